This design comes from an exercise in tuning for small area, a short achievable clock period and few clock cycles on the open sky130 flow, not from production work.
At most, simulation tests tie the RTL to the original design; equivalence was not proved.
Order is by start time. A run may have started before the one above it ended, and the first run may already hold edits.
Some runs may be left out. An edit can pass the tests and still lose a function that they never use.
Function not checked in run 3: the RTL went through the layout flow alone.
No activity file was given, so power comes from the tool's default toggle rates.

==> flow/constraint.sdc <==
create_clock -name core_clock -period 12.0 [get_ports {clk}]
set_input_delay 2.4000 -clock core_clock [delete_from_list [all_inputs] [get_ports {clk}]]
set_output_delay 2.4000 -clock core_clock [all_outputs]
set_load 0.01 [all_outputs]
==> flow/run.sh <==
#!/bin/bash
# synth_recipe.tcl (not shown) runs the flow's synth.tcl, then flattens the netlist and writes it again
# the make line also repeats each setting of config.mk as NAME=value (left out here)
make -C /OpenROAD-flow-scripts/flow DESIGN_CONFIG=/design/flow/config.mk WORK_HOME=/design/flow/orfs CLKGATE_MAP_FILE= SYNTH_SCRIPT=/design/flow/synth_recipe.tcl finish
==> flow/design.v <==
module ALU(Data1In,Data2In,OperatorIn,LessOut,ZeroOut,ResultOut);
  input[31:0] Data1In;         
  input[31:0] Data2In;         
  input[2:0] OperatorIn;       
  output LessOut;              
  output ZeroOut;              
  output reg[31:0] ResultOut;  
  always @(*) begin
    case (OperatorIn)
      3'b001: ResultOut<=Data1In+Data2In;  
      3'b010: ResultOut<=Data1In-Data2In;  
      3'b011: ResultOut<=Data1In&Data2In;  
      3'b100: ResultOut<=Data1In|Data2In;  
      3'b101: ResultOut<=Data1In^Data2In;  
      3'b110: if (Data2In>31) ResultOut<=32'h00000000;
              else if (Data2In>0) ResultOut<=Data1In<<Data2In;  
              else ResultOut<=Data1In;
      3'b111: if (Data2In>31) ResultOut<=32'h00000000;
              else if (Data2In>0) ResultOut<=Data1In>>Data2In;  
              else ResultOut<=Data1In;
     default: ResultOut<=32'h00000000;  
    endcase
  end  
  assign LessOut=(Data1In<Data2In)?1:0;
  assign ZeroOut=(ResultOut==0)?1:0;
endmodule
module ALUMUX(DataIn,Imm32In,SelectorIn,DataOut);
  input[31:0] DataIn;  
  input[31:0] Imm32In;     
  input SelectorIn;        
  output[31:0] DataOut;    
  assign DataOut=SelectorIn?DataIn:Imm32In;
endmodule
module AddrMUX(LessIn,ZeroIn,RegRelAddrIn,
               PCRelAddrIn,SeqAddrIn,SelectorIn,AddrOut);
  input LessIn;               
  input ZeroIn;               
  input[31:0] RegRelAddrIn;   
  input[31:0] PCRelAddrIn;    
  input[31:0] SeqAddrIn;      
  input[2:0] SelectorIn;      
  output reg[31:0] AddrOut;   
  always @(*) begin
    if (SelectorIn==0) AddrOut<=SeqAddrIn;
    else if (SelectorIn==1) begin              
      if (LessIn==1) AddrOut<=PCRelAddrIn; 
      else AddrOut<=SeqAddrIn;
    end
    else if (SelectorIn==2) begin              
      if (ZeroIn==1) AddrOut<=PCRelAddrIn; 
      else AddrOut<=SeqAddrIn;
    end
    else if (SelectorIn==3) AddrOut<=PCRelAddrIn;     
    else if (SelectorIn==4) AddrOut<=RegRelAddrIn;     
    else AddrOut<=0;   
  end
endmodule
module Controller(opcodeIn,ctrSignalsOut);
  input[4:0] opcodeIn;  
  output reg[11:0] ctrSignalsOut; 
  always @(*) begin
    case (opcodeIn)
      5'b00001: ctrSignalsOut<=12'b100000000011;  
      5'b00010: ctrSignalsOut<=12'b100000000010;  
      5'b00011: ctrSignalsOut<=12'b100000000101;  
      5'b00100: ctrSignalsOut<=12'b100000000111;  
      5'b00101: ctrSignalsOut<=12'b100000000110;  
      5'b00110: ctrSignalsOut<=12'b100000001001;  
      5'b00111: ctrSignalsOut<=12'b100000001000;  
      5'b01000: ctrSignalsOut<=12'b100000001011;  
      5'b01001: ctrSignalsOut<=12'b100000001010;  
      5'b01010: ctrSignalsOut<=12'b100000001101;  
      5'b01011: ctrSignalsOut<=12'b100000001100;  
      5'b01100: ctrSignalsOut<=12'b100000001111;  
      5'b01101: ctrSignalsOut<=12'b100000001110;  
      5'b01110: ctrSignalsOut<=12'b101000000000;  
      5'b01111: ctrSignalsOut<=12'b110100000010;  
      5'b10000: ctrSignalsOut<=12'b000010000010;  
      5'b10001: ctrSignalsOut<=12'b000000010101;  
      5'b10010: ctrSignalsOut<=12'b000000100101;  
      5'b10011: ctrSignalsOut<=12'b111000110000;  
      5'b10100: ctrSignalsOut<=12'b111001000010;  
       default: ctrSignalsOut<=12'b000000000000;  
    endcase
  end
endmodule
module DMem(clkIn,resetIn,AddrIn,DataIn,ReadIn,WriteIn,DataOut);
  input clkIn;           
  input resetIn;
  input[31:0] AddrIn;    
  input[31:0] DataIn;    
  input ReadIn;          
  input WriteIn;         
  output[31:0] DataOut;  
  reg[31:0] RAM[31:0];   
  integer k;
  assign DataOut=ReadIn?RAM[AddrIn[4:0]]:0;
  always @(posedge clkIn) begin
    if (~resetIn) begin
      for (k=0;k<32;k=k+1) RAM[k]<=0;
    end
    else if (WriteIn) RAM[AddrIn[4:0]]<=DataIn;
  end
endmodule
module DataMUX(ResultIn,Imm32In,DataIn,AddrIn,SelectorIn,DataOut);
  input[31:0] ResultIn;      
  input[31:0] Imm32In;       
  input[31:0] DataIn;        
  input[31:0] AddrIn;        
  input[1:0] SelectorIn;     
  output reg[31:0] DataOut;  
  always @(*) begin
    if (SelectorIn==0) DataOut<=ResultIn;
    else if (SelectorIn==1) DataOut<=Imm32In;
    else if (SelectorIn==2) DataOut<=DataIn;
    else DataOut<=AddrIn;
  end
endmodule
`timescale 1ns / 1ps
module EXMEMReg(clkIn,resetn,flushIn,rdIn,AddrIn,retAddrIn,ImmIn,Data2In,LessIn,ZeroIn,ResultIn,Ctrl_signalIn,rdOut,AddrOut,retAddrOut,ImmOut,Data2Out,LessOut,ZeroOut,ResultOut,ctrSignalsOut);
input clkIn;
input resetn;
input flushIn;
input[4:0] rdIn;
input[31:0] AddrIn;
input[31:0] retAddrIn;
input[31:0] ImmIn;
input[31:0] Data2In;
input LessIn;
input ZeroIn;
input[31:0] ResultIn;
input[11:0] Ctrl_signalIn;
output reg [4:0] rdOut;
output reg [31:0] AddrOut;
output reg [31:0] retAddrOut;
output reg [31:0] ImmOut;
output reg [31:0] Data2Out;
output reg LessOut;
output reg ZeroOut;
output reg [31:0] ResultOut;
output reg [11:0] ctrSignalsOut;
always @(posedge clkIn) begin
   if(~resetn)begin
      rdOut<=5'b0;
      AddrOut<=32'b0;
      retAddrOut<=32'b0;
      ImmOut<=32'b0;
      Data2Out<=32'b0;
      LessOut<=0;
      ZeroOut<=0;
      ResultOut<=32'b0;
      ctrSignalsOut<=12'b0;
   end
   else if(flushIn)begin
      rdOut<=5'b0;
      AddrOut<=32'b0;
      retAddrOut<=32'b0;
      ImmOut<=32'b0;
      Data2Out<=32'b0;
      LessOut<=0;
      ZeroOut<=0;
      ResultOut<=32'b0;
      ctrSignalsOut<=12'b0;
   end 
   else begin
      rdOut<=rdIn;
      AddrOut<=AddrIn;
      retAddrOut<=retAddrIn;
      ImmOut<=ImmIn;
      Data2Out<=Data2In;
      LessOut<=LessIn;
      ZeroOut<=ZeroIn;
      ResultOut<=ResultIn;
      ctrSignalsOut<=Ctrl_signalIn;
   end
end
endmodule
module FWD(
  input[4:0]      IDEXrs1In,     
  input[4:0]      IDEXrs2In,     
  input           EXMAwriteIn,   
  input[4:0]      EXMArdIn,      
  input[1:0]      EXMADataSelectorIn,      
  input           MAWBwriteIn,   
  input[4:0]      MAWBrdIn,      
  output reg[2:0] forward1Out,      
  output reg[2:0] forward2Out       
);
  always @(*) begin
    if ((EXMAwriteIn)&&(EXMArdIn==IDEXrs1In)) begin
      if      (EXMADataSelectorIn==0) forward1Out<=1;
      else if (EXMADataSelectorIn==1) forward1Out<=2;
      else if (EXMADataSelectorIn==3) forward1Out<=3;
      else                            forward1Out<=5;
    end
    else if ((MAWBwriteIn)&&(MAWBrdIn==IDEXrs1In)) forward1Out<=4;
    else forward1Out<=0;
  end
  always @(*) begin
    if ((EXMAwriteIn)&&(EXMArdIn==IDEXrs2In)) begin
      if      (EXMADataSelectorIn==0) forward2Out<=1;
      else if (EXMADataSelectorIn==1) forward2Out<=2;
      else if (EXMADataSelectorIn==3) forward2Out<=3;
      else                            forward2Out<=5;  
    end
    else if ((MAWBwriteIn)&&(MAWBrdIn==IDEXrs2In)) forward2Out<=4;
    else forward2Out<=0;
  end
endmodule
module FWDMUX(
  input[31:0]      IDEXdata1In,
  input[31:0]      IDEXdata2In,
  input[31:0]      EXMAresultIn,   
  input[31:0]      EXMAimm32In,
  input[31:0]      EXMAaddrIn,
  input[31:0]      MAWBdataIn,
  input[2:0]       forward1In,
  input[2:0]       forward2In,
  output reg[31:0] data1Out,
  output reg[31:0] data2Out
);
  always @(IDEXdata1In,EXMAresultIn,EXMAimm32In,EXMAaddrIn,MAWBdataIn,forward1In) begin
    if      (forward1In==0) data1Out<=IDEXdata1In;
    else if (forward1In==1) data1Out<=EXMAresultIn;
    else if (forward1In==2) data1Out<=EXMAimm32In;
    else if (forward1In==3) data1Out<=EXMAaddrIn;
    else if (forward1In==4) data1Out<=MAWBdataIn;
    else                    data1Out<=0;
  end                         
  always @(IDEXdata2In,EXMAresultIn,EXMAimm32In,EXMAaddrIn,MAWBdataIn,forward2In) begin
    if      (forward2In==0) data2Out<=IDEXdata2In;
    else if (forward2In==1) data2Out<=EXMAresultIn;
    else if (forward2In==2) data2Out<=EXMAimm32In;
    else if (forward2In==3) data2Out<=EXMAaddrIn;
    else if (forward2In==4) data2Out<=MAWBdataIn;
    else                    data2Out<=0;
  end
endmodule
module Flush(
  input lessIn,          
  input zeroIn,          
  input[2:0] AddrSelectorIn,   
  output reg flushOut    
);
  always @(*) begin
    if (AddrSelectorIn==1) begin   
      if (lessIn==1) flushOut<=1; 
      else flushOut<=0; 
    end
    else if (AddrSelectorIn==2) begin   
      if (zeroIn==1) flushOut<=1;
      else flushOut<=0;
    end
    else if (AddrSelectorIn==3) flushOut<=1;   
    else if (AddrSelectorIn==4) flushOut<=1;   
    else flushOut<=0;
  end
endmodule
`timescale 1ns / 1ps
module IDEXReg(clkIn,resetn,flushIn,stallIn,rs1In,rs2In,rdIn,AddrIn,ImmIn,
Data1In,Data2In,rdOut,rs1Out,rs2Out,AddrOut,ImmOut,Data1Out,Data2Out,ctrSignalsIn,ctrSignalsOut);
input clkIn;
input resetn;
input flushIn;       
input stallIn;
input[4:0] rs1In;
input[4:0] rs2In;        
input[4:0] rdIn;
input[31:0] AddrIn;
input[31:0] ImmIn;
input[31:0] Data1In;
input[31:0] Data2In;
input[11:0] ctrSignalsIn;
output reg [4:0] rdOut;
output reg [4:0] rs1Out;
output reg [4:0] rs2Out;
output reg [31:0] AddrOut;
output reg [31:0] ImmOut;
output reg [31:0] Data1Out;
output reg [31:0] Data2Out;
output reg [11:0] ctrSignalsOut;
always @(posedge clkIn) begin
   if(~resetn)begin
      rdOut<=5'b0;
      AddrOut<=32'b0;
      ImmOut<=32'b0;
      Data1Out<=32'b0;
      Data2Out<=32'b0;
      ctrSignalsOut<=12'b0;
      rs1Out<=5'b0;
      rs2Out<=5'b0;
   end
   else if(flushIn)begin
      rdOut<=5'b0;
      AddrOut<=32'b0;
      ImmOut<=32'b0;
      Data1Out<=32'b0;
      Data2Out<=32'b0;
      ctrSignalsOut<=12'b0;
      rs1Out<=5'b0;
      rs2Out<=5'b0;
   end
   else if(stallIn==0)begin
      rdOut<=rdIn;
      AddrOut<=AddrIn;
      ImmOut<=ImmIn;
      Data1Out<=Data1In;
      Data2Out<=Data2In;
      ctrSignalsOut<=ctrSignalsIn;
      rs1Out<=rs1In;
      rs2Out<=rs2In;
   end
   else begin
      rdOut<=5'b0;
      AddrOut<=32'b0;
      ImmOut<=32'b0;
      Data1Out<=32'b0;
      Data2Out<=32'b0;
      ctrSignalsOut<=12'b0;
      rs1Out<=5'b0;
      rs2Out<=5'b0;
   end
end
endmodule
`timescale 1ns / 1ps
module IFIDReg(clkIn,resetn,AddrIn,InsIn,flushIn,stallIn,AddrOut,InsOut);
input clkIn;
input resetn;
input [31:0]AddrIn;
input [31:0]InsIn;
input flushIn;
input stallIn;
output reg [31:0] AddrOut;
output reg [31:0] InsOut;
always @(posedge clkIn) begin
   if(~resetn)begin
      InsOut<=32'b0;
      AddrOut<=32'b0;
   end
   else if(flushIn) begin
       AddrOut<=32'b0;
       InsOut<=32'b0;
   end
   else if(stallIn==0)begin
      InsOut<=InsIn;
      AddrOut<=AddrIn;
   end
end
endmodule
module ImmGen(InsIn,Imm32Out);
  input[31:0] InsIn;          
  output reg[31:0] Imm32Out;  
  wire[4:0] opcode;
  assign opcode=InsIn[4:0];
  wire[4:0] imm5;
  assign imm5=InsIn[11:7];
  wire[5:0] imm6;
  assign imm6=InsIn[25:20];
  wire[6:0] imm7;
  assign imm7=InsIn[31:25];
  wire[11:0] imm12;
  assign imm12=InsIn[31:20];
  wire[19:0] imm20;
  assign imm20=InsIn[31:12];
  always @(InsIn) begin
    case (opcode)
      5'b00010: if (imm12[11]) Imm32Out<={20'hfffff,imm12[11:0]};
                else Imm32Out<={20'h00000,imm12[11:0]};
      5'b00101: Imm32Out<={20'h00000,imm12[11:0]};
      5'b00111: Imm32Out<={20'h00000,imm12[11:0]};
      5'b01001: Imm32Out<={20'h00000,imm12[11:0]};
      5'b01011: Imm32Out<={26'h0000000,imm6[5:0]};
      5'b01101: Imm32Out<={26'h0000000,imm6[5:0]};
      5'b01110: Imm32Out<={imm20,12'h000};
      5'b01111: if (imm12[11]) Imm32Out<={20'hfffff,imm12[11:0]};
                else Imm32Out<={20'h00000,imm12[11:0]};
      5'b10000: if (imm7[6]) Imm32Out<={20'hfffff,imm7[6:0],imm5[4:0]};
                else Imm32Out<={20'h00000,imm7[6:0],imm5[4:0]};
      5'b10001: if (imm7[6]) Imm32Out<={20'hfffff,imm7[6:0],imm5[4:0]};
                else Imm32Out<={20'h00000,imm7[6:0],imm5[4:0]};
      5'b10010: if (imm7[6]) Imm32Out<={20'hfffff,imm7[6:0],imm5[4:0]};
                else Imm32Out<={20'h00000,imm7[6:0],imm5[4:0]};
      5'b10011: if (imm20[19]) Imm32Out<={12'hfff,imm20[19:0]};
                else Imm32Out<={12'h000,imm20[19:0]};
      5'b10100: if (imm12[11]) Imm32Out<={20'hfffff,imm12[11:0]};
                else Imm32Out<={20'h00000,imm12[11:0]};
       default: Imm32Out<=32'h00000000;
    endcase
  end
endmodule
`timescale 1ns / 1ps
module MEMWBReg(clkIn,resetn,rdIn,retAddrIn,ImmIn,Data2In,ResultIn,Ctrl_signalIn,rdOut,retAddrOut,ImmOut,Data2Out,ResultOut,ctrSignalsOut);
input clkIn;
input resetn;
input[4:0] rdIn;
input[31:0] retAddrIn;
input[31:0] ImmIn;
input[31:0] Data2In;
input[31:0] ResultIn;
input[11:0] Ctrl_signalIn;
output reg [4:0] rdOut;
output reg [31:0] retAddrOut;
output reg [31:0] ImmOut;
output reg [31:0] Data2Out;
output reg [31:0] ResultOut;
output reg [11:0] ctrSignalsOut;
always @(posedge clkIn) begin
   if(~resetn)begin
      rdOut<=5'b0;
      retAddrOut<=32'b0;
      ImmOut<=32'b0;
      Data2Out<=32'b0;
      ResultOut<=32'b0;
      ctrSignalsOut<=12'b0;
   end
   else begin
      rdOut<=rdIn;
      retAddrOut<=retAddrIn;
      ImmOut<=ImmIn;
      Data2Out<=Data2In;
      ResultOut<=ResultIn;
      ctrSignalsOut<=Ctrl_signalIn;
   end
end
endmodule
module PC(clkIn,resetIn,AddrIn,flushIn,stallIn,AddrOut);
  input clkIn;
  input resetIn;
  input[31:0] AddrIn;
  input flushIn;
  input stallIn;
  output reg[31:0] AddrOut;
  always @(posedge clkIn) begin
    if (~resetIn) AddrOut<=0;
    else if (flushIn) AddrOut<=AddrIn;
    else if (stallIn==0) AddrOut<=AddrIn;
  end
endmodule
module PCRelAddrAdder(OffsetIn,AddrIn,AddrOut);
  input[31:0] OffsetIn;  
  input[31:0] AddrIn;    
  output[31:0] AddrOut;  
  assign AddrOut=AddrIn+OffsetIn;
endmodule
 module Reg(clkIn,resetIn,rs1In,rs2In,rdIn,DataIn,WriteIn,Data1Out,Data2Out,portOut);
  input clkIn;           
  input resetIn;
  input[4:0] rs1In;       
  input[4:0] rs2In;       
  input[4:0] rdIn;        
  input[31:0] DataIn;     
  input WriteIn;          
  output[31:0] Data1Out;  
  output[31:0] Data2Out;  
  output[15:0] portOut;   
  reg[31:0] regs[31:0];   
  integer k;
  assign Data1Out=regs[rs1In];
  assign Data2Out=regs[rs2In];
  assign portOut=regs[31][15:0];  
  always @(posedge clkIn) begin
    if (~resetIn) begin
      for (k=0;k<32;k=k+1) regs[k]<=0;
    end
    else if (WriteIn) regs[rdIn]<=DataIn;
  end
endmodule
module SeqAddrAdder(AddrIn,AddrOut);
  input[31:0] AddrIn;    
  output[31:0] AddrOut;  
  assign AddrOut=AddrIn+1;
endmodule
module Stall(
  input[4:0] IFIDrs1In,     
  input[4:0] IFIDrs2In,     
  input      IDEXIn,    
  input[4:0] IDEXrdIn,      
  input      MEMWBRegWriteIn,
  input[4:0] MEMWBrdIn,  
  output reg stallOut   
);
  always @(*) begin
    if ((IDEXIn)&&(IDEXrdIn==IFIDrs1In||IDEXrdIn==IFIDrs2In)) stallOut<=1;
    else if ((MEMWBRegWriteIn)&&(MEMWBrdIn==IFIDrs1In||MEMWBrdIn==IFIDrs2In)) stallOut<=1;
    else stallOut<=0;
  end
endmodule
`timescale 1ns / 1ps
module retAddrAdder(AddrIn,AddrOut);
  input[31:0] AddrIn;
  output[31:0] AddrOut;
  assign AddrOut=AddrIn+1;
endmodule
module Core(clk,rstn,imem_addr,imem_data,wb_en,wb_rd,wb_data,st_en,st_addr,st_data);
  input clk;
  input rstn;
  output [31:0] imem_addr;
  input  [31:0] imem_data;
  output wb_en;
  output [4:0] wb_rd;
  output [31:0] wb_data;
  output st_en;
  output [4:0] st_addr;
  output [31:0] st_data;
  wire clkIn;
  assign clkIn=clk;
  wire flush;
  wire stall;
  wire[31:0] AddrMUX_AddrOut;
  wire[31:0] PC_AddrOut;
  PC myPC(clkIn,rstn,AddrMUX_AddrOut,flush,stall,PC_AddrOut);
  wire[31:0] IMem_InsOut;
  assign imem_addr=PC_AddrOut;
  assign IMem_InsOut=imem_data;
  wire [31:0] IFID_AddrOut;
  wire [31:0] IFID_InsOut;
  IFIDReg IFIDRegister(clkIn,rstn,PC_AddrOut,IMem_InsOut,flush,stall,IFID_AddrOut,IFID_InsOut);
  wire[31:0] SeqAddrAdder_AddrOut;
  SeqAddrAdder mySeqAddrAdder(PC_AddrOut,SeqAddrAdder_AddrOut);
  wire[11:0] Controller_ctrSignalsOut;
  Controller myController (IFID_InsOut[4:0],Controller_ctrSignalsOut);
  wire [11:0] MEMWB_ctrSignalsOut;
  wire [4:0] MEMWB_rdOut;
  wire [31:0] DataMUX_DataOut;
  wire [31:0] Reg_Data1Out;
  wire [31:0] Reg_Data2Out;
  wire [15:0] portOut;
  Reg myReg(clkIn,rstn,IFID_InsOut[19:15],IFID_InsOut[24:20],MEMWB_rdOut,DataMUX_DataOut,MEMWB_ctrSignalsOut[11],Reg_Data1Out,Reg_Data2Out,portOut);
  wire[31:0] ImmGen_Imm32Out;
  ImmGen myImmGen(IFID_InsOut,ImmGen_Imm32Out);
  wire[4:0] IDEX_rdOut;
  wire[11:0] IDEX_ctrSignalsOut;
  wire [4:0] EXMEM_rdOut;
  wire[11:0] EXMEM_ctrSignalsOut;
  Stall myStall(IFID_InsOut[19:15],IFID_InsOut[24:20],IDEX_ctrSignalsOut[8],IDEX_rdOut,MEMWB_ctrSignalsOut[11],MEMWB_rdOut,stall);
  wire[31:0] IDEX_AddrOut;
  wire[31:0] IDEX_Imm32Out;
  wire[31:0] IDEX_Data1Out;
  wire[31:0] IDEX_Data2Out;
  wire[4:0] IDEX_rs1Out;
  wire[4:0] IDEX_rs2Out;
  IDEXReg IDEXRegister(clkIn,rstn,flush,stall,IFID_InsOut[19:15],IFID_InsOut[24:20],IFID_InsOut[11:7],IFID_AddrOut,ImmGen_Imm32Out,Reg_Data1Out,
  Reg_Data2Out,IDEX_rdOut,IDEX_rs1Out,IDEX_rs2Out,IDEX_AddrOut,IDEX_Imm32Out,IDEX_Data1Out,IDEX_Data2Out,Controller_ctrSignalsOut,IDEX_ctrSignalsOut);
  wire [31:0] EXMEM_ResultOut;
  wire [31:0] EXMEM_Imm32Out;
  wire [31:0] EXMEM_AddrOut;
  wire [31:0] EXMEM_retAddrOut;
  wire[31:0] FWDMUX_Data1Out;
  wire[31:0] FWDMUX_Data2Out;
  wire [2:0]forward1;
  wire [2:0]forward2;
  FWDMUX myFWDMUX(IDEX_Data1Out,IDEX_Data2Out,EXMEM_ResultOut,EXMEM_Imm32Out,EXMEM_retAddrOut,
  DataMUX_DataOut,forward1,forward2,FWDMUX_Data1Out,FWDMUX_Data2Out);
  FWD myFWD(IDEX_rs1Out,IDEX_rs2Out,EXMEM_ctrSignalsOut[11],EXMEM_rdOut
  ,EXMEM_ctrSignalsOut[10:9],MEMWB_ctrSignalsOut[11],MEMWB_rdOut,forward1,forward2);
  wire[31:0] ALUMUX_DataOut;
  ALUMUX myALUMUX(FWDMUX_Data2Out,IDEX_Imm32Out,IDEX_ctrSignalsOut[0],ALUMUX_DataOut);
  wire ALU_LessOut;
  wire ALU_ZeroOut;
  wire[31:0] ALU_ResultOut;
  ALU myALU(FWDMUX_Data1Out,ALUMUX_DataOut,IDEX_ctrSignalsOut[3:1],ALU_LessOut,ALU_ZeroOut,ALU_ResultOut);
  wire[31:0] PCRelAddrAdder_AddrOut;
  PCRelAddrAdder myPCRelAddrAdder(IDEX_Imm32Out,IDEX_AddrOut,PCRelAddrAdder_AddrOut);
  wire[31:0] retAddrAdder_retAddrOut;
  retAddrAdder myretAddrAdder(IDEX_AddrOut,retAddrAdder_retAddrOut);
  wire EXMEM_LessOut;
  wire EXMEM_ZeroOut;
  wire [31:0] EXMEM_Data2Out;
  EXMEMReg EXMEMRegister(clkIn,rstn,flush,IDEX_rdOut,PCRelAddrAdder_AddrOut,retAddrAdder_retAddrOut,IDEX_Imm32Out,FWDMUX_Data2Out,ALU_LessOut,ALU_ZeroOut,ALU_ResultOut,IDEX_ctrSignalsOut,
  EXMEM_rdOut,EXMEM_AddrOut,EXMEM_retAddrOut,EXMEM_Imm32Out,EXMEM_Data2Out,EXMEM_LessOut,EXMEM_ZeroOut,EXMEM_ResultOut,EXMEM_ctrSignalsOut);
  AddrMUX myAddrMUX(EXMEM_LessOut,EXMEM_ZeroOut,EXMEM_ResultOut,EXMEM_AddrOut,SeqAddrAdder_AddrOut,EXMEM_ctrSignalsOut[6:4],AddrMUX_AddrOut);
  Flush myFlush(EXMEM_LessOut,EXMEM_ZeroOut,EXMEM_ctrSignalsOut[6:4],flush);
  wire[31:0] DMem_DataOut;
  DMem myDMem(clkIn,rstn,EXMEM_ResultOut,EXMEM_Data2Out,EXMEM_ctrSignalsOut[8],EXMEM_ctrSignalsOut[7],DMem_DataOut);
  wire [31:0] MEMWB_ResultOut;
  wire [31:0] MEMWB_Data2Out;
  wire [31:0] MEMWB_Imm32Out;
  wire [31:0] MEMWB_retAddrOut;
  MEMWBReg MEMWBRegister(clkIn,rstn,EXMEM_rdOut,EXMEM_retAddrOut,EXMEM_Imm32Out,DMem_DataOut,EXMEM_ResultOut,EXMEM_ctrSignalsOut
  ,MEMWB_rdOut,MEMWB_retAddrOut,MEMWB_Imm32Out,MEMWB_Data2Out,MEMWB_ResultOut,MEMWB_ctrSignalsOut);
  DataMUX myDataMUX(MEMWB_ResultOut,MEMWB_Imm32Out,MEMWB_Data2Out,MEMWB_retAddrOut,MEMWB_ctrSignalsOut[10:9],DataMUX_DataOut);
  assign wb_en=MEMWB_ctrSignalsOut[11];
  assign wb_rd=MEMWB_rdOut;
  assign wb_data=DataMUX_DataOut;
  assign st_en=EXMEM_ctrSignalsOut[7];
  assign st_addr=EXMEM_ResultOut[4:0];
  assign st_data=EXMEM_Data2Out;
endmodule
==> flow/config.mk <==
export PLATFORM = sky130hd
export DESIGN_NAME = Core
export DESIGN_NICKNAME = Core
export VERILOG_FILES = /design/flow/design.v
export SDC_FILE = /design/flow/constraint.sdc
export NUM_CORES = 4
export LEC_CHECK = 0
export CAP_MARGIN = 20
export CORE_MARGIN = 2
export CORE_UTILIZATION = 45
export PLACE_DENSITY = 0.6
export SLEW_MARGIN = 20
==> results of run 1 <==
[sequential cells by signal, indices dropped and copies added (netlist names), 12 cells and up]
| register | flops |
|---|---|
| myPC.AddrOut | 32 |
| EXMEMRegister.retAddrOut | 32 |
| EXMEMRegister.ResultOut | 32 |
| IFIDRegister.InsOut | 30 |
| myDMem.RAM | 1024 |
| MEMWBRegister.retAddrOut | 32 |
| IDEXRegister.Data2Out | 32 |
| EXMEMRegister.AddrOut | 32 |
| myReg.regs | 1024 |
| EXMEMRegister.ImmOut | 32 |
| IDEXRegister.ctrSignalsOut | 12 |
| MEMWBRegister.Data2Out | 32 |
| MEMWBRegister.ResultOut | 32 |
| EXMEMRegister.Data2Out | 32 |
| IDEXRegister.Data1Out | 32 |
| IDEXRegister.AddrOut | 32 |
| MEMWBRegister.ImmOut | 32 |
| IFIDRegister.AddrOut | 32 |
| IDEXRegister.ImmOut | 32 |
[kinds of logic (layout without fill, tap and decap cells)]
kind of cell | count (synthesis) | count (layout)
flops | 2608 | 2608
mux | 1295 | 1295
fa+ha+maj | 139 | 139
other cells | 0 | 16
compound gates | 1172 | 1172
xor+xnor | 94 | 94
simple gates | 3607 | 3607
buf+inv | 1112 | 1109
[metrics by stage]
stage / instance area, sq um / worst slack [ns] / total power, mW
after global routing: 145000 / 2.99 / 22.7
after CTS: 145000 / 3.43 / 22.2
final: 145000 / 3.05 / 22.2
after global placement: 136000 / 3.48 / 13.3
after floorplan: 130000 / 5.62 / 12.1
after detailed placement: 136000 / 3.45 / 13.3
[worst reg2reg max path: stages, from the launching register on]
cell	delay, ns
dfxtp_4	0.71
mux2i_1	0.26
mux2_2	0.74
a21oi_1	0.15
o311ai_2	0.62
and2_2	0.64
clkinv_4	0.63
ha_1	0.48
fa_1	0.44
nor2b_1	0.17
o21a_1	0.15
o21ai_0	0.11
a21oi_1	0.43
a21oi_1	0.16
o31ai_1	0.29
a21oi_1	0.14
nand2_1	0.08
o211ai_1	0.09
a222oi_1	0.74
o2111ai_1	0.36
nand2b_1	0.26
nor4_1	0.62
nand4_1	0.37
nor2_1	0.20
[synthesized netlist by cell type, drive strengths merged, types with 136 or more instances]
cell type     n  area share (%)
a21oi       209            0.80
a22oi       166            0.96
and2       1178             5.7
and3        159            0.76
buf         199            0.81
clkbuf      770             2.2
dfxtp       560             8.6
edfxtp     2048              47
ha          136             1.3
inv         140            0.40
mux2i       345             2.7
mux4        897              16
nand2       351             1.0
nor2       1498             4.3
o21ai       238            0.94
[metal layers]
metal	up-vias	share of wire [%]	global-route usage, %
met5	-	0.022	0
met4	16	5.3	14.7
li1	36963	-	-
met1	46243	38	43.1
met2	5443	46	49.8
met3	1056	10	6.44
[layout by cell type, fill, tap and decap left out, drive strengths merged, types with 209 or more instances in the layout]
| cell | Yosys | final |
|---|---|---|
| edfxtp | 2048 | 2048 |
| dfxtp | 560 | 560 |
| o21ai | 238 | 238 |
| nand2 | 351 | 351 |
| and2 | 1178 | 1178 |
| nor2 | 1498 | 1498 |
| buf | 199 | 301 |
| mux2i | 345 | 345 |
| mux4 | 897 | 897 |
| clkbuf | 770 | 373 |
| a21oi | 209 | 209 |
[where the power goes]
| group | internal (mW) | switching [mW] | leakage, nW | total, mW |
|---|---|---|---|---|
| logic | 0.992 | 1.97 | 20.6 | 2.96 |
| registers | 10.0 | 0.256 | 25.7 | 10.3 |
| clock network | 5.14 | 3.81 | 4.63 | 8.95 |
[final timing paths]
kind,from,to,depth (start not counted)
hold / removal,EXMEMRegister.ImmOut[6],MEMWBRegister.ImmOut[6],1
hold reg to reg,EXMEMRegister.ImmOut[6],MEMWBRegister.ImmOut[6],1
setup / recovery,MEMWBRegister.ctrSignalsOut[9],EXMEMRegister.ZeroOut,23
setup reg to reg,MEMWBRegister.ctrSignalsOut[9],EXMEMRegister.ZeroOut,23
[layout make-up]
| cell class | instances | area, sq um |
|---|---|---|
| inverter | 143 | 543 |
| clock buffer | 373 | 7990 |
| sequential | 2608 | 72800 |
| antenna | 16 | 40.0 |
| timing repair buffer | 439 | 3840 |
| clock inverter | 154 | 1420 |
| multi-input combinational | 6307 | 53800 |
| tap | 3781 | 4730 |
| fill | 24520 | 143000 |
==> impl_metrics.env, run 1 <==
export IMPL_status="complete, no violations"
export IMPL_hold_path_class="flop to flop"
export IMPL_period_share_pct=74.6
export IMPL_synth_compound_area_share_pct=6.31
export IMPL_gp_congestion=1.01
export IMPL_pwr_density_cell_nw_per_um2=153
export IMPL_coreArea_sq_um=288000
export IMPL_finalSetupTns_ns=0
export IMPL_post_route_drc_count=0
export IMPL_cp_slowest_cell="mux2_2"
export IMPL_synth_edff_count=2048
export IMPL_hpwl_um=305000
export IMPL_slew_violations=0
export IMPL_ys_seq_elements=2608
export IMPL_cts_root_buffer="clkbuf_16"
export IMPL_area_growth_pct=11.6
export IMPL_synth_top_family_by_area="multiplexers"
export IMPL_ir_drop_mv=0.120
export IMPL_fin_nets=9965
export IMPL_synth_mux_area_share_pct=18.6
export IMPL_synthSimpleGateAreaFrac_pct=13.7
export IMPL_fp_dieArea_sq_um=293000
export IMPL_cp_required_ns=12.82
export IMPL_cts_sinks=2608
export IMPL_synth_warnings=16
export IMPL_vias_per_cell=6.49
export IMPL_drt_iter0_drc=12438
export IMPL_synth_nets=10200
export IMPL_cp_end_kind="flop"
export IMPL_clkTransAtPathRegs_ns=0.06
export IMPL_h_tree_depth=5
export IMPL_synthCells=10027
export IMPL_max_stage_delay_ns=0.74
export IMPL_cts_hold_buf=0
export IMPL_cp_start_kind="flop"
export IMPL_num_vias=89721
export IMPL_synth_area_sq_um=130000
export IMPL_tritoncts="yes"
export IMPL_rsz0062_at_grt="false"
export IMPL_die_w_um=542
export IMPL_fin_skew_ns=0.0651
export IMPL_synth_xor_area_share_pct=0.633
export IMPL_clockBufferDepth=4
export IMPL_critPathMaxFanout=65
export IMPL_postRouteAntennaNets=0
export IMPL_pin_count=142
export IMPL_drv_cap=0
export IMPL_clock_latency_ns=0.92
export IMPL_critical_path_top_delay_family="compound AO/OA/AOI/OAI gates"
export IMPL_total_leakage_power_nw=50.9
export IMPL_fmax_mhz=112
export IMPL_slew_limit_headroom_pct=13.9
export IMPL_tightest_slew_ns=1.29
export IMPL_post_route_min_period_ns=8.95
export IMPL_crit_buf_inv=1
export IMPL_ys_types=107
export IMPL_worstSetupPathType="flop to flop"
export IMPL_synth_adder_area_share_pct=1.35
export IMPL_hold_viol=0
export IMPL_crit_top_cell="a21oi_1"
export IMPL_whs_ns=0.467
export IMPL_initial_core_util_pct=45.2
export IMPL_cp_cell_sequence="mux2i_1, mux2_2, a21oi_1, o311ai_2, and2_2, clkinv_4, ha_1, fa_1, nor2b_1, o21a_1, o21ai_0, a21oi_1, a21oi_1, o31ai_1, a21oi_1, nand2_1, o211ai_1, a222oi_1, o2111ai_1, nand2b_1, nor4_1, nand4_1, nor2_1"
export IMPL_cts_buffers=293
export IMPL_seq_area_frac_synth_pct=55.9
export IMPL_antenna_found_initial=34
export IMPL_grt_max_degree=129
export IMPL_cts_setup_buffers=0
export IMPL_grt_pass1_vias=87672
export IMPL_wl_um=475000
export IMPL_yosys_most_used_dff="edfxtp_1"
export IMPL_setup_viol=0
export IMPL_final_util_pct=50.4
export IMPL_regToRegSetupSlack_ns=3.05
export IMPL_wl_per_cell_um=34.4
export IMPL_core_rowCount=197
export IMPL_cts_resized=0
export IMPL_final_layout_size_suffix_gt1_share_pct=19.2
export IMPL_layout_cells_non_filler=13821
export IMPL_die_h_um=542
export IMPL_async_flop_share_pct=0
export IMPL_dp_cells=13273
export IMPL_io_buffer_count=139
export IMPL_track_usage_pct=31.9
export IMPL_overflow=0
export IMPL_grt_pass1_wl_um=667000
export IMPL_dr_pass1_iters=9
export IMPL_cp_data_arrival_time_ns=9.77
export IMPL_syn_area_per_cell_sq_um=13.0
Testbench counts, summed over its fixed seeds: cycles 48,142.
==> run 2: changes to the inputs <==
==> flow/design.v (replaced) <==
module Core(clk,rstn,imem_addr,imem_data,wb_en,wb_rd,wb_data,st_en,st_addr,st_data);
  input clk;
  input rstn;
  output [31:0] imem_addr;
  input  [31:0] imem_data;
  output wb_en;
  output [4:0] wb_rd;
  output [31:0] wb_data;
  output st_en;
  output [4:0] st_addr;
  output [31:0] st_data;
  reg [31:0] pc;
  reg [31:0] id_ins;    
  reg [31:0] id_pc;
  reg [4:0]  ex_rd;     
  reg        ex_wr, ex_ld, ex_st, ex_blt, ex_beq, ex_jal, ex_jalr;
  reg        ex_add, ex_sub, ex_and, ex_or, ex_xor, ex_sll, ex_srl, ex_lui;
  reg        ex_bimm;   
  reg        ex_fa_m, ex_fa_w, ex_fb_m, ex_fb_w;
  reg [31:0] ex_d1, ex_d2, ex_x;
  reg [4:0]  m_rd;      
  reg        m_wr, m_ld, m_st, m_tk;
  reg [31:0] m_val, m_aux;
  reg [4:0]  w_rd;      
  reg        w_wr;
  reg [31:0] w_val;
  reg [31:0] regs [0:31];
  reg [31:0] mem  [0:31];
  wire [4:0] id_rs1 = id_ins[19:15];
  wire [4:0] id_rs2 = id_ins[24:20];
  wire stall = (ex_ld & ((ex_rd == id_rs1) | (ex_rd == id_rs2))) |
               (w_wr  & ((w_rd  == id_rs1) | (w_rd  == id_rs2)));
  wire flush = m_tk;
  assign imem_addr = pc;
  wire [4:0] op = id_ins[4:0];
  wire d_add  = (op == 5'd1);
  wire d_addi = (op == 5'd2);
  wire d_sub  = (op == 5'd3);
  wire d_and  = (op == 5'd4);
  wire d_andi = (op == 5'd5);
  wire d_or   = (op == 5'd6);
  wire d_ori  = (op == 5'd7);
  wire d_xor  = (op == 5'd8);
  wire d_xori = (op == 5'd9);
  wire d_sll  = (op == 5'd10);
  wire d_slli = (op == 5'd11);
  wire d_srl  = (op == 5'd12);
  wire d_srli = (op == 5'd13);
  wire d_lui  = (op == 5'd14);
  wire d_lw   = (op == 5'd15);
  wire d_sw   = (op == 5'd16);
  wire d_blt  = (op == 5'd17);
  wire d_beq  = (op == 5'd18);
  wire d_jal  = (op == 5'd19);
  wire d_jalr = (op == 5'd20);
  wire d_wr = (op != 5'd0) & ((op <= 5'd15) | d_jal | d_jalr);
  wire [31:0] imm_is = {{20{id_ins[31]}}, id_ins[31:20]};
  wire [31:0] imm_iz = {20'b0, id_ins[31:20]};
  wire [31:0] imm_sh = {26'b0, id_ins[25:20]};
  wire [31:0] imm_ss = {{20{id_ins[31]}}, id_ins[31:25], id_ins[11:7]};
  wire [31:0] imm_u  = {id_ins[31:12], 12'b0};
  wire [31:0] imm_j  = {{12{id_ins[31]}}, id_ins[31:12]};
  wire [31:0] pcrel = id_pc + (d_jal ? imm_j : imm_ss);
  wire [31:0] link  = id_pc + 32'd1;
  wire [31:0] d_x = (d_blt | d_beq | d_jal) ? pcrel :
                    (d_andi | d_ori | d_xori) ? imm_iz :
                    (d_slli | d_srli) ? imm_sh :
                    d_lui ? imm_u :
                    d_sw ? imm_ss : imm_is;
  wire [31:0] rd1 = regs[id_rs1];
  wire [31:0] rd2 = regs[id_rs2];
  wire fa_m = ex_wr & (ex_rd == id_rs1);
  wire fa_w = m_wr & (m_rd == id_rs1);
  wire fb_m = ex_wr & (ex_rd == id_rs2) & ~(d_jal | d_jalr);
  wire fb_w = m_wr & (m_rd == id_rs2) & ~(d_jal | d_jalr);
  wire [31:0] a  = ex_fa_m ? m_val : ex_fa_w ? w_val : ex_d1;
  wire [31:0] bf = ex_fb_m ? m_val : ex_fb_w ? w_val : ex_d2;
  wire [31:0] b  = ex_bimm ? ex_x : bf;
  wire        subm = ex_sub | ex_blt;
  wire [32:0] sum  = {1'b0, a} + {1'b0, subm ? ~b : b} + {32'b0, subm};
  wire [31:0] xv   = a ^ b;
  wire        lt   = ~sum[32];
  wire        eq   = (xv == 32'b0);
  wire        shz  = (b[31:5] != 27'b0);
  wire [31:0] shl  = shz ? 32'b0 : (a << b[4:0]);
  wire [31:0] shr  = shz ? 32'b0 : (a >> b[4:0]);
  wire [31:0] result =
      ({32{ex_add | ex_sub}} & sum[31:0]) |
      ({32{ex_and}} & (a & b)) |
      ({32{ex_or }} & (a | b)) |
      ({32{ex_xor}} & xv) |
      ({32{ex_sll}} & shl) |
      ({32{ex_srl}} & shr) |
      ({32{ex_lui}} & ex_x) |
      ({32{ex_jal | ex_jalr}} & bf);
  wire        taken  = ex_jal | ex_jalr | (ex_blt & lt) | (ex_beq & eq);
  wire [31:0] target = ex_jalr ? sum[31:0] : ex_x;
  wire [31:0] aux    = ex_st ? bf : target;
  wire [31:0] ldata = mem[m_val[4:0]];
  always @(posedge clk) begin
    if (~rstn) pc <= 32'b0;
    else if (flush) pc <= m_aux;
    else if (~stall) pc <= pc + 32'd1;
  end
  always @(posedge clk) begin
    if (~rstn | flush) begin
      id_ins <= 32'b0;
      id_pc  <= 32'b0;
    end else if (~stall) begin
      id_ins <= imem_data;
      id_pc  <= pc;
    end
  end
  always @(posedge clk) begin
    if (~rstn | flush | stall) begin
      ex_rd <= 5'b0;
      {ex_wr, ex_ld, ex_st, ex_blt, ex_beq, ex_jal, ex_jalr} <= 7'b0;
      {ex_add, ex_sub, ex_and, ex_or, ex_xor, ex_sll, ex_srl, ex_lui} <= 8'b0;
      ex_bimm <= 1'b0;
      {ex_fa_m, ex_fa_w, ex_fb_m, ex_fb_w} <= 4'b0;
      ex_d1 <= 32'b0;
      ex_d2 <= 32'b0;
      ex_x  <= 32'b0;
    end else begin
      ex_rd <= id_ins[11:7];
      ex_wr <= d_wr;
      ex_ld <= d_lw;
      ex_st <= d_sw;
      ex_blt <= d_blt;
      ex_beq <= d_beq;
      ex_jal <= d_jal;
      ex_jalr <= d_jalr;
      ex_add <= d_add | d_addi | d_lw | d_sw;
      ex_sub <= d_sub;
      ex_and <= d_and | d_andi;
      ex_or  <= d_or | d_ori;
      ex_xor <= d_xor | d_xori;
      ex_sll <= d_sll | d_slli;
      ex_srl <= d_srl | d_srli;
      ex_lui <= d_lui;
      ex_bimm <= d_addi | d_andi | d_ori | d_xori | d_slli | d_srli | d_lw | d_sw | d_jalr;
      ex_fa_m <= fa_m;
      ex_fa_w <= fa_w & ~fa_m;
      ex_fb_m <= fb_m;
      ex_fb_w <= fb_w & ~fb_m;
      ex_d1 <= rd1;
      ex_d2 <= (d_jal | d_jalr) ? link : rd2;
      ex_x  <= d_x;
    end
  end
  always @(posedge clk) begin
    if (~rstn | flush) begin
      m_rd <= 5'b0;
      {m_wr, m_ld, m_st, m_tk} <= 4'b0;
      m_val <= 32'b0;
      m_aux <= 32'b0;
    end else begin
      m_rd <= ex_rd;
      m_wr <= ex_wr;
      m_ld <= ex_ld;
      m_st <= ex_st;
      m_tk <= taken;
      m_val <= result;
      m_aux <= aux;
    end
  end
  always @(posedge clk) begin
    if (~rstn) begin
      w_rd <= 5'b0;
      w_wr <= 1'b0;
      w_val <= 32'b0;
    end else begin
      w_rd <= m_rd;
      w_wr <= m_wr;
      w_val <= m_ld ? ldata : m_val;
    end
  end
  wire [31:0] rf_wd = rstn ? w_val : 32'b0;
  wire [31:0] dm_wd = rstn ? m_aux : 32'b0;
  integer k;
  always @(posedge clk) begin
    for (k = 0; k < 32; k = k + 1) begin
      if (~rstn | (w_wr & (w_rd == k))) regs[k] <= rf_wd;
      if (~rstn | (m_st & (m_val[4:0] == k))) mem[k] <= dm_wd;
    end
  end
  assign wb_en   = w_wr;
  assign wb_rd   = w_rd;
  assign wb_data = w_val;
  assign st_en   = m_st;
  assign st_addr = m_val[4:0];
  assign st_data = m_aux;
endmodule
==> run 2 against run 1 <==
Clock power is 15% lower. Die area is 21% lower. Fmax is 40% higher. Via count is 9.0% lower. Global-route usage is 7.0 points higher. Sequential power is 6% lower. Cell area is 19% lower. Non-clock buffer count is 55 lower. Clock skew is 0.042 ns higher. Synthesized area is 21% lower. Largest power group unchanged.
==> impl_metrics.env, run 2 <==
export IMPL_cp_end_kind="flop"
export IMPL_antenna_found_initial=28
export IMPL_synth_edff_count=2048
export IMPL_slew_limit_headroom_pct=8.86
export IMPL_fmax_mhz=157
export IMPL_overflow=0
export IMPL_core_rowCount=175
export IMPL_slew_violations=0
export IMPL_die_w_um=482
export IMPL_fin_skew_ns=0.107
export IMPL_fp_dieArea_sq_um=232000
export IMPL_postRouteAntennaNets=0
export IMPL_cts_sinks=2374
export IMPL_cts_hold_buf=0
export IMPL_fillers=18961
export IMPL_wl_per_cell_um=42.7
export IMPL_cts_resized=0
export IMPL_tritoncts="yes"
export IMPL_cp_start_kind="flop"
export IMPL_track_usage_pct=38.9
export IMPL_layout_commonest_cell="edfxtp_1"
export IMPL_final_util_pct=51.5
export IMPL_synth_compound_area_share_pct=17.5
export IMPL_grt_pass1_vias=74697
export IMPL_dp_cells=10426
export IMPL_status="complete, no violations"
export IMPL_reg_top3="mem (1024), regs (1024)"
export IMPL_async_flop_share_pct=0
export IMPL_hpwl_um=259000
export IMPL_cp_cell_sequence="buf_4, mux2i_1, o21ai_0, a21boi_4, buf_4, inv_2, buf_4, xnor2_1, ha_1, nand2_1, a2111oi_0, mux2i_1, o21ai_1, a2111oi_1, o31ai_1, a21boi_1, or3_1, o211ai_1"
export IMPL_h_tree_depth=4
export IMPL_synthSimpleGateAreaFrac_pct=7.32
export IMPL_yosys_top_cells_count="edfxtp_1, a221oi_1, a22o_1, a22oi_1, nor2_1"
export IMPL_multi_input_area_sq_um=33600
export IMPL_dr_pass1_iters=12
export IMPL_clkTransAtPathRegs_ns=0.07
export IMPL_die_h_um=482
export IMPL_synth_nets=7741
export IMPL_wl_um=466000
export IMPL_fin_nets=7825
export IMPL_synth_adder_area_share_pct=1.63
export IMPL_synth_warnings=3
export IMPL_period_share_pct=53.2
export IMPL_io_buffer_count=139
export IMPL_pin_count=142
export IMPL_cp_required_ns=12.86
export IMPL_grt_max_degree=102
export IMPL_pre_cts_slack_ns=5.94
export IMPL_cts_buffers=237
export IMPL_hold_path_class="flop to flop"
export IMPL_coreArea_sq_um=227000
export IMPL_cp_data_arrival_time_ns=7.24
export IMPL_cts_root_buffer="clkbuf_16"
export IMPL_drt_iter0_drc=17793
export IMPL_clockBufferDepth=3
export IMPL_post_route_min_period_ns=6.38
export IMPL_yosysMostFrequentCell="edfxtp_1"
export IMPL_synth_top_family_by_area="compound AO/OA/AOI/OAI gates"
export IMPL_drv_cap=0
export IMPL_synth_xor_area_share_pct=1.46
export IMPL_grt_pass1_wl_um=626000
export IMPL_seq_area_sq_um=68000
export IMPL_synthCells=7574
export IMPL_critPathMaxFanout=58
export IMPL_layout_common_cells="edfxtp_1, a221oi_1, a22o_1"
export IMPL_cp_slowest_cell="o31ai_1"
export IMPL_initial_core_util_pct=45.3
export IMPL_whs_ns=0.482
export IMPL_ir_drop_mv=0.141
export IMPL_setup_ws_ns=5.62
export IMPL_yosys_most_used_dff="edfxtp_1"
export IMPL_total_leakage_power_nw=40.8
export IMPL_pwr_density_cell_nw_per_um2=165
export IMPL_clock_latency_ns=0.95
export IMPL_num_vias=81636
export IMPL_synth_area_sq_um=103000
export IMPL_synth_area_top_cells="edfxtp_1, dfxtp_1, a221oi_1, a22o_1, a22oi_1"
export IMPL_yosys_area_top_type="edfxtp_1"
export IMPL_synth_mux_area_share_pct=3.47
export IMPL_setup_viol=0
export IMPL_max_stage_delay_ns=0.70
export IMPL_seq_area_frac_synth_pct=66.1
export IMPL_final_layout_size_suffix_gt1_share_pct=11.3
export IMPL_finalSetupTns_ns=0
export IMPL_post_route_drc_count=0
export IMPL_hold_viol=0
export IMPL_cts_setup_buffers=0
export IMPL_gp_congestion=1.01
export IMPL_layout_cells_non_filler=10906
export IMPL_worstSetupPathType="flop to flop"
export IMPL_vias_per_cell=7.49
export IMPL_area_growth_pct=13.7
export IMPL_ys_types=88
export IMPL_syn_area_per_cell_sq_um=13.6
export IMPL_rsz0062_at_grt="false"
export IMPL_crit_top_cell="buf_4"
export IMPL_ys_seq_elements=2374
export IMPL_tightest_slew_ns=1.36
export IMPL_yosysTopAreaCellShare_pct=59.8
==> run 2: cell families (layout without fill, tap and decap cells) <==
| family | Yosys count | count (layout) |
|---|---|---|
| fa+ha+maj | 133 | 133 |
| buf+inv | 650 | 942 |
| xor+xnor | 171 | 171 |
| mux | 345 | 345 |
| compound gates | 2342 | 2342 |
| flops | 2374 | 2374 |
| simple gates | 1559 | 1559 |
| other cells | 0 | 31 |
==> run 2: metrics by stage <==
stage	power [mW]	cell area (sq um)
6_report	19.3	117000
5_1_grt	19.6	117000
4_1_cts	19.1	117000
3_5_place_dp	11.7	109000
3_3_place_gp	11.7	109000
2_1_floorplan	10.8	103000
==> run 2: cell type report <==
| type | instances | share of cell area [%] |
|---|---|---|
| flip-flops and latches | 2374 | 58.1 |
| multi-input cells | 4550 | 28.7 |
| clock buffers | 314 | 5.46 |
| well taps | 3009 | 3.22 |
| repair buffers | 384 | 2.79 |
| clock inverters | 133 | 1.30 |
| inverters | 111 | 0.356 |
| diodes | 31 | 0.0663 |
==> run 2: per-layer routing <==
metal / global-route usage [%] / wire length [um] / part of all wire [%] / vias to the layer above
met2: 54.8 / 191000 / 41 / 8156
met5: 0.347 / 434 / 0.093 / -
li1: - / - / - / 30896
met4: 23.6 / 36300 / 7.8 / 20
met1: 50.5 / 164000 / 35 / 40473
met3: 15.3 / 74800 / 16 / 2091
==> run 2: path summary, 6_finish.rpt <==
kind / startpoint / endpoint / slack [ns] / depth (start not counted)
setup / recovery: ex_fb_w / m_aux[31] / 5.62 / 18
hold / removal: m_val[10] / w_val[10] / 0.48 / 2
setup reg to reg: ex_fb_w / m_aux[31] / 5.62 / 18
hold reg to reg: m_val[10] / w_val[10] / 0.48 / 2
==> run 2: report_power, final <==
part,internal (mW),switching (mW)
clock network,4.22,3.35
logic,0.559,1.53
registers,9.37,0.269
total,14.1,5.15
==> run 2: critical path, delay by kind of cell (launching register included) <==
kind | cells | cell delay [ns]
DFF | 1 | 0.31
and+or+nand+nor | 2 | 0.45
muxes | 2 | 0.74
buffers and inverters | 4 | 1.47
adders and majority gates | 1 | 0.35
AOI/OAI and AO/OA | 8 | 2.67
xor gates and xnor gates | 1 | 0.26
Testbench counts for the RTL of run 2, summed over its fixed seeds: cycles 48,142.
==> run 3: changes to the inputs <==
==> flow/design.v (replaced) <==
module Core(clk,rstn,imem_addr,imem_data,wb_en,wb_rd,wb_data,st_en,st_addr,st_data);
  input clk;
  input rstn;
  output [31:0] imem_addr;
  input  [31:0] imem_data;
  output wb_en;
  output [4:0] wb_rd;
  output [31:0] wb_data;
  output st_en;
  output [4:0] st_addr;
  output [31:0] st_data;
  reg [31:0] pc;
  reg [31:0] id_ins;    
  reg [4:0]  ex_rd;     
  reg        ex_wr, ex_ld, ex_st, ex_blt, ex_beq, ex_jal, ex_jalr;
  reg        ex_add, ex_sub, ex_and, ex_or, ex_xor, ex_sll, ex_srl, ex_lui;
  reg [31:0] ex_a;      
  reg [31:0] ex_b;      
  reg [31:0] ex_c;      
  reg [4:0]  m_rd;      
  reg        m_wr, m_ld, m_st, m_tk;
  reg [31:0] m_val;     
  reg [31:0] m_aux;     
  reg [4:0]  w_rd;      
  reg        w_wr;
  reg [31:0] w_val;
  reg [31:0] regs [0:31];
  reg [31:0] mem  [0:31];
  wire [4:0] id_rs1 = id_ins[19:15];
  wire [4:0] id_rs2 = id_ins[24:20];
  wire stall = (ex_ld & ((ex_rd == id_rs1) | (ex_rd == id_rs2))) |
               (w_wr  & ((w_rd  == id_rs1) | (w_rd  == id_rs2)));
  wire flush = m_tk;
  assign imem_addr = pc;
  wire [4:0] op = id_ins[4:0];
  wire d_add  = (op == 5'd1);
  wire d_addi = (op == 5'd2);
  wire d_sub  = (op == 5'd3);
  wire d_and  = (op == 5'd4);
  wire d_andi = (op == 5'd5);
  wire d_or   = (op == 5'd6);
  wire d_ori  = (op == 5'd7);
  wire d_xor  = (op == 5'd8);
  wire d_xori = (op == 5'd9);
  wire d_sll  = (op == 5'd10);
  wire d_slli = (op == 5'd11);
  wire d_srl  = (op == 5'd12);
  wire d_srli = (op == 5'd13);
  wire d_lui  = (op == 5'd14);
  wire d_lw   = (op == 5'd15);
  wire d_sw   = (op == 5'd16);
  wire d_blt  = (op == 5'd17);
  wire d_beq  = (op == 5'd18);
  wire d_jal  = (op == 5'd19);
  wire d_jalr = (op == 5'd20);
  wire d_wr = (op != 5'd0) & ((op <= 5'd15) | d_jal | d_jalr);
  wire [31:0] imm_is = {{20{id_ins[31]}}, id_ins[31:20]};
  wire [31:0] imm_iz = {20'b0, id_ins[31:20]};
  wire [31:0] imm_sh = {26'b0, id_ins[25:20]};
  wire [31:0] imm_ss = {{20{id_ins[31]}}, id_ins[31:25], id_ins[11:7]};
  wire [31:0] imm_u  = {id_ins[31:12], 12'b0};
  wire [31:0] imm_j  = {{12{id_ins[31]}}, id_ins[31:12]};
  wire d_bimm = d_addi | d_andi | d_ori | d_xori | d_slli | d_srli | d_lui | d_lw | d_sw | d_jalr;
  wire [31:0] d_imm = (d_andi | d_ori | d_xori) ? imm_iz :
                      (d_slli | d_srli) ? imm_sh :
                      d_lui ? imm_u :
                      d_sw ? imm_ss : imm_is;
  wire [31:0] immd  = (d_jal ? imm_j : imm_ss) - 32'd1;
  wire [31:0] pcrel = pc + immd;
  wire [31:0] rd1 = regs[id_rs1];
  wire [31:0] rd2 = regs[id_rs2];
  wire [31:0] result;
  wire [31:0] wnext;
  wire fa_m = ex_wr & (ex_rd == id_rs1);
  wire fa_w = m_wr & (m_rd == id_rs1);
  wire fb_m = ex_wr & (ex_rd == id_rs2);
  wire fb_w = m_wr & (m_rd == id_rs2);
  wire [31:0] fwd1 = fa_m ? result : fa_w ? wnext : rd1;
  wire [31:0] fwd2 = fb_m ? result : fb_w ? wnext : rd2;
  wire        subm = ex_sub | ex_blt;
  wire [32:0] sum  = {1'b0, ex_a} + {1'b0, subm ? ~ex_b : ex_b} + {32'b0, subm};
  wire [31:0] xv   = ex_a ^ ex_b;
  wire        lt   = ~sum[32];
  wire        eq   = (xv == 32'b0);
  function [31:0] rev32(input [31:0] v);
    integer i;
    for (i = 0; i < 32; i = i + 1) rev32[i] = v[31 - i];
  endfunction
  wire        shz  = (ex_b[31:5] != 27'b0);
  wire [31:0] shin = ex_sll ? rev32(ex_a) : ex_a;
  wire [31:0] shr  = shin >> ex_b[4:0];
  assign result =
      ({32{ex_add | ex_sub}} & sum[31:0]) |
      ({32{ex_and}} & (ex_a & ex_b)) |
      ({32{ex_or }} & (ex_a | ex_b)) |
      ({32{ex_xor}} & xv) |
      ({32{ex_sll & ~shz}} & rev32(shr)) |
      ({32{ex_srl & ~shz}} & shr) |
      ({32{ex_lui}} & ex_b) |
      ({32{ex_jal}} & ex_a) |
      ({32{ex_jalr}} & ex_c);
  wire taken = ex_jal | ex_jalr | (ex_blt & lt) | (ex_beq & eq);
  wire [31:0] ldata = mem[m_val[4:0]];
  assign wnext = m_ld ? ldata : m_val;
  always @(posedge clk) begin
    if (~rstn) pc <= 32'b0;
    else if (flush) pc <= m_aux;
    else if (~stall) pc <= pc + 32'd1;
  end
  always @(posedge clk) begin
    if (~rstn | flush) id_ins <= 32'b0;
    else if (~stall) id_ins <= imem_data;
  end
  always @(posedge clk) begin
    if (~rstn | flush | stall) begin
      ex_rd <= 5'b0;
      {ex_wr, ex_ld, ex_st, ex_blt, ex_beq, ex_jal, ex_jalr} <= 7'b0;
      {ex_add, ex_sub, ex_and, ex_or, ex_xor, ex_sll, ex_srl, ex_lui} <= 8'b0;
    end else begin
      ex_rd <= id_ins[11:7];
      ex_wr <= d_wr;
      ex_ld <= d_lw;
      ex_st <= d_sw;
      ex_blt <= d_blt;
      ex_beq <= d_beq;
      ex_jal <= d_jal;
      ex_jalr <= d_jalr;
      ex_add <= d_add | d_addi | d_lw | d_sw;
      ex_sub <= d_sub;
      ex_and <= d_and | d_andi;
      ex_or  <= d_or | d_ori;
      ex_xor <= d_xor | d_xori;
      ex_sll <= d_sll | d_slli;
      ex_srl <= d_srl | d_srli;
      ex_lui <= d_lui;
    end
  end
  always @(posedge clk) begin
    if (~rstn) begin
      ex_a <= 32'b0;
      ex_b <= 32'b0;
      ex_c <= 32'b0;
    end else begin
      ex_a <= d_jal ? pc : fwd1;
      ex_b <= d_bimm ? d_imm : fwd2;
      ex_c <= d_sw ? fwd2 : d_jalr ? pc : pcrel;
    end
  end
  always @(posedge clk) begin
    if (~rstn | flush) begin
      m_rd <= 5'b0;
      {m_wr, m_ld, m_st, m_tk} <= 4'b0;
    end else begin
      m_rd <= ex_rd;
      m_wr <= ex_wr;
      m_ld <= ex_ld;
      m_st <= ex_st;
      m_tk <= taken;
    end
  end
  always @(posedge clk) begin
    if (~rstn) begin
      m_val <= 32'b0;
      m_aux <= 32'b0;
    end else begin
      m_val <= result;
      m_aux <= ex_jalr ? sum[31:0] : ex_c;
    end
  end
  always @(posedge clk) begin
    if (~rstn) begin
      w_rd <= 5'b0;
      w_wr <= 1'b0;
      w_val <= 32'b0;
    end else begin
      w_rd <= m_rd;
      w_wr <= m_wr;
      w_val <= wnext;
    end
  end
  wire [31:0] rf_wd = rstn ? w_val : 32'b0;
  wire [31:0] dm_wd = rstn ? m_aux : 32'b0;
  integer k;
  always @(posedge clk) begin
    for (k = 0; k < 32; k = k + 1) begin
      if (~rstn | (w_wr & (w_rd == k))) regs[k] <= rf_wd;
      if (~rstn | (m_st & (m_val[4:0] == k))) mem[k] <= dm_wd;
    end
  end
  assign wb_en   = w_wr;
  assign wb_rd   = w_rd;
  assign wb_data = w_val;
  assign st_en   = m_st;
  assign st_addr = m_val[4:0];
  assign st_data = m_aux;
endmodule
==> flow/flow/run.sh (new file) <==
#!/bin/bash
# Layout flow: the standard flow, with the resizer asked to keep 8 ns of
# setup slack at the design's 12 ns clock. Tool output goes to standard.log.
bash standard.sh SETUP_SLACK_MARGIN=8 finish > standard.log 2>&1
==> flow/standard.sh (new file) <==
#!/bin/bash
# synth_recipe.tcl (not shown) runs the flow's synth.tcl, then flattens the netlist and writes it again
# the make line also repeats each setting of config.mk as NAME=value (left out here)
make -C /OpenROAD-flow-scripts/flow DESIGN_CONFIG=/design/flow/config.mk WORK_HOME=/design/flow/orfs CLKGATE_MAP_FILE= SYNTH_SCRIPT=/design/flow/synth_recipe.tcl "${@:-finish}"
removed: flow/run.sh
==> run 3 against run 2 <==
Utilization rose by 1.8 points. Flip-flop and latch count down 37. Critical endpoint is now ex_c[29]. Synthesized cell count increased by 8.8%. Still clean. Highest routed layer unchanged. Global-route usage grew 2.2 points. Clock-buffer cell count fell by 20. Wire length increased by 7.6%. Clock power is 2% lower. Worst setup slack improved by 1.9 ns. Synthesized area grew 1.3%. Via count rose by 6.6%. Sequential power about the same. Final cell count up 7.8%.
==> impl_metrics.env, run 3 <==
export IMPL_drt_iter0_drc=18421
export IMPL_synth_mux_area_share_pct=2.06
export IMPL_pwr_density_cell_nw_per_um2=160
export IMPL_postRouteAntennaNets=0
export IMPL_async_flop_share_pct=0
export IMPL_final_util_pct=53.3
export IMPL_cts_hold_buf=0
export IMPL_crit_top_cell="buf_6"
export IMPL_synth_top_family_by_area="compound AO/OA/AOI/OAI gates"
export IMPL_synthCells=8243
export IMPL_wl_um=502000
export IMPL_grt_max_degree=70
export IMPL_post_route_drc_count=0
export IMPL_reg_top3="mem (1024), regs (1024)"
export IMPL_ir_drop_mv=0.132
export IMPL_ys_seq_elements=2337
export IMPL_core_rowCount=176
export IMPL_dp_cells=11101
export IMPL_synth_xor_area_share_pct=1.24
export IMPL_clkTransAtPathRegs_ns=0.06
export IMPL_cp_required_ns=12.76
export IMPL_synth_compound_area_share_pct=15.6
export IMPL_worstSetupPathType="flop to flop"
export IMPL_hold_viol=0
export IMPL_hold_path_class="flop to flop"
export IMPL_io_buffer_count=139
export IMPL_synth_edff_count=2048
export IMPL_grt_pass1_wl_um=669000
export IMPL_cp_data_arrival_time_ns=5.21
export IMPL_die_h_um=485
export IMPL_max_stage_delay_ns=0.51
export IMPL_yosys_most_used_dff="edfxtp_1"
export IMPL_seq_area_frac_synth_pct=64.5
export IMPL_period_share_pct=37.1
export IMPL_hpwl_um=288000
export IMPL_slew_limit_headroom_pct=13.2
export IMPL_post_route_min_period_ns=4.45
export IMPL_synth_adder_area_share_pct=1.61
export IMPL_fin_nets=8684
export IMPL_layout_cells_non_filler=11761
export IMPL_dr_pass1_iters=8
export IMPL_setup_viol=0
export IMPL_antenna_found_initial=30
export IMPL_yosys_top_cells_count="edfxtp_1, a22oi_1, nand2_1, nand3_1, clkbuf_1"
export IMPL_rsz0062_at_grt="true"
export IMPL_cts_buffers=236
export IMPL_die_w_um=485
export IMPL_yosysTopAreaCellShare_pct=59.0
export IMPL_synth_nets=8410
export IMPL_fin_skew_ns=0.0797
export IMPL_cp_end_kind="flop"
export IMPL_gp_congestion=1.02
export IMPL_total_leakage_power_nw=45.3
export IMPL_grt_pass1_vias=79663
export IMPL_fp_dieArea_sq_um=236000
export IMPL_final_layout_size_suffix_gt1_share_pct=18.1
export IMPL_syn_area_per_cell_sq_um=12.6
export IMPL_synthSimpleGateAreaFrac_pct=12.1
export IMPL_h_tree_depth=4
export IMPL_wl_per_cell_um=42.7
export IMPL_area_growth_pct=17.6
export IMPL_synth_area_sq_um=104000
export IMPL_regToRegSetupSlack_ns=7.55
export IMPL_status="complete, no violations"
export IMPL_num_vias=87018
export IMPL_cts_sinks=2337
export IMPL_coreArea_sq_um=230000
export IMPL_ys_types=83
export IMPL_synth_warnings=3
export IMPL_tritoncts="yes"
export IMPL_layout_common_cells="edfxtp_1, a22oi_1, nand2_1"
export IMPL_finalSetupTns_ns=0
export IMPL_cp_cell_sequence="nor2_4, nand4_4, or4_4, a221o_1, nor2_4, buf_6, buf_6, buf_6, nand3_2, o21ai_2, a21oi_2, ha_4, a21o_1, a21o_1, a21o_1, a221o_1, buf_4, buf_6, o21ai_4, nand4_1, nor3b_4, o21ai_2, nor3_2"
export IMPL_cp_slowest_cell="or4_4"
export IMPL_critPathMaxFanout=3
export IMPL_cts_root_buffer="clkbuf_16"
export IMPL_yosysMostFrequentCell="edfxtp_1"
export IMPL_slew_violations=0
export IMPL_drv_cap=0
export IMPL_power_mw=19.7
export IMPL_layout_commonest_cell="edfxtp_1"
export IMPL_pin_count=142
export IMPL_overflow=0
export IMPL_fmax_mhz=225
export IMPL_synth_area_top_cells="edfxtp_1, a22oi_1, dfxtp_1, nand2_1, nand3_1"
export IMPL_cp_start_kind="flop"
export IMPL_initial_core_util_pct=45.3
export IMPL_yosys_area_top_type="edfxtp_1"
export IMPL_clock_latency_ns=0.93
export IMPL_tightest_slew_ns=1.30
export IMPL_track_usage_pct=41.1
export IMPL_clockBufferDepth=3
export IMPL_vias_per_cell=7.40
==> run 3: changes by cell type in the layout (fill, tap and decap cells not counted), moves of 271 or more <==
| cell | previous run | this run |
|---|---|---|
| a22o_1 | 500 | 48 |
| a22oi_1 | 454 | 1094 |
| a221oi_1 | 543 | 60 |
| and3_1 | 20 | 291 |
| nand2_1 | 313 | 591 |
| nand3_1 | 159 | 449 |
==> run 3: cell families (layout without fill, tap and decap cells) <==
family,Yosys count,after routing
AND/OR/NAND/NOR,2465,2469
flip-flops,2337,2337
AO/OA/AOI/OAI,2266,2266
buffers and inverters,738,1208
multiplexers,156,156
XOR/XNOR,148,148
adder cells (fa/ha/maj),133,133
other,0,18
==> run 3: power by group <==
part	internal [mW]	leakage [nW]	total [mW]	switching [mW]
clock network	4.12	3.75	7.42	3.30
logic	0.735	18.0	2.61	1.87
registers	9.29	23.6	9.63	0.338
total	14.1	45.3	19.7	5.52
==> run 3: layout make-up <==
type / count / area [sq um]
multi-input cells: 5172 / 37000
repair buffers: 658 / 6020
diodes: 18 / 45.0
flip-flops and latches: 2337 / 67600
inverters: 111 / 424
well taps: 3026 / 3790
repair inverters: 1 / 5.00
clock buffers: 294 / 6260
fillers: 19154 / 108000
clock inverters: 144 / 1450
==> run 3: metrics by stage <==
step | setup slack, ns | hold WS, ns | cell area (sq um)
global route | 7.44 | 0.495 | 123000
detailed placement | 6.25 | 0.441 | 110000
CTS | 7.56 | 0.459 | 121000
finish | 7.55 | 0.464 | 123000
floorplan | 7.57 | 0.406 | 104000
global placement | 6.32 | 0.440 | 110000
==> run 3: path summary, 6_finish.rpt <==
path	cells past startpoint	start	to
setup reg to reg	23	id_ins[2]	ex_c[29]
setup / recovery	23	id_ins[2]	ex_c[29]
hold / removal	1	ex_st	m_st
hold reg to reg	1	ex_st	m_st
==> run 3: worst max-delay path, delay by kind of cell, from the launching register on <==
family          cells  cell delay [ns]
compound gates      9             1.87
fa+ha+maj           1             0.16
buf+inv             5             0.58
flops               1             0.36
simple gates        8             1.34
==> run 3: repair_timing <==
| item | CTS | global route |
|---|---|---|
| buffers inserted | 140 | 51 |
| gates resized for setup | 796 | 244 |
| endpoints found under the setup margin | 1843 | 438 |
| gates cloned | 7 | 5 |
| pin swaps | 92 | 94 |
==> run 3: per-layer routing <==
metal,vias to the layer above,share of wire [%],track usage [%],wire (um)
met5,-,0.041,0.0612,205
met4,14,8.9,27.9,44500
met3,2144,16,14.1,78200
met2,8658,41,58.3,206000
met1,42991,34,53.1,173000
li1,33211,-,-,-
==> run 4: changes to the inputs <==
--- a/flow/design.v
+++ b/flow/design.v
@@ -11,6 +11,7 @@
   output [31:0] st_data;
   reg [31:0] pc;
   reg [31:0] id_ins;    
+  reg        id_jal, id_jalr, id_sw, id_bimm;   
   reg [4:0]  ex_rd;     
   reg        ex_wr, ex_ld, ex_st, ex_blt, ex_beq, ex_jal, ex_jalr;
   reg        ex_add, ex_sub, ex_and, ex_or, ex_xor, ex_sll, ex_srl, ex_lui;
@@ -48,11 +49,11 @@
   wire d_srli = (op == 5'd13);
   wire d_lui  = (op == 5'd14);
   wire d_lw   = (op == 5'd15);
-  wire d_sw   = (op == 5'd16);
+  wire d_sw   = id_sw;
   wire d_blt  = (op == 5'd17);
   wire d_beq  = (op == 5'd18);
-  wire d_jal  = (op == 5'd19);
-  wire d_jalr = (op == 5'd20);
+  wire d_jal  = id_jal;
+  wire d_jalr = id_jalr;
   wire d_wr = (op != 5'd0) & ((op <= 5'd15) | d_jal | d_jalr);
   wire [31:0] imm_is = {{20{id_ins[31]}}, id_ins[31:20]};
   wire [31:0] imm_iz = {20'b0, id_ins[31:20]};
@@ -60,15 +61,25 @@
   wire [31:0] imm_ss = {{20{id_ins[31]}}, id_ins[31:25], id_ins[11:7]};
   wire [31:0] imm_u  = {id_ins[31:12], 12'b0};
   wire [31:0] imm_j  = {{12{id_ins[31]}}, id_ins[31:12]};
-  wire d_bimm = d_addi | d_andi | d_ori | d_xori | d_slli | d_srli | d_lui | d_lw | d_sw | d_jalr;
+  wire d_bimm = id_bimm;
   wire [31:0] d_imm = (d_andi | d_ori | d_xori) ? imm_iz :
                       (d_slli | d_srli) ? imm_sh :
                       d_lui ? imm_u :
                       d_sw ? imm_ss : imm_is;
-  wire [31:0] immd  = (d_jal ? imm_j : imm_ss) - 32'd1;
-  wire [31:0] pcrel = pc + immd;
-  wire [31:0] rd1 = regs[id_rs1];
-  wire [31:0] rd2 = regs[id_rs2];
+  wire [31:0] pcm1  = pc - 32'd1;
+  wire [31:0] pcrel = pcm1 + (d_jal ? imm_j : imm_ss);
+  wire [1023:0] rf_q;
+  wire [1023:0] dm_q;
+  genvar gw;
+  generate
+    for (gw = 0; gw < 32; gw = gw + 1) begin : words
+      assign rf_q[gw*32 +: 32] = regs[gw];
+      assign dm_q[gw*32 +: 32] = mem[gw];
+    end
+  endgenerate
+  wire [31:0] rd1, rd2;
+  RdMux32 rp1 (.a(id_rs1), .q(rf_q), .o(rd1));
+  RdMux32 rp2 (.a(id_rs2), .q(rf_q), .o(rd2));
   wire [31:0] result;
   wire [31:0] wnext;
   wire fa_m = ex_wr & (ex_rd == id_rs1);
@@ -100,16 +111,28 @@
       ({32{ex_jal}} & ex_a) |
       ({32{ex_jalr}} & ex_c);
   wire taken = ex_jal | ex_jalr | (ex_blt & lt) | (ex_beq & eq);
-  wire [31:0] ldata = mem[m_val[4:0]];
+  wire [31:0] ldata;
+  RdMux32 rp3 (.a(m_val[4:0]), .q(dm_q), .o(ldata));
   assign wnext = m_ld ? ldata : m_val;
   always @(posedge clk) begin
     if (~rstn) pc <= 32'b0;
     else if (flush) pc <= m_aux;
     else if (~stall) pc <= pc + 32'd1;
   end
-  always @(posedge clk) begin
-    if (~rstn | flush) id_ins <= 32'b0;
-    else if (~stall) id_ins <= imem_data;
+  wire [4:0] fop = imem_data[4:0];
+  wire f_jal  = (fop == 5'd19);
+  wire f_jalr = (fop == 5'd20);
+  wire f_sw   = (fop == 5'd16);
+  wire f_bimm = (fop == 5'd2) | (fop == 5'd5) | (fop == 5'd7) | (fop == 5'd9) | (fop == 5'd11) |
+                (fop == 5'd13) | (fop == 5'd14) | (fop == 5'd15) | (fop == 5'd16) | (fop == 5'd20);
+  always @(posedge clk) begin
+    if (~rstn | flush) begin
+      id_ins <= 32'b0;
+      {id_jal, id_jalr, id_sw, id_bimm} <= 4'b0;
+    end else if (~stall) begin
+      id_ins <= imem_data;
+      {id_jal, id_jalr, id_sw, id_bimm} <= {f_jal, f_jalr, f_sw, f_bimm};
+    end
   end
   always @(posedge clk) begin
     if (~rstn | flush | stall) begin
@@ -194,3 +217,9 @@
   assign st_addr = m_val[4:0];
   assign st_data = m_aux;
 endmodule
+module RdMux32(a, q, o);
+  input  [4:0]    a;
+  input  [1023:0] q;
+  output [31:0]   o;
+  assign o = q[a*32 +: 32];
+endmodule
==> flow/flow/run.sh (replaced) <==
#!/bin/bash
# Layout flow. It is the standard flow (standard.sh) with these changes:
#  - synthesis reads design.v with the behavioural RdMux32 (read ports of the
#    register file and data memory) replaced by a gate-level one built from
#    a222oi/nand/or cells (flow/gen_rdmux.py); every register is unchanged;
#  - the resizer is asked to keep 8 ns of setup slack at the 12 ns clock;
#  - CTS uses sink clusters of up to 30 flip-flops (80 um) and no dummy loads.
# Each tool's output goes to a log file in this folder.
set -euo pipefail
python3 flow/gen_rdmux.py rdmux_cells.v > gen_rdmux.log 2>&1
python3 flow/swap_module.py design.v rdmux_cells.v design_custom.v > swap_module.log 2>&1
bash standard.sh VERILOG_FILES="$PWD/design_custom.v" SETUP_SLACK_MARGIN=8 \
  CTS_ARGS="-sink_clustering_enable -repair_clock_nets -sink_clustering_size 30 -sink_clustering_max_diameter 80 -dont_use_dummy_load" \
  finish > standard.log 2>&1
==> flow/flow/gen_rdmux.py (new file) <==
#!/usr/bin/env python3
# Writes flow/rdmux_cells.v: a gate-level RdMux32 (32-word x 32-bit read
# port) built from sky130_fd_sc_hd a222oi/a22oi, nand4/nand3 and or3 cells,
# which the custom flow synthesizes in place of the behavioural RdMux32.
import sys
L = []
w = L.append
w("// Generated by gen/gen_rdmux.py: gate-level RdMux32 for the layout flow.")
w("module RdMux32(a, q, o);")
w("  input  [4:0]    a;")
w("  input  [1023:0] q;")
w("  output [31:0]   o;")
w("  wire [31:0] s;")
w("  genvar i;")
w("  generate for (i = 0; i < 32; i = i + 1) begin : dec")
w("    assign s[i] = (a == i);")
w("  end endgenerate")
for b in range(32):
    w(f"  wire [10:0] p{b};")
    w(f"  wire [2:0] n{b};")
    for g in range(10):
        k = 3 * g
        w(f"  sky130_fd_sc_hd__a222oi_1 g{b}_{g} (.A1(s[{k}]), .A2(q[{k*32+b}]), .B1(s[{k+1}]), .B2(q[{(k+1)*32+b}]), .C1(s[{k+2}]), .C2(q[{(k+2)*32+b}]), .Y(p{b}[{g}]));")
    w(f"  sky130_fd_sc_hd__a22oi_1 g{b}_10 (.A1(s[30]), .A2(q[{30*32+b}]), .B1(s[31]), .B2(q[{31*32+b}]), .Y(p{b}[10]));")
    w(f"  sky130_fd_sc_hd__nand4_1 h{b}_0 (.A(p{b}[0]), .B(p{b}[1]), .C(p{b}[2]), .D(p{b}[3]), .Y(n{b}[0]));")
    w(f"  sky130_fd_sc_hd__nand4_1 h{b}_1 (.A(p{b}[4]), .B(p{b}[5]), .C(p{b}[6]), .D(p{b}[7]), .Y(n{b}[1]));")
    w(f"  sky130_fd_sc_hd__nand3_1 h{b}_2 (.A(p{b}[8]), .B(p{b}[9]), .C(p{b}[10]), .Y(n{b}[2]));")
    w(f"  sky130_fd_sc_hd__or3_1 o{b} (.A(n{b}[0]), .B(n{b}[1]), .C(n{b}[2]), .X(o[{b}]));")
w("endmodule")
open(sys.argv[1] if len(sys.argv) > 1 else "rdmux_cells.v", "w").write("\n".join(L) + "\n")
==> flow/flow/swap_module.py (new file) <==
#!/usr/bin/env python3
# swap_module.py IN.v REPLACEMENT.v OUT.v: copy IN.v to OUT.v with every
# module that REPLACEMENT.v defines replaced by REPLACEMENT.v's definition.
import re, sys
src = open(sys.argv[1]).read()
rep = open(sys.argv[2]).read()
names = re.findall(r'^\s*module\s+(\w+)', rep, re.M)
for n in names:
    pat = re.compile(r'^\s*module\s+' + n + r'\b.*?^\s*endmodule\b', re.M | re.S)
    src, k = pat.subn('', src)
    if k != 1:
        sys.exit('module %s found %d times' % (n, k))
open(sys.argv[3], 'w').write(src + '\n' + rep)
--- a/flow/config.mk
+++ b/flow/config.mk
@@ -7,6 +7,6 @@
 export LEC_CHECK = 0
 export CAP_MARGIN = 20
 export CORE_MARGIN = 2
-export CORE_UTILIZATION = 45
-export PLACE_DENSITY = 0.6
+export CORE_UTILIZATION = 55
+export PLACE_DENSITY = 0.65
 export SLEW_MARGIN = 20
==> run 4 against run 3 <==
Non-clock buffer count down 224. Highest routed layer unchanged. Register-to-register slack better by 0.18 ns. Wire length down 27%. Largest cell class unchanged. Utilization up 8.3 points. Largest power group unchanged.
==> impl_metrics.env, run 4 <==
export IMPL_critical_path_top_delay_family="simple AND/OR/NAND/NOR gates"
export IMPL_cp_required_ns=12.67
export IMPL_clkPwrFrac_pct=25.4
export IMPL_synth_area_sq_um=97500
export IMPL_total_leakage_power_nw=37.6
export IMPL_gp_congestion=1.05
export IMPL_synth_warnings=3
export IMPL_final_util_pct=61.5
export IMPL_vias_per_cell=7.70
export IMPL_min_path_cells=1
export IMPL_status="complete, no violations"
export IMPL_track_usage_pct=39.2
export IMPL_cts_hold_buf=0
export IMPL_rr_worst_depth=11
export IMPL_grt_pass1_vias=65317
export IMPL_layout_common_cells="edfxtp_1, a222oi_1, nor2_1"
export IMPL_synth_adder_area_share_pct=2.08
export IMPL_ys_types=87
export IMPL_wl_um=364000
export IMPL_overflow=0
export IMPL_p_switching_mw=4.23
export IMPL_synth_compound_area_share_pct=16.2
export IMPL_cts_buffers=109
export IMPL_synth_nets=6719
export IMPL_critPathMaxFanout=24
export IMPL_synthCells=6524
export IMPL_yosysMostFrequentCell="edfxtp_1"
export IMPL_clock_latency_ns=0.84
export IMPL_fin_skew_ns=0.100
export IMPL_hold_viol=0
export IMPL_cts_sinks=2341
export IMPL_clockBufferDepth=3
export IMPL_ir_drop_mv=0.135
export IMPL_hold_path_startpoint="m_wr"
export IMPL_combPwrFrac_pct=13.3
export IMPL_fillers=13183
export IMPL_cp_end_kind="flop"
export IMPL_drt_iter0_drc=15904
export IMPL_synthSimpleGateAreaFrac_pct=7.22
export IMPL_slew_violations=0
export IMPL_coreArea_sq_um=176000
export IMPL_drv_cap=0
export IMPL_regToRegSetupSlack_ns=7.73
export IMPL_num_vias=70907
export IMPL_grt_max_degree=89
export IMPL_h_tree_depth=3
export IMPL_pin_count=142
export IMPL_wl_per_cell_um=39.6
export IMPL_die_h_um=425
export IMPL_yosysTopAreaCellShare_pct=63.1
export IMPL_seq_area_frac_synth_pct=69.1
export IMPL_synth_mux_area_share_pct=2.61
export IMPL_ys_seq_elements=2341
export IMPL_final_cell_area_sq_um=108000
export IMPL_dp_cells=9023
export IMPL_r2r_end="ex_a[22]"
export IMPL_max_stage_delay_ns=0.78
export IMPL_slew_limit_headroom_pct=23.1
export IMPL_post_route_drc_count=0
export IMPL_synth_xor_area_share_pct=1.19
export IMPL_min_to="w_wr"
export IMPL_yosys_most_used_dff="edfxtp_1"
export IMPL_tritoncts="yes"
export IMPL_setup_viol=0
export IMPL_pre_cts_slack_ns=5.96
export IMPL_postRouteAntennaNets=0
export IMPL_power_frac_seq_pct=61.3
export IMPL_setup_ws_ns=7.73
export IMPL_tightest_slew_ns=1.14
export IMPL_initial_core_util_pct=55.4
export IMPL_swShare_pct=26.8
export IMPL_cp_start_kind="flop"
export IMPL_cp_cell_sequence="buf_6, nand2b_2, nor2_4, buf_4, a222oi_1, nand4_1, or3_1, nor2_1, a21oi_1, a32oi_2, o21ai_0"
export IMPL_crit_buf_inv=2
export IMPL_rsz0062_at_grt="true"
export IMPL_period_share_pct=35.6
export IMPL_final_layout_size_suffix_gt1_share_pct=13.3
export IMPL_hold_path_class="flop to flop"
export IMPL_layout_cells_non_filler=9207
export IMPL_area_growth_pct=11.2
export IMPL_post_route_min_period_ns=4.27
export IMPL_r2r_start="id_ins[16]"
export IMPL_die_w_um=425
export IMPL_layout_commonest_cell="edfxtp_1"
export IMPL_fin_nets=7040
export IMPL_hpwl_um=231000
export IMPL_cts_root_buffer="clkbuf_16"
export IMPL_synth_area_top_cells="edfxtp_1, a222oi_1, dfxtp_1, ha_1, nor2_1"
export IMPL_pwr_density_cell_nw_per_um2=146
export IMPL_path_depth=11
export IMPL_finalSetupTns_ns=0
export IMPL_dr_pass1_iters=14
export IMPL_fmax_mhz=234
export IMPL_yosys_area_top_type="edfxtp_1"
export IMPL_placed_cell_area_sq_um=104000
export IMPL_antenna_found_initial=30
export IMPL_synth_edff_count=2048
export IMPL_cp_data_arrival_time_ns=4.94
export IMPL_worstSetupPathType="flop to flop"
export IMPL_clkTransAtPathRegs_ns=0.12
export IMPL_fp_dieArea_sq_um=181000
export IMPL_grt_pass1_wl_um=500000
export IMPL_core_rowCount=154
export IMPL_reg_top3="mem (1024), regs (1024)"
export IMPL_yosys_top_cells_count="edfxtp_1, a222oi_1, nor2_1, dfxtp_1, o21ai_0"
export IMPL_synth_top_family_by_area="compound AO/OA/AOI/OAI gates"
export IMPL_internal_power_mw=11.6
export IMPL_io_buffer_count=139
export IMPL_cp_slowest_cell="nand4_1"
export IMPL_async_flop_share_pct=0
export IMPL_syn_area_per_cell_sq_um=14.9
run 4: kinds of logic after synthesis:
| family | Yosys count |
|---|---|
| multiplexers | 200 |
| AO/OA/AOI/OAI | 1886 |
| XOR/XNOR | 133 |
| buffers and inverters | 405 |
| adder cells (fa/ha/maj) | 161 |
| AND/OR/NAND/NOR | 1398 |
| flip-flops | 2341 |
run 4: metal layers:
metal  part of all wire [%]  global-route usage [%]  up-vias
met1                     35                    52.2    35515
li1                       -                       -    28636
met4                    8.3                    25.9       14
met5                  0.027                       0        -
met2                     43                    57.9     5759
met3                     13                    9.04      983
run 4: cell type report:
cell class	count	area, sq um	share of cell area (%)
Tap cell	2340	2930	2.70
Sequential cell	2341	67700	62.5
Antenna cell	24	60.1	0.0554
Timing Repair Buffer	434	3880	3.58
Multi-Input combinational cell	3778	30400	28.0
Clock buffer	109	2730	2.52
Inverter	181	691	0.637
run 4: worst max-delay path by stage:
| stage | start | end | slack, ns |
|---|---|---|---|
| final | id_ins[16] | ex_a[22] | 7.73 |
| after global routing | id_ins[16] | ex_a[22] | 7.89 |
| after CTS | id_ins[22] | ex_c[28] | 7.87 |
| after detailed placement | rstn | mem[0][25] | 5.96 |
| after global placement | rstn | mem[10][30] | 6.07 |
| after floorplan | rstn | mem[28][0] | 7.59 |
run 4: metrics by stage:
stage / hold WS (ns) / total power, mW
after global placement: 0.480 / 11.7
after global routing: 0.508 / 16.2
after detailed placement: 0.478 / 11.8
final: 0.484 / 15.8
after CTS: 0.490 / 15.7
after floorplan: 0.406 / 10.7
run 4: power groups by stage:
| stage | logic, mW | registers [mW] | clock network [mW] |
|---|---|---|---|
| 2_1_floorplan | 1.03 | 9.72 | 0 |
| 3_3_place_gp | 1.90 | 9.84 | 0 |
| 3_5_place_dp | 1.92 | 9.87 | 0 |
| 4_1_cts | 1.96 | 9.66 | 4.02 |
| 5_1_grt | 2.14 | 9.72 | 4.30 |
| 6_report | 2.09 | 9.69 | 4.01 |
run 4: repair_timing:
action | CTS | global route
endpoints found under the setup margin | 2064 | 329
pin swaps | 16 | 30
endpoints found under the hold margin | 0 | 0
resized for setup | 460 | 99
gates cloned | 2 | 1
setup buffers | 33 | 10
Testbench counts for the RTL of run 4, summed over its fixed seeds: cycles 48,142.
==> run 5: changes to the inputs <==
==> flow/flow/run.sh (replaced) <==
#!/bin/bash
# Layout flow. It is the standard flow (standard.sh) with these changes:
#  - synthesis reads design.v with the behavioural RdMux32 (read ports of the
#    register file and data memory) replaced by a gate-level one built from
#    a222oi/nand/or cells (flow/gen_rdmux.py); every register is unchanged;
#  - the resizer is asked to keep 8.2 ns of setup slack at the 12 ns clock;
#  - CTS uses sink clusters of up to 28 flip-flops (70 um) and no dummy loads.
# Each tool's output goes to a log file in this folder.
set -euo pipefail
python3 flow/gen_rdmux.py rdmux_cells.v > gen_rdmux.log 2>&1
python3 flow/swap_module.py design.v rdmux_cells.v design_custom.v > swap_module.log 2>&1
bash standard.sh VERILOG_FILES="$PWD/design_custom.v" SETUP_SLACK_MARGIN=8.2 \
  CTS_ARGS="-sink_clustering_enable -repair_clock_nets -sink_clustering_size 28 -sink_clustering_max_diameter 70 -dont_use_dummy_load" \
  finish > standard.log 2>&1
--- a/flow/flow/gen_rdmux.py
+++ b/flow/flow/gen_rdmux.py
@@ -25,6 +25,6 @@
     w(f"  sky130_fd_sc_hd__nand4_1 h{b}_0 (.A(p{b}[0]), .B(p{b}[1]), .C(p{b}[2]), .D(p{b}[3]), .Y(n{b}[0]));")
     w(f"  sky130_fd_sc_hd__nand4_1 h{b}_1 (.A(p{b}[4]), .B(p{b}[5]), .C(p{b}[6]), .D(p{b}[7]), .Y(n{b}[1]));")
     w(f"  sky130_fd_sc_hd__nand3_1 h{b}_2 (.A(p{b}[8]), .B(p{b}[9]), .C(p{b}[10]), .Y(n{b}[2]));")
-    w(f"  sky130_fd_sc_hd__or3_1 o{b} (.A(n{b}[0]), .B(n{b}[1]), .C(n{b}[2]), .X(o[{b}]));")
+    w(f"  sky130_fd_sc_hd__or3_2 o{b} (.A(n{b}[0]), .B(n{b}[1]), .C(n{b}[2]), .X(o[{b}]));")
 w("endmodule")
 open(sys.argv[1] if len(sys.argv) > 1 else "rdmux_cells.v", "w").write("\n".join(L) + "\n")
==> run 5 against run 4 <==
Still clean. Combinational power increased by 5%. First-iteration DRC count increased by 0.52%. Synthesized cell count unchanged. Worst setup slack improved by 0.19 ns. Register-to-register slack improved by 0.19 ns. Fmax increased by 4.6%. Via count increased by 0.58%. Critical path type unchanged. Largest power group unchanged. Highest routed layer unchanged.
==> impl_metrics.env, run 5 <==
export IMPL_cp_data_arrival_time_ns=4.74
export IMPL_tritoncts="yes"
export IMPL_clock_latency_ns=0.89
export IMPL_slew_limit_headroom_pct=24.5
export IMPL_drt_iter0_drc=15987
export IMPL_yosys_most_used_dff="edfxtp_1"
export IMPL_cp_required_ns=12.65
export IMPL_critPathMaxFanout=32
export IMPL_pwr_density_cell_nw_per_um2=147
export IMPL_fin_nets=7108
export IMPL_synth_nets=6719
export IMPL_area_growth_pct=12.3
export IMPL_ir_drop_mv=0.171
export IMPL_grt_max_degree=76
export IMPL_ys_seq_elements=2341
export IMPL_r2r_start="id_ins[23]"
export IMPL_hold_viol=0
export IMPL_yosysMostFrequentCell="edfxtp_1"
export IMPL_worstSetupPathType="flop to flop"
export IMPL_cp_slowest_cell="or3_2"
export IMPL_seq_area_sq_um=67800
export IMPL_yosysTopAreaCellShare_pct=63.0
export IMPL_synth_warnings=3
export IMPL_wl_per_cell_um=40.1
export IMPL_dp_cells=8994
export IMPL_rr_worst_depth=12
export IMPL_regToRegSetupSlack_ns=7.92
export IMPL_synth_area_top_cells="edfxtp_1, a222oi_1, dfxtp_1, ha_1, nor2_1"
export IMPL_hold_path_startpoint="ex_c[28]"
export IMPL_async_flop_share_pct=0
export IMPL_io_buffer_count=139
export IMPL_layout_common_cells="edfxtp_1, a222oi_1, buf_4"
export IMPL_clkTransAtPathRegs_ns=0.10
export IMPL_seq_area_frac_synth_pct=69.0
export IMPL_min_to="m_aux[28]"
export IMPL_clockBufferDepth=3
export IMPL_h_tree_depth=3
export IMPL_die_w_um=425
export IMPL_hold_path_class="flop to flop"
export IMPL_multi_input_area_sq_um=31000
export IMPL_synthCells=6524
export IMPL_core_rowCount=154
export IMPL_ys_types=88
export IMPL_period_share_pct=34.0
export IMPL_post_route_drc_count=0
export IMPL_tightest_slew_ns=1.13
export IMPL_rsz0062_at_grt="true"
export IMPL_drv_cap=0
export IMPL_vias_per_cell=7.70
export IMPL_cts_buffers=120
export IMPL_yosys_area_top_type="edfxtp_1"
export IMPL_layout_commonest_cell="edfxtp_1"
export IMPL_cp_end_kind="flop"
export IMPL_postRouteAntennaNets=0
export IMPL_fin_skew_ns=0.139
export IMPL_cp_cell_sequence="buf_6, nand3b_1, buf_4, nor2_2, buf_4, a222oi_1, nand4_1, or3_2, nor2_1, a21oi_1, a21oi_1, o21ai_0"
export IMPL_antenna_found_initial=20
export IMPL_hpwl_um=228000
export IMPL_slew_violations=0
export IMPL_num_vias=71319
export IMPL_status="complete, no violations"
export IMPL_syn_area_per_cell_sq_um=15.0
export IMPL_min_path_cells=2
export IMPL_grt_pass1_vias=66300
export IMPL_reg_top3="mem (1024), regs (1024)"
export IMPL_die_h_um=425
export IMPL_finalSetupTns_ns=0
export IMPL_cts_sinks=2341
export IMPL_fillers=13270
export IMPL_cp_start_kind="flop"
export IMPL_setup_viol=0
export IMPL_wl_um=371000
export IMPL_synth_edff_count=2048
export IMPL_grt_pass1_wl_um=507000
export IMPL_pin_count=142
export IMPL_dr_pass1_iters=14
export IMPL_cts_root_buffer="clkbuf_16"
export IMPL_fp_dieArea_sq_um=181000
export IMPL_gp_congestion=1.05
export IMPL_cts_hold_buf=0
export IMPL_r2r_end="ex_b[9]"
export IMPL_initial_core_util_pct=55.4
export IMPL_max_stage_delay_ns=0.73
export IMPL_total_leakage_power_nw=37.8
export IMPL_fmax_mhz=245
export IMPL_yosys_top_cells_count="edfxtp_1, a222oi_1, nor2_1, dfxtp_1, o21ai_0"
export IMPL_coreArea_sq_um=176000
export IMPL_track_usage_pct=39.9
export IMPL_layout_cells_non_filler=9262
export IMPL_synth_area_sq_um=97600
export IMPL_overflow=0
export IMPL_final_layout_size_suffix_gt1_share_pct=17.9
export IMPL_post_route_min_period_ns=4.08
==> run 5: power breakdown <==
| part | total (mW) | switching [mW] | internal (mW) | leakage (nW) |
|---|---|---|---|---|
| sequential | 9.68 | 0.334 | 9.35 | 23.6 |
| clock | 4.21 | 2.45 | 1.76 | 1.48 |
| combinational | 2.19 | 1.54 | 0.650 | 12.7 |
| total | 16.1 | 4.32 | 11.8 | 37.8 |
==> run 5: cell families after synthesis <==
group / Yosys count / synth area share, %
AO/OA/AOI/OAI: 1886 / 16.1
multiplexers: 200 / 2.61
buffers and inverters: 405 / 1.63
XOR/XNOR: 133 / 1.19
flip-flops: 2341 / 69.0
AND/OR/NAND/NOR: 1398 / 7.34
adder cells (fa/ha/maj): 161 / 2.08
==> run 5: through the flow <==
step / power [mW] / hold slack [ns] / setup slack [ns] / cell area, sq um / util [%]
floorplan: 10.8 / 0.406 / 8.08 / 98400 / -
global placement: 11.8 / 0.468 / 6.54 / 104000 / 59.0
detailed placement: 11.8 / 0.477 / 6.50 / 104000 / 59.0
CTS: 15.9 / 0.464 / 8.02 / 109000 / 61.8
global route: 16.4 / 0.491 / 8.09 / 110000 / 62.2
finish: 16.1 / 0.494 / 7.92 / 110000 / 62.2
==> run 5: critical path, delay by kind of cell, from the launching register on <==
kind / cells / cell delay [ns]
flip-flops: 1 / 0.47
buffers and inverters: 3 / 0.78
AO/OA/AOI/OAI: 4 / 1.14
AND/OR/NAND/NOR: 5 / 1.47
==> run 5: worst max-delay path by stage <==
stage	startpoint	endpoint	slack (ns)	cells after the start
global placement	rstn	regs[25][21]	6.54	5
CTS	id_ins[22]	ex_c[28]	8.02	12
floorplan	rstn	mem[16][0]	8.08	4
finish	id_ins[23]	ex_b[9]	7.92	12
global route	id_jal	ex_c[28]	8.09	14
detailed placement	rstn	regs[25][18]	6.50	5
==> run 5: per-layer routing <==
layer / share of wire (%) / vias up / track usage [%]
met5: 0.12 / - / 0.635
met4: 8.7 / 16 / 28.0
met3: 13 / 1084 / 9.11
met2: 44 / 5805 / 60.2
met1: 34 / 35639 / 51.3
li1: - / 28775 / -
==> run 5: timing repair <==
| action | 4_1_cts | 5_1_grt |
|---|---|---|
| gates resized for setup | 759 | 131 |
| pin swaps | 38 | 54 |
| setup endpoints to repair | 1505 | 103 |
| setup buffers | 109 | 22 |
| cloned | 6 | 0 |
==> run 5: area by class of cell <==
type,count,share of cell area [%]
multi-input cells,3778,28.3
flip-flops and latches,2341,61.8
diodes,11,0.0251
repair buffers,491,3.84
inverters,181,0.633
clock buffers,120,2.74
well taps,2340,2.67
==> run 6: changes to the inputs <==
--- a/flow/design.v
+++ b/flow/design.v
@@ -12,6 +12,8 @@
   reg [31:0] pc;
   reg [31:0] id_ins;    
   reg        id_jal, id_jalr, id_sw, id_bimm;   
+  reg [3:0]  id_r1a, id_r2a;   
+  reg [7:0]  id_r1b, id_r2b;   
   reg [4:0]  ex_rd;     
   reg        ex_wr, ex_ld, ex_st, ex_blt, ex_beq, ex_jal, ex_jalr;
   reg        ex_add, ex_sub, ex_and, ex_or, ex_xor, ex_sll, ex_srl, ex_lui;
@@ -78,8 +80,8 @@
     end
   endgenerate
   wire [31:0] rd1, rd2;
-  RdMux32 rp1 (.a(id_rs1), .q(rf_q), .o(rd1));
-  RdMux32 rp2 (.a(id_rs2), .q(rf_q), .o(rd2));
+  RdMux32P rp1 (.ah(id_r1a), .bh(id_r1b), .q(rf_q), .o(rd1));
+  RdMux32P rp2 (.ah(id_r2a), .bh(id_r2b), .q(rf_q), .o(rd2));
   wire [31:0] result;
   wire [31:0] wnext;
   wire fa_m = ex_wr & (ex_rd == id_rs1);
@@ -125,13 +127,19 @@
   wire f_sw   = (fop == 5'd16);
   wire f_bimm = (fop == 5'd2) | (fop == 5'd5) | (fop == 5'd7) | (fop == 5'd9) | (fop == 5'd11) |
                 (fop == 5'd13) | (fop == 5'd14) | (fop == 5'd15) | (fop == 5'd16) | (fop == 5'd20);
+  wire [3:0] f_r1a = 4'b1 << imem_data[16:15];
+  wire [7:0] f_r1b = 8'b1 << imem_data[19:17];
+  wire [3:0] f_r2a = 4'b1 << imem_data[21:20];
+  wire [7:0] f_r2b = 8'b1 << imem_data[24:22];
   always @(posedge clk) begin
     if (~rstn | flush) begin
       id_ins <= 32'b0;
       {id_jal, id_jalr, id_sw, id_bimm} <= 4'b0;
+      {id_r1a, id_r1b, id_r2a, id_r2b} <= 24'b0;
     end else if (~stall) begin
       id_ins <= imem_data;
       {id_jal, id_jalr, id_sw, id_bimm} <= {f_jal, f_jalr, f_sw, f_bimm};
+      {id_r1a, id_r1b, id_r2a, id_r2b} <= {f_r1a, f_r1b, f_r2a, f_r2b};
     end
   end
   always @(posedge clk) begin
@@ -223,3 +231,15 @@
   output [31:0]   o;
   assign o = q[a*32 +: 32];
 endmodule
+module RdMux32P(ah, bh, q, o);
+  input  [3:0]    ah;
+  input  [7:0]    bh;
+  input  [1023:0] q;
+  output reg [31:0] o;
+  integer k;
+  always @(*) begin
+    o = 32'b0;
+    for (k = 0; k < 32; k = k + 1)
+      o = o | ({32{ah[k % 4] & bh[k / 4]}} & q[k*32 +: 32]);
+  end
+endmodule
--- a/flow/flow/run.sh
+++ b/flow/flow/run.sh
@@ -1,6 +1,6 @@
 #!/bin/bash
 # Layout flow. It is the standard flow (standard.sh) with these changes:
-#  - synthesis reads design.v with the behavioural RdMux32 (read ports of the
+#  - synthesis reads design.v with the behavioural RdMux32 and RdMux32P (read ports of the
 #    register file and data memory) replaced by a gate-level one built from
 #    a222oi/nand/or cells (flow/gen_rdmux.py); every register is unchanged;
 #  - the resizer is asked to keep 8.2 ns of setup slack at the 12 ns clock;
--- a/flow/flow/gen_rdmux.py
+++ b/flow/flow/gen_rdmux.py
@@ -1,6 +1,6 @@
 #!/usr/bin/env python3
-# Writes flow/rdmux_cells.v: a gate-level RdMux32 (32-word x 32-bit read
-# port) built from sky130_fd_sc_hd a222oi/a22oi, nand4/nand3 and or3 cells,
+# Writes flow/rdmux_cells.v: gate-level RdMux32 and RdMux32P (32-word x 32-bit read
+# ports) built from sky130_fd_sc_hd a222oi/a22oi, nand4/nand3 and or3 cells,
 # which the custom flow synthesizes in place of the behavioural RdMux32.
 import sys
 L = []
@@ -27,4 +27,27 @@
     w(f"  sky130_fd_sc_hd__nand3_1 h{b}_2 (.A(p{b}[8]), .B(p{b}[9]), .C(p{b}[10]), .Y(n{b}[2]));")
     w(f"  sky130_fd_sc_hd__or3_2 o{b} (.A(n{b}[0]), .B(n{b}[1]), .C(n{b}[2]), .X(o[{b}]));")
 w("endmodule")
+# RdMux32P: same tree, word selects from predecoded one-hot halves
+w("module RdMux32P(ah, bh, q, o);")
+w("  input  [3:0]    ah;")
+w("  input  [7:0]    bh;")
+w("  input  [1023:0] q;")
+w("  output [31:0]   o;")
+w("  wire [31:0] s;")
+w("  genvar i;")
+w("  generate for (i = 0; i < 32; i = i + 1) begin : dec")
+w("    assign s[i] = ah[i % 4] & bh[i / 4];")
+w("  end endgenerate")
+for b in range(32):
+    w(f"  wire [10:0] p{b};")
+    w(f"  wire [2:0] n{b};")
+    for g in range(10):
+        k = 3 * g
+        w(f"  sky130_fd_sc_hd__a222oi_1 g{b}_{g} (.A1(s[{k}]), .A2(q[{k*32+b}]), .B1(s[{k+1}]), .B2(q[{(k+1)*32+b}]), .C1(s[{k+2}]), .C2(q[{(k+2)*32+b}]), .Y(p{b}[{g}]));")
+    w(f"  sky130_fd_sc_hd__a22oi_1 g{b}_10 (.A1(s[30]), .A2(q[{30*32+b}]), .B1(s[31]), .B2(q[{31*32+b}]), .Y(p{b}[10]));")
+    w(f"  sky130_fd_sc_hd__nand4_1 h{b}_0 (.A(p{b}[0]), .B(p{b}[1]), .C(p{b}[2]), .D(p{b}[3]), .Y(n{b}[0]));")
+    w(f"  sky130_fd_sc_hd__nand4_1 h{b}_1 (.A(p{b}[4]), .B(p{b}[5]), .C(p{b}[6]), .D(p{b}[7]), .Y(n{b}[1]));")
+    w(f"  sky130_fd_sc_hd__nand3_1 h{b}_2 (.A(p{b}[8]), .B(p{b}[9]), .C(p{b}[10]), .Y(n{b}[2]));")
+    w(f"  sky130_fd_sc_hd__or3_2 o{b} (.A(n{b}[0]), .B(n{b}[1]), .C(n{b}[2]), .X(o[{b}]));")
+w("endmodule")
 open(sys.argv[1] if len(sys.argv) > 1 else "rdmux_cells.v", "w").write("\n".join(L) + "\n")
==> run 6 against run 5 <==
Still clean. Final cell count grew 1.3%. Via count grew 0.86%. Sequential power is essentially flat. Die area grew 0.47%. Wire length grew 1.0%. Critical path type unchanged. Critical endpoint is now ex_c[31].
==> impl_metrics.env, run 6 <==
export IMPL_status="complete, no violations"
export IMPL_grt_max_degree=85
export IMPL_die_w_um=426
export IMPL_regToRegSetupSlack_ns=8.05
export IMPL_cts_sinks=2365
export IMPL_synth_mux_area_share_pct=2.21
export IMPL_synthCells=6593
export IMPL_whs_ns=0.477
export IMPL_ir_drop_mv=0.156
export IMPL_vias_per_cell=7.67
export IMPL_synth_warnings=3
export IMPL_wl_per_cell_um=39.9
export IMPL_slew_violations=0
export IMPL_dr_pass1_iters=13
export IMPL_combPwrFrac_pct=9.8
export IMPL_io_buffer_count=139
export IMPL_seq_area_frac_synth_pct=69.2
export IMPL_power_mw=15.7
export IMPL_setup_worst_path_end="ex_c[31]"
export IMPL_placed_cell_area_sq_um=104000
export IMPL_total_leakage_power_nw=38.3
export IMPL_die_h_um=426
export IMPL_h_tree_depth=4
export IMPL_final_layout_size_suffix_gt1_share_pct=17.4
export IMPL_antenna_found_initial=28
export IMPL_fmax_mhz=253
export IMPL_fp_dieArea_sq_um=182000
export IMPL_fin_nets=7221
export IMPL_ys_seq_elements=2365
export IMPL_hold_viol=0
export IMPL_yosys_most_used_dff="edfxtp_1"
export IMPL_coreArea_sq_um=177000
export IMPL_clkTransAtPathRegs_ns=0.09
export IMPL_rsz0062_at_grt="true"
export IMPL_hold_path_class="flop to flop"
export IMPL_postRouteAntennaNets=0
export IMPL_synth_adder_area_share_pct=2.07
export IMPL_r2r_end="ex_c[31]"
export IMPL_layout_commonest_cell="edfxtp_1"
export IMPL_area_growth_pct=12.3
export IMPL_synth_area_top_cells="edfxtp_1, a222oi_1, dfxtp_1, ha_1, a21oi_1"
export IMPL_reg_top3="mem (1024), regs (1024)"
export IMPL_cts_root_buffer="clkbuf_16"
export IMPL_yosysMostFrequentCell="edfxtp_1"
export IMPL_synth_xor_area_share_pct=1.33
export IMPL_synth_top_family_by_area="compound AO/OA/AOI/OAI gates"
export IMPL_synth_area_sq_um=98100
export IMPL_tritoncts="yes"
export IMPL_internal_power_mw=11.8
export IMPL_slew_limit_headroom_pct=19.5
export IMPL_r2r_start="id_jal"
export IMPL_overflow=0
export IMPL_clkPwrFrac_pct=28.3
export IMPL_cts_buffers=130
export IMPL_pin_count=142
export IMPL_tightest_slew_ns=1.20
export IMPL_core_rowCount=154
export IMPL_gp_congestion=1.04
export IMPL_final_cell_area_sq_um=110000
export IMPL_yosys_top_cells_count="edfxtp_1, a222oi_1, dfxtp_1, nand2_1, nor2_1"
export IMPL_track_usage_pct=40.2
export IMPL_post_route_min_period_ns=3.95
export IMPL_clock_latency_ns=0.85
export IMPL_yosys_area_top_type="edfxtp_1"
export IMPL_pwr_density_cell_nw_per_um2=142
export IMPL_ys_types=89
export IMPL_grt_pass1_vias=65917
export IMPL_num_vias=71933
export IMPL_critPathMaxFanout=6
export IMPL_syn_area_per_cell_sq_um=14.9
export IMPL_cp_required_ns=12.71
export IMPL_synth_nets=6788
export IMPL_fin_skew_ns=0.113
export IMPL_cp_data_arrival_time_ns=4.66
export IMPL_swShare_pct=24.7
export IMPL_cp_start_kind="flop"
export IMPL_setup_viol=0
export IMPL_async_flop_share_pct=0
export IMPL_worstSetupPathType="flop to flop"
export IMPL_synth_compound_area_share_pct=16.2
export IMPL_cp_end_kind="flop"
export IMPL_drv_cap=0
export IMPL_hold_path_startpoint="m_wr"
export IMPL_finalSetupTns_ns=0
export IMPL_synthSimpleGateAreaFrac_pct=7.34
export IMPL_drt_iter0_drc=16607
export IMPL_yosysTopAreaCellShare_pct=62.7
export IMPL_initial_core_util_pct=55.5
export IMPL_startpoint="id_jal"
export IMPL_hpwl_um=229000
export IMPL_grt_pass1_wl_um=511000
export IMPL_wl_um=375000
export IMPL_power_frac_seq_pct=61.9
export IMPL_period_share_pct=32.9
export IMPL_synth_edff_count=2048
export IMPL_layout_common_cells="edfxtp_1, a222oi_1, buf_4"
export IMPL_clockBufferDepth=3
export IMPL_post_route_drc_count=0
export IMPL_p_switching_mw=3.87
export IMPL_rr_worst_depth=17
-- run 6: cell families after synthesis --
kind of cell / Yosys count
and+or+nand+nor: 1399
AOI/OAI and AO/OA: 1946
muxes: 166
buffers and inverters: 407
adders and majority gates: 161
DFF: 2365
xor gates and xnor gates: 149
-- run 6: worst max-delay path, stage by stage, from the launching register on --
cell and delay [ns]:
dfxtp_4 0.38, buf_12 0.14, mux2i_1 0.19, ha_1 0.25, inv_2 0.07, ha_4 0.13, inv_2 0.04, fa_2 0.39
nand2b_4 0.15, a21o_1 0.21, a31oi_4 0.24, o31ai_4 0.13, a21boi_2 0.19, o211ai_1 0.17, a31oi_4 0.35, xnor2_4 0.18
or3_1 0.35, a311oi_2 0.26
-- run 6: how the worst min path moves through the flow --
| stage | slack, ns | depth (start not counted) | end |
|---|---|---|---|
| 2_1_floorplan | 0.44 | 1 | w_wr |
| 3_3_place_gp | 0.46 | 2 | id_r2b[5] |
| 3_5_place_dp | 0.48 | 2 | id_r1b[5] |
| 4_1_cts | 0.47 | 1 | w_wr |
| 5_1_grt | 0.49 | 1 | w_wr |
| 6_report | 0.48 | 1 | w_wr |
-- run 6: layer usage --
metal  part of all wire (%)  wire, um  global-route usage (%)
met1                     35    132000                    53.9
met2                     43    161000                    58.7
met3                     13     50100                    9.72
met4                    8.3     31300                    26.5
met5                 0.0099        37                       0
-- run 6: cell type report --
cell class	instances	area, sq um
repair buffers	529	4430
diodes	18	45.0
well taps	2340	2930
inverters	179	689
fillers	13186	66600
flip-flops and latches	2365	68200
multi-input cells	3821	30500
clock buffers	130	3250
-- run 6: stage by stage --
step                utilization (%)  std cells  setup WS [ns]
finish                         62.3       9382           8.05
global route                   62.3       9364           7.96
CTS                            61.8       9329           8.10
detailed placement             58.9       9073           6.58
global placement               58.9       9073           6.47
floorplan                         -       6593           8.06
-- run 6: power by group through the flow --
stage	registers, mW	clock network, mW	logic (mW)
floorplan	9.75	0	0.730
finish	9.69	4.44	1.53
global route	9.72	4.71	1.57
CTS	9.67	4.44	1.45
detailed placement	9.90	0	1.32
global placement	9.87	0	1.30
-- run 6: repair_timing --
| item | CTS | global route |
|---|---|---|
| hold buffers | 0 | 0 |
| setup buffers | 120 | 34 |
| endpoints found under the setup margin | 1779 | 101 |
| pin swaps | 56 | 79 |
| gates resized for setup | 845 | 117 |
| cloned | 6 | 0 |
Testbench counts for the RTL of run 6, summed over its fixed seeds: cycles 48,142.
==> run 7: changes to the inputs <==
==> flow/flow/run.sh (replaced) <==
#!/bin/bash
# Layout flow. It is the standard flow (standard.sh) with these changes:
#  - synthesis reads design.v with the behavioural RdMux32 and RdMux32P (read ports of the
#    register file and data memory) replaced by a gate-level one built from
#    a222oi/nand/or cells (flow/gen_rdmux.py); every register is unchanged;
#  - the resizer is asked to keep 8.4 ns of setup slack at the 12 ns clock;
#  - CTS uses sink clusters of up to 28 flip-flops (70 um) and no dummy loads.
# Each tool's output goes to a log file in this folder.
set -euo pipefail
python3 flow/gen_rdmux.py rdmux_cells.v > gen_rdmux.log 2>&1
python3 flow/swap_module.py design.v rdmux_cells.v design_custom.v > swap_module.log 2>&1
bash standard.sh VERILOG_FILES="$PWD/design_custom.v" SETUP_SLACK_MARGIN=8.4 \
  CTS_ARGS="-sink_clustering_enable -repair_clock_nets -sink_clustering_size 28 -sink_clustering_max_diameter 70 -dont_use_dummy_load" \
  finish > standard.log 2>&1
==> run 7 against run 6 <==
Worst hold slack better by 0.012 ns. Largest cell class unchanged. Still clean on timing, DRC and antenna. Sequential power barely moved. Final cell count increased by 1.0%. Die area unchanged. Via count increased by 0.58%. Sequential share of layout area decreased by 1.6 points. Total power increased by 0.84%. Non-clock buffer count is 103 higher. Synthesized cell count stayed put.
==> impl_metrics.env, run 7 <==
export IMPL_setup_ws_ns=8.09
export IMPL_layout_commonest_cell="edfxtp_1"
export IMPL_reg_top3="mem (1024), regs (1024)"
export IMPL_clockBufferDepth=3
export IMPL_cp_data_arrival_time_ns=4.62
export IMPL_grt_pass1_vias=65835
export IMPL_yosysMostFrequentCell="edfxtp_1"
export IMPL_antenna_found_initial=15
export IMPL_post_route_min_period_ns=3.91
export IMPL_clock_latency_ns=0.86
export IMPL_core_rowCount=154
export IMPL_synth_nets=6788
export IMPL_hpwl_um=227000
export IMPL_async_flop_share_pct=0
export IMPL_track_usage_pct=39.8
export IMPL_yosys_top_cells_count="edfxtp_1, a222oi_1, dfxtp_1, nand2_1, nor2_1"
export IMPL_slew_limit_headroom_pct=24.9
export IMPL_total_leakage_power_nw=39.4
export IMPL_multi_input_area_sq_um=31700
export IMPL_fillers=12829
export IMPL_tritoncts="yes"
export IMPL_yosys_area_top_type="edfxtp_1"
export IMPL_drt_iter0_drc=16686
export IMPL_cp_start_kind="flop"
export IMPL_rsz0062_at_grt="true"
export IMPL_tightest_slew_ns=1.12
export IMPL_ys_types=89
export IMPL_pre_cts_slack_ns=6.57
export IMPL_fin_nets=7327
export IMPL_post_route_drc_count=0
export IMPL_hold_viol=0
export IMPL_wl_um=376000
export IMPL_area_growth_pct=15.3
export IMPL_critPathMaxFanout=5
export IMPL_dr_pass1_iters=15
export IMPL_cts_root_buffer="clkbuf_16"
export IMPL_pin_count=142
export IMPL_fp_dieArea_sq_um=182000
export IMPL_num_vias=72348
export IMPL_seq_area_frac_synth_pct=69.2
export IMPL_finalSetupTns_ns=0
export IMPL_grt_pass1_wl_um=507000
export IMPL_coreArea_sq_um=177000
export IMPL_final_layout_size_suffix_gt1_share_pct=20.7
export IMPL_period_share_pct=32.6
export IMPL_ys_seq_elements=2365
export IMPL_initial_core_util_pct=55.5
export IMPL_cts_sinks=2365
export IMPL_grt_max_degree=80
export IMPL_synth_warnings=3
export IMPL_final_cell_area_sq_um=113000
export IMPL_cp_end_kind="flop"
export IMPL_h_tree_depth=4
export IMPL_worstSetupPathType="flop to flop"
export IMPL_status="complete, no violations"
export IMPL_syn_area_per_cell_sq_um=14.9
export IMPL_setup_viol=0
export IMPL_clkTransAtPathRegs_ns=0.08
export IMPL_gp_congestion=1.04
export IMPL_placed_cell_area_sq_um=104000
export IMPL_synth_area_top_cells="edfxtp_1, a222oi_1, dfxtp_1, ha_1, a21oi_1"
export IMPL_postRouteAntennaNets=0
export IMPL_yosys_most_used_dff="edfxtp_1"
export IMPL_cp_required_ns=12.71
export IMPL_wl_per_cell_um=39.7
export IMPL_slew_violations=0
export IMPL_layout_common_cells="edfxtp_1, a222oi_1, buf_4"
export IMPL_synthCells=6593
export IMPL_fin_skew_ns=0.102
export IMPL_overflow=0
export IMPL_vias_per_cell=7.63
export IMPL_ir_drop_mv=0.144
export IMPL_die_h_um=426
export IMPL_io_buffer_count=139
export IMPL_synth_area_sq_um=98100
export IMPL_yosysTopAreaCellShare_pct=62.7
export IMPL_power_mw=15.8
export IMPL_seq_area_sq_um=68300
export IMPL_die_w_um=426
export IMPL_drv_cap=0
export IMPL_fmax_mhz=255
export IMPL_cts_buffers=132
export IMPL_synth_edff_count=2048
export IMPL_hold_path_class="flop to flop"
export IMPL_pwr_density_cell_nw_per_um2=140
## run 7: changes by cell type in the layout (fill, tap and decap cells not counted), moves of 10 or more
cell	previous run	this run
and2_4	3	27
a21oi_1	260	239
and2_1	110	83
buf_4	352	392
xnor2_1	99	88
diode_2	18	6
clkbuf_16	130	143
a21oi_4	5	21
mux2i_1	81	70
buf_2	69	1
buf_12	13	31
buf_6	48	152
nor2_1	270	260
## run 7: cell type report
| cell class | count | share of cell area (%) |
|---|---|---|
| Antenna cell | 6 | 0.0133 |
| Clock buffer | 132 | 2.92 |
| Inverter | 179 | 0.616 |
| Multi-Input combinational cell | 3821 | 28.0 |
| Sequential cell | 2365 | 60.4 |
| Tap cell | 2340 | 2.59 |
| Timing Repair Buffer | 632 | 5.47 |
| Timing Repair inverter | 1 | 0.00443 |
## run 7: repair_timing
action / 4_1_cts / 5_1_grt
hold buffers: 0 / 0
pin swaps: 107 / 169
resized for setup: 1039 / 303
setup endpoints to repair: 3555 / 1005
cloned: 6 / 11
buffers inserted: 173 / 96
## run 7: worst paths after layout
kind / from / end / slack (ns) / depth (start not counted)
worst max-delay path: id_jal / ex_c[31] / 8.09 / 17
worst min-delay path: id_sw / id_sw / 0.49 / 2
worst max register to register: id_jal / ex_c[31] / 8.09 / 17
worst min register to register: id_sw / id_sw / 0.49 / 2
## run 7: logic make-up after synthesis
group | Yosys count | synth area share (%)
adders and majority gates | 161 | 2.07
xor gates and xnor gates | 149 | 1.33
buffers and inverters | 407 | 1.68
DFF | 2365 | 69.2
muxes | 166 | 2.21
and+or+nand+nor | 1399 | 7.34
AOI/OAI and AO/OA | 1946 | 16.2
## run 7: critical path, stage by stage (launching register included)
cell and delay [ns]:
dfxtp_4 0.37, buf_12 0.13, mux2i_4 0.18, ha_1 0.30, inv_1 0.06, ha_2 0.18, inv_2 0.04, fa_2 0.33
nand2b_4 0.16, a21o_1 0.21, a31oi_4 0.26, o31ai_4 0.13, a21boi_2 0.19, o211ai_1 0.14, a31oi_4 0.37, xnor2_4 0.16
or3_1 0.35, a311oi_2 0.23
## run 7: layer usage
layer | wire [um] | up-vias | GRT usage (%)
met2 | 160000 | 5966 | 57.7
li1 | - | 29227 | -
met1 | 131000 | 36109 | 53.8
met5 | 98 | - | 0
met4 | 31400 | 14 | 25.9
met3 | 53300 | 1032 | 9.72
## run 7: power breakdown
part	leakage, nW	internal, mW	switching, mW
clock	1.63	1.96	2.50
sequential	23.8	9.41	0.283
combinational	14.0	0.517	1.11
total	39.4	11.9	3.90
## run 7: stage by stage
stage | hold WS, ns | instances | util (%)
2_1_floorplan | 0.440 | 6593 | -
3_3_place_gp | 0.464 | 9052 | 58.9
3_5_place_dp | 0.463 | 9052 | 58.9
4_1_cts | 0.487 | 9363 | 62.6
5_1_grt | 0.518 | 9470 | 64.0
6_report | 0.489 | 9476 | 64.0

==> afterwards: timing with drivers on the ports <==
How much do the figures lean on ideal ports? The routed layouts below were timed once more, with nothing changed but the port constraints. Step 1 (the two cells are an assumption about what drives the block):
set clk [get_ports {clk}]
set_driving_cell -lib_cell sky130_fd_sc_hd__clkbuf_16 $clk
set_driving_cell -lib_cell sky130_fd_sc_hd__buf_2 [delete_from_list [all_inputs] $clk]
Step 2 times the ports against the registers' clock, not the clock port: input delays grow and output delays shrink by t, the midpoint of the rising clock arrivals with the driver on. a / b / c = no drivers / after step 1 / after step 2; a / b = the first two.
| run | t, ns | setup slack, ns | hold slack, ns | clock arrival spread, ns | worst data-port slew with drivers (ns) |
|---|---|---|---|---|---|
| run 1 | 0.996 | 3.053 / 3.053 / 3.053 | 0.467 / 0.467 / 0.467 | 0.073 / 0.073 | 0.06 |
| run 2 | 0.996 | 5.617 / 5.617 / 5.617 | 0.482 / 0.482 / 0.482 | 0.109 / 0.109 | 0.09 |
| run 3 | 0.996 | 7.547 / 7.547 / 7.027 | 0.464 / 0.464 / 0.464 | 0.092 / 0.092 | 0.06 |
| run 4 | 0.881 | 7.729 / 7.729 / 7.212 | 0.484 / 0.484 / 0.484 | 0.105 / 0.105 | 0.08 |
| run 5 | 0.900 | 7.918 / 7.918 / 7.310 | 0.494 / 0.494 / 0.494 | 0.141 / 0.141 | 0.06 |
| run 6 | 0.888 | 8.053 / 8.053 / 7.298 | 0.477 / 0.477 / 0.477 | 0.124 / 0.124 | 0.09 |
| run 7 | 0.910 | 8.085 / 8.073 / 7.544 | 0.489 / 0.489 / 0.489 | 0.113 / 0.113 | 0.07 |
After both steps setup and hold are still met in every run listed. For run 6, which loses most, drivers alone change the setup slack by 0.000 ns; drivers and shift together by -0.755 ns.
